What follows belongs to an exercise in optimizing a design on an open flow for small area, a short achievable clock period and few clock cycles; a production flow would make more cautious choices. Function was checked by simulation only, so behaviour that the tests miss may differ from the original. Order is by start time. A run may have started before the one above it ended, and the first run may already hold edits. Some runs may be left out. An edit can pass the tests and still lose a function that they never use.

==> design/flow/design.v <==
  localparam R_TYPE = 7'b0110011;
  localparam I_TYPE = 7'b0010011;
  localparam LOAD   = 7'b0000011;
  localparam STORE  = 7'b0100011;
module instruction_memory #(parameter NumEntries = 64) (
  input  logic                               clk_100MHz,
  input  logic                               writeEn   ,
  input  logic                               readEn    ,
  input  logic                               reset     ,
  input  logic [($clog2(NumEntries<<2))-1:0] writeAddr ,
  input  logic [                     32-1:0] writeData ,
  input  logic [($clog2(NumEntries<<2))-1:0] readAddr  ,
  output logic [                     32-1:0] readData  ,
  input  logic                               readEn_2  ,
  input  logic [($clog2(NumEntries<<2))-1:0] readAddr_2,
  output logic [                     32-1:0] readData_2
);
  logic [NumEntries-1:0][32-1:0] mem;
  always_ff @(posedge clk_100MHz) begin
    if (writeEn) begin
      mem[writeAddr>>2] <= writeData;
    end
  end
  assign readData   = readEn   ? mem[readAddr>>2]   : 32'd0;
  assign readData_2 = readEn_2 ? mem[readAddr_2>>2] : 32'd0;
endmodule
module system_memory #(parameter NumEntries = 32) (
  input  logic                               clk_100MHz,
  input  logic                               reset     ,
  input  logic [($clog2(NumEntries<<2))-1:0] writeAddr ,
  input  logic [                     32-1:0] writeData ,
  input  logic                               writeEn   ,
  input  logic [($clog2(NumEntries<<2))-1:0] readAddr  ,
  output logic [                     32-1:0] readData  ,
  input  logic                               readEn    ,
  output logic [NumEntries-1:0][32-1:0]      mem
);
  always_ff @(posedge clk_100MHz) begin
    if (reset) begin
      mem <= '0;
    end
    else if (writeEn) begin
      mem[writeAddr>>2] <= writeData;
    end
  end
  assign readData = readEn ? mem[readAddr>>2] : 32'd0;
endmodule
module r_file_memory #(parameter  NumEntries = 32) (
  input  logic                                       clk_100MHz,
  input  logic                                       writeEn   ,
  input  logic                                       readEn    ,
  input  logic                                       reset     ,
  input  logic [($clog2(NumEntries<<2))-1:0]         writeAddr ,
  input  logic [                     32-1:0]         writeData ,
  input  logic [($clog2(NumEntries<<2))-1:0]         readAddr  ,
  input  logic                                       readEn_2  ,
  input  logic [($clog2(NumEntries<<2))-1:0]         readAddr_2,
  output logic [                     32-1:0]         readData_2,
  output logic [                     32-1:0]         readData  
);
  logic [NumEntries-1:0][32-1:0] mem;
  always_ff @(posedge clk_100MHz) begin
    if (reset) begin
      mem <= '0;  
    end
    else begin
      if (writeAddr==0) begin
        mem[0] <= 0;  
      end
      else if(writeEn) begin
        mem[writeAddr>>2] <= writeData;  
      end
    end
  end
  assign readData   = readEn ? mem[readAddr] : 0; 
  assign readData_2 = readEn_2 ? mem[readAddr_2] : 0; 
endmodule
module fetch #(parameter IM_DEPTH = 64) (
  input  logic                             clk_100MHz           ,
  input  logic                             reset                ,
  input  logic [($clog2(IM_DEPTH<<2))-1:0] writeAddr_IM         ,
  input  logic [                     31:0] writeData_IM         ,
  input  logic                             writeEn_IM           ,
  input                                    Memory_Initialization,
  input  logic                             stall                ,
  output logic [                     31:0] instruction_fetched
);
  localparam R_TYPE = 7'b0110011;
  localparam I_TYPE = 7'b0010011;
  localparam LOAD   = 7'b0000011;
  localparam STORE  = 7'b0100011;
  logic [($clog2(IM_DEPTH<<2))-1:0] Program_Counter,Program_Counter_Next;
  logic [                     31:0] readData_IM;
  logic                             PC_en          ;
  always_ff @(posedge clk_100MHz) begin
    if (reset | Memory_Initialization) begin
      instruction_fetched <= 0;
      Program_Counter     <= 0;
    end
    else if (PC_en) begin
      instruction_fetched <= readData_IM;
      if (Program_Counter_Next == (IM_DEPTH<<2)) begin  
        Program_Counter <= 0;
      end
      else begin
        Program_Counter <= Program_Counter_Next;
      end
    end
  end
  always_comb begin
    if (reset| Memory_Initialization) begin
      Program_Counter_Next = 0;
    end
    else if(PC_en) begin
      Program_Counter_Next = Program_Counter + 4;
    end
    else begin
      Program_Counter_Next = Program_Counter;
    end
  end
  assign PC_en = ~stall;
  instruction_memory #(.NumEntries(IM_DEPTH)) Instruction_Memory (
    .clk_100MHz(clk_100MHz     ),
    .writeEn   (writeEn_IM     ),
    .readEn    (1'b1           ),
    .reset     (reset          ),
    .writeAddr (writeAddr_IM   ),
    .writeData (writeData_IM   ),
    .readAddr  (Program_Counter),
    .readData  (readData_IM    ),
    .readEn_2  (1'b0           ),
    .readAddr_2('0             ),
    .readData_2(               )
  );
endmodule
module decode #(parameter RF_DEPTH = 32) (
  input  logic                             clk_100MHz            ,
  input  logic                             reset                 ,
  input  logic [                     31:0] instruction_fetched   ,
  input  logic [                     31:0] readData_RF           ,
  input  logic [                     31:0] readData_RF_2         ,
  output logic [($clog2(RF_DEPTH<<2))-1:0] readAddr_RF           ,
  output logic [($clog2(RF_DEPTH<<2))-1:0] readAddr_RF_2         ,
  output logic [                     31:0] data_rs1              ,
  output logic [                     31:0] data_rs2              ,
  output logic [                      4:0] rd_0                  ,
  output logic [                     11:0] I_imm                 ,
  output logic [                     31:0] instruction_fetched_R0,
  output       [                      2:0] funct3                ,
  output       [                      6:0] funct7                ,
  output       [                      4:0] shamt                 ,
  input  logic                             stall
);
  localparam R_TYPE = 7'b0110011;
  localparam I_TYPE = 7'b0010011;
  localparam LOAD   = 7'b0000011;
  localparam STORE  = 7'b0100011;
  logic [6:0] OPCODE;
  logic [4:0] rd,rs1,rs2;
  assign OPCODE = instruction_fetched[06:00];
  assign rs1    = instruction_fetched[19:15];  
  assign rs2    = instruction_fetched[24:20];  
  assign rd     = instruction_fetched[11:07];  
  assign funct3        = instruction_fetched_R0[14:12];
  assign funct7        = instruction_fetched_R0[31:25];
  assign shamt         = instruction_fetched_R0[24:20];
  assign readAddr_RF   = rs1;
  assign readAddr_RF_2 = rs2;
  always_ff @(posedge clk_100MHz) begin
    if (reset | stall) begin  
      data_rs1               <= 0;
      data_rs2               <= 0;
      rd_0                   <= 0;
      instruction_fetched_R0 <= 0;
      I_imm                  <= 0;
    end
    else begin
      data_rs1               <= readData_RF;
      data_rs2               <= readData_RF_2;
      rd_0                   <= rd;
      instruction_fetched_R0 <= instruction_fetched;
      if (OPCODE == STORE) begin
        I_imm <= {instruction_fetched[31:25],instruction_fetched[11:7]};  
      end
      else begin
        I_imm <= instruction_fetched[31:20];  
      end
    end
  end
endmodule
module execute (
  input  logic        clk_100MHz            ,
  input  logic        reset                 ,
  input  logic [31:0] instruction_fetched   ,
  input  logic [31:0] data_rs1              ,
  input  logic [31:0] data_rs2              ,
  input  logic [ 4:0] rd_0                  ,
  input  logic [11:0] I_imm                 ,
  input        [ 2:0] funct3                ,
  input        [ 6:0] funct7                ,
  input        [ 4:0] shamt                 ,
  output logic [31:0] data_out_exe          ,
  output logic [31:0] instruction_fetched_R1,
  output logic [ 4:0] rd_1                  ,
  output logic [31:0] data_rs2_R1
);
  localparam R_TYPE = 7'b0110011;
  localparam I_TYPE = 7'b0010011;
  localparam LOAD   = 7'b0000011;
  localparam STORE  = 7'b0100011;
  parameter OutputWidth = 32;  
  parameter InputWidth  = 12;  
  logic [31:0] SLTU,SLT,ADD,XOR,OR,AND,SRL,SLL,SUB,SRA;
  logic [31:0] I_imm_Sign_extended;
  logic [31:0] Second_Operand;
  logic [ 3:0] MUX_SELECT         ;
  logic [ 4:0] Second_Operand_2;
  logic [ 6:0] OPCODE             ;
  assign OPCODE = instruction_fetched[6:0];
  always_comb begin
    if (OPCODE == R_TYPE) begin
      MUX_SELECT = {funct7[5],funct3};
    end
    else if (OPCODE == I_TYPE) begin
      if (funct3 == 3'b001 || funct3 == 3'b101) begin
        MUX_SELECT = {funct7[5],funct3};
      end
      else begin
        MUX_SELECT = {1'b0,funct3};
      end
    end
    else if ( (OPCODE == LOAD) || (OPCODE == STORE)) begin
      MUX_SELECT = 0;
    end
    else begin
      MUX_SELECT = 15;
    end
  end
  always_ff @(posedge clk_100MHz) begin
    if (reset) begin
      instruction_fetched_R1 <= 0;
      rd_1                   <= 0;
      data_rs2_R1            <= 0;
      data_out_exe           <= 0;
    end
    else
      begin
        instruction_fetched_R1 <= instruction_fetched;
        rd_1                   <= rd_0;
        data_rs2_R1            <= data_rs2;
        case (MUX_SELECT)  
          4'd0 : begin   
            data_out_exe <= ADD;
          end
          4'd1 : begin   
            data_out_exe <= SLL;
          end
          4'd2 : begin    
            data_out_exe <= SLT;
          end
          4'd3 : begin    
            data_out_exe <= SLTU;
          end
          4'd4 : begin    
            data_out_exe <= XOR;
          end
          4'd5 : begin    
            data_out_exe <= SRL;
          end
          4'd6 : begin    
            data_out_exe <= OR;
          end
          4'd7 : begin    
            data_out_exe <= AND;
          end
          4'd8 : begin    
            data_out_exe <= SUB;
          end
          4'd13 : begin    
            data_out_exe <= SRA;
          end
          4'd15 : begin    
            data_out_exe <= 0;
          end
          default : begin
            data_out_exe <= 32'd0;
          end
        endcase
      end
  end
  assign I_imm_Sign_extended = { {OutputWidth-InputWidth{I_imm[InputWidth-1]}}, I_imm };  
  assign Second_Operand      = (OPCODE == R_TYPE) ? data_rs2 : I_imm_Sign_extended;
  assign Second_Operand_2    = (OPCODE == R_TYPE) ? data_rs2[4:0] : shamt;
  assign ADD                 = data_rs1 + Second_Operand ;  
  assign SLL                 = (data_rs1 << Second_Operand_2)  ;  
  assign SLT                 = {31'd0 , ($signed(data_rs1) < $signed(Second_Operand))} ;  
  assign SLTU                = {31'd0 , (data_rs1 < Second_Operand )};  
  assign XOR                 = data_rs1 ^ Second_Operand ;  
  assign SRL                 = (data_rs1 >> Second_Operand_2) ;  
  assign OR                  = data_rs1 | Second_Operand ;  
  assign AND                 = data_rs1 & Second_Operand ;  
  assign SUB                 = data_rs1 - data_rs2 ;  
  assign SRA                 = ($signed(data_rs1) >>> Second_Operand_2)  ;  
endmodule
module memory #(parameter SM_DEPTH = 32) (
  input  logic                             clk_100MHz            ,
  input  logic                             reset                 ,
  input  logic [                     31:0] data_out_exe          ,
  input  logic [                      4:0] rd_1                  ,
  input  logic [                     31:0] data_rs2_R1           ,
  input  logic [                     31:0] instruction_fetched_R1,
  input  logic                             Memory_Initialization ,
  input  logic [($clog2(SM_DEPTH<<2))-1:0] writeAddr_SM_TB       ,
  input  logic [                     31:0] writeData_SM_TB       ,
  input  logic                             writeEn_SM_TB         ,
  output logic [                     31:0] instruction_fetched_R2,
  output logic [                      4:0] rd_2                  ,
  output logic [                     31:0] data_out_exe_R2       ,
  output logic                             writeEn_SM_pipe       ,
  output logic [($clog2(SM_DEPTH<<2))-1:0] writeAddr_SM_pipe     
);
  localparam R_TYPE = 7'b0110011;
  localparam I_TYPE = 7'b0010011;
  localparam LOAD   = 7'b0000011;
  localparam STORE  = 7'b0100011;
  logic [             SM_DEPTH-1:0][32-1:0] system_mem  ;
  logic [($clog2(SM_DEPTH<<2))-1:0]         writeAddr_SM;
  logic[31:0] writeData_SM ;
  logic       writeEn_SM;
  logic [6:0] OPCODE    ;
  assign OPCODE = instruction_fetched_R1 [ 6:0];
  always_ff @(posedge clk_100MHz ) begin
    if(reset) begin
      instruction_fetched_R2 <= 0;
      rd_2                   <= 0;
    end else begin
      instruction_fetched_R2 <= instruction_fetched_R1;
      rd_2                   <= rd_1;
      case (OPCODE)
        R_TYPE : begin
          data_out_exe_R2 <= data_out_exe;
        end
        I_TYPE : begin
          data_out_exe_R2 <= data_out_exe;
        end
        LOAD : begin
          data_out_exe_R2 <= system_mem[data_out_exe[($clog2(SM_DEPTH<<2))-1:2]];  
        end
        STORE : begin
        end
        default : begin
          data_out_exe_R2 <= 0;
        end
      endcase
    end
  end
  assign writeEn_SM_pipe   = (OPCODE==STORE) ? 1 : 0;
  assign writeAddr_SM_pipe = data_out_exe[($clog2(SM_DEPTH<<2))-1:0];
  assign writeAddr_SM = writeEn_SM_TB ? writeAddr_SM_TB : writeAddr_SM_pipe;
  assign writeData_SM = writeEn_SM_TB ? writeData_SM_TB : data_rs2_R1;
  assign writeEn_SM   = writeEn_SM_TB | writeEn_SM_pipe;
  system_memory #(.NumEntries(SM_DEPTH)) System_memory (
    .clk_100MHz(clk_100MHz  ),
    .reset     (reset       ),
    .writeAddr (writeAddr_SM),
    .writeData (writeData_SM),
    .writeEn   (writeEn_SM  ),
    .readAddr  (7'd0        ),
    .readData  (            ),
    .readEn    (1'b0        ),
    .mem       (system_mem  )
  );
endmodule
module write_back #(parameter RF_DEPTH = 32) (
  input  logic                                   clk_100MHz            ,
  input  logic                                   reset                 ,
  input  logic [                     31:0]       data_out_exe_R2       ,
  input  logic [                     31:0]       instruction_fetched_R2,
  input  logic [                      4:0]       rd_2                  ,
  output logic [($clog2(RF_DEPTH<<2))-1:0]       writeAddr_RF_WB       ,
  output logic [                     31:0]       writeData_RF_WB       ,
  output logic                                   writeEn_RF_WB
);
  localparam R_TYPE = 7'b0110011;
  localparam I_TYPE = 7'b0010011;
  localparam LOAD   = 7'b0000011;
  localparam STORE  = 7'b0100011;
  logic [6:0] OPCODE;
  assign OPCODE = instruction_fetched_R2[6:0];
  always_ff @(posedge clk_100MHz) begin
    writeAddr_RF_WB <= 0;
    writeData_RF_WB <= 0;
    writeEn_RF_WB   <= 0;
    if ((OPCODE == R_TYPE) || (OPCODE == I_TYPE) || (OPCODE == LOAD)) begin
      writeAddr_RF_WB <= (rd_2<<2) ;
      writeData_RF_WB <= data_out_exe_R2;
      writeEn_RF_WB   <= 1;
    end
    else begin
      writeAddr_RF_WB <= 0;
      writeData_RF_WB <= 0;
      writeEn_RF_WB   <= 0;
    end
  end
endmodule : write_back
module riscv_top #(
    parameter IM_DEPTH = 64,
    parameter RF_DEPTH = 32,
    parameter SM_DEPTH = 32
) (
    input  logic clk_100MHz,
    input  logic reset,
    input  logic Memory_Initialization,
    input  logic [($clog2(IM_DEPTH<<2))-1:0] writeAddr_IM,
    input  logic [31:0] writeData_IM,
    input  logic writeEn_IM,
    input  logic [($clog2(SM_DEPTH<<2))-1:0] writeAddr_SM_TB,
    input  logic [31:0] writeData_SM_TB,
    input  logic writeEn_SM_TB,
    output logic        rf_we,
    output logic [4:0]  rf_waddr,
    output logic [31:0] rf_wdata,
    output logic        sm_we,
    output logic [4:0]  sm_waddr,
    output logic [31:0] sm_wdata
);
  localparam R_TYPE = 7'b0110011;
  localparam I_TYPE = 7'b0010011;
  localparam LOAD   = 7'b0000011;
  localparam STORE  = 7'b0100011;
    logic [31:0] instruction_fetched;
    logic [31:0] readData_RF, readData_RF_2;
    logic [($clog2(RF_DEPTH<<2))-1:0] readAddr_RF, readAddr_RF_2;
    logic [31:0] data_rs1, data_rs2;
    logic [4:0] rd_0, rd_1, rd_2;
    logic [11:0] I_imm;
    logic [4:0] shamt;
    logic [2:0] funct3;
    logic [6:0] funct7;
    logic [31:0] instruction_fetched_R0, instruction_fetched_R1, instruction_fetched_R2;
    logic [31:0] data_out_exe, data_out_exe_R2, data_rs2_R1;
    logic [$clog2(RF_DEPTH<<2)-1:0] writeAddr_RF_WB;
    logic [31:0] writeData_RF_WB;
    logic writeEn_RF_WB;
    logic stall;
    logic writeEn_SM_pipe;
    logic [($clog2(SM_DEPTH<<2))-1:0] writeAddr_SM_pipe;
    logic [6:0] op_D, op_E, op_M, op_W;
    logic [4:0] rs1_D, rs2_D;
    logic       use_rs1, use_rs2;
    logic       wr_E, wr_M, wr_W, wr_WB;
    logic       hit_rs1, hit_rs2;
    assign op_D    = instruction_fetched[6:0];
    assign rs1_D   = instruction_fetched[19:15];
    assign rs2_D   = instruction_fetched[24:20];
    assign use_rs1 = (op_D == R_TYPE) || (op_D == I_TYPE) || (op_D == LOAD) || (op_D == STORE);
    assign use_rs2 = (op_D == R_TYPE) || (op_D == STORE);
    assign op_E    = instruction_fetched_R0[6:0];
    assign op_M    = instruction_fetched_R1[6:0];
    assign op_W    = instruction_fetched_R2[6:0];
    assign wr_E    = ((op_E == R_TYPE) || (op_E == I_TYPE) || (op_E == LOAD)) && (rd_0 != 0);
    assign wr_M    = ((op_M == R_TYPE) || (op_M == I_TYPE) || (op_M == LOAD)) && (rd_1 != 0);
    assign wr_W    = ((op_W == R_TYPE) || (op_W == I_TYPE) || (op_W == LOAD)) && (rd_2 != 0);
    assign wr_WB   = writeEn_RF_WB && (writeAddr_RF_WB[6:2] != 0);
    assign hit_rs1 = (wr_E && (rd_0 == rs1_D)) || (wr_M && (rd_1 == rs1_D)) ||
                     (wr_W && (rd_2 == rs1_D)) || (wr_WB && (writeAddr_RF_WB[6:2] == rs1_D));
    assign hit_rs2 = (wr_E && (rd_0 == rs2_D)) || (wr_M && (rd_1 == rs2_D)) ||
                     (wr_W && (rd_2 == rs2_D)) || (wr_WB && (writeAddr_RF_WB[6:2] == rs2_D));
    assign stall   = (use_rs1 && hit_rs1) || (use_rs2 && hit_rs2);
    assign rf_we    = writeEn_RF_WB;
    assign rf_waddr = writeAddr_RF_WB[6:2];
    assign rf_wdata = writeData_RF_WB;
    assign sm_we    = writeEn_SM_pipe;
    assign sm_waddr = writeAddr_SM_pipe[6:2];
    assign sm_wdata = data_rs2_R1;
    fetch #(.IM_DEPTH(IM_DEPTH)) u_fetch (
        .clk_100MHz(clk_100MHz),
        .reset(reset),
        .writeAddr_IM(writeAddr_IM),
        .writeData_IM(writeData_IM),
        .writeEn_IM(writeEn_IM),
        .Memory_Initialization(Memory_Initialization),
        .stall(stall),
        .instruction_fetched(instruction_fetched)
    );
    decode #(.RF_DEPTH(RF_DEPTH)) u_decode (
        .clk_100MHz(clk_100MHz),
        .reset(reset),
        .instruction_fetched(instruction_fetched),
        .readData_RF(readData_RF),
        .readData_RF_2(readData_RF_2),
        .readAddr_RF(readAddr_RF),
        .readAddr_RF_2(readAddr_RF_2),
        .data_rs1(data_rs1),
        .data_rs2(data_rs2),
        .rd_0(rd_0),
        .I_imm(I_imm),
        .instruction_fetched_R0(instruction_fetched_R0),
        .funct3(funct3),
        .funct7(funct7),
        .shamt(shamt),
        .stall(stall)
    );
    execute u_execute (
        .clk_100MHz(clk_100MHz),
        .reset(reset),
        .instruction_fetched(instruction_fetched_R0),
        .data_rs1(data_rs1),
        .data_rs2(data_rs2),
        .rd_0(rd_0),
        .I_imm(I_imm),
        .funct3(funct3),
        .funct7(funct7),
        .shamt(shamt),
        .data_out_exe(data_out_exe),
        .instruction_fetched_R1(instruction_fetched_R1),
        .rd_1(rd_1),
        .data_rs2_R1(data_rs2_R1)
    );
    memory #(.SM_DEPTH(SM_DEPTH)) u_memory (
        .clk_100MHz(clk_100MHz),
        .reset(reset),
        .data_out_exe(data_out_exe),
        .rd_1(rd_1),
        .data_rs2_R1(data_rs2_R1),
        .instruction_fetched_R1(instruction_fetched_R1),
        .Memory_Initialization(Memory_Initialization),
        .writeAddr_SM_TB(writeAddr_SM_TB),
        .writeData_SM_TB(writeData_SM_TB),
        .writeEn_SM_TB(writeEn_SM_TB),
        .instruction_fetched_R2(instruction_fetched_R2),
        .rd_2(rd_2),
        .data_out_exe_R2(data_out_exe_R2),
        .writeEn_SM_pipe(writeEn_SM_pipe),
        .writeAddr_SM_pipe(writeAddr_SM_pipe)
    );
    write_back #(.RF_DEPTH(RF_DEPTH)) u_write_back (
        .clk_100MHz(clk_100MHz),
        .reset(reset),
        .data_out_exe_R2(data_out_exe_R2),
        .instruction_fetched_R2(instruction_fetched_R2),
        .rd_2(rd_2),
        .writeAddr_RF_WB(writeAddr_RF_WB),
        .writeData_RF_WB(writeData_RF_WB),
        .writeEn_RF_WB(writeEn_RF_WB)
    );
    r_file_memory #(.NumEntries(RF_DEPTH)) u_r_file_memory (
        .clk_100MHz(clk_100MHz),
        .writeEn(writeEn_RF_WB),
        .readEn(1'b1),
        .reset(reset),
        .writeAddr(writeAddr_RF_WB),
        .writeData(writeData_RF_WB),
        .readAddr(readAddr_RF),
        .readEn_2(1'b1),
        .readAddr_2(readAddr_RF_2),
        .readData_2(readData_RF_2),
        .readData(readData_RF)
    );
endmodule
==> design/flow/run.sh <==
#!/bin/bash
# synth_recipe.tcl (not shown) runs the flow's synth.tcl, then flattens the netlist and writes it again
# the make line also repeats each setting of config.mk as NAME=value (left out here)
make -C /OpenROAD-flow-scripts/flow DESIGN_CONFIG=/design/flow/config.mk WORK_HOME=/design/flow/orfs CLKGATE_MAP_FILE= SYNTH_SCRIPT=/design/flow/synth_recipe.tcl finish
==> design/flow/config.mk <==
export PLATFORM = sky130hd
export DESIGN_NAME = riscv_top
export DESIGN_NICKNAME = riscv_top
export VERILOG_FILES = /design/flow/design.v
export SDC_FILE = /design/flow/constraint.sdc
export NUM_CORES = 4
export LEC_CHECK = 0
export CAP_MARGIN = 20
export CORE_MARGIN = 2
export CORE_UTILIZATION = 45
export SLEW_MARGIN = 20
==> design/flow/constraint.sdc <==
create_clock -name core_clock -period 10.0 [get_ports {clk_100MHz}]
set_input_delay 2.0000 -clock core_clock [delete_from_list [all_inputs] [get_ports {clk_100MHz}]]
set_output_delay 2.0000 -clock core_clock [all_outputs]
set_load 0.01 [all_outputs]
==> results of run 1 <==
cell usage after synthesis (164+ instances only):
cell      count  area [µm²]
clkbuf_1   1441        5410
dfxtp_1    2308       46200
nand2_1     739        2770
a32oi_1     267        2340
o21ai_0     164         821
nor2_1     2083        7820
buf_1       334        1250
a22oi_1     530        3980
a21oi_1     376        1880
mux4_2     1657       37300
a211oi_1   1069        8030
mux2i_1     234        2340
mux2_2     2062       23200
edfxtp_1   2080       62500
kinds of logic after synthesis:
kind of cell | synth area share
multiplexers | 0.293
XOR/XNOR | 0.00367
flip-flops | 0.506
AND/OR/NAND/NOR | 0.0629
buffers and inverters | 0.0341
adder cells (fa/ha/maj) | 0.00902
AO/OA/AOI/OAI | 0.0907
registers in the layout (all words and copies together), names as in the netlist, 25 cells and up:
signal / count
u_fetch.Instruction_Memory.mem: 2048
u_memory.System_memory.mem: 1024
u_r_file_memory.mem: 1024
u_decode.data_rs1: 32
u_decode.data_rs2: 32
u_execute.data_out_exe: 32
u_execute.data_rs2_R1: 32
u_fetch.instruction_fetched: 32
u_memory.data_out_exe_R2: 32
u_write_back.writeData_RF_WB: 32
u_decode.instruction_fetched_R0: 25
area by class of cell:
type	instances	area share
inverter	103	0.00163
tap	6247	0.0330
clock inverter	218	0.00887
timing repair buffer	573	0.0218
antenna	13	0.000137
multi-input combinational	10189	0.421
clock buffer	632	0.0551
sequential	4388	0.459
metal layers:
layer | track usage | up-vias | wire length, µm
li1 | - | 62022 | -
met1 | 0.369 | 74276 | 277000
met5 | 0 | - | 219
met3 | 0.0485 | 1388 | 55100
met2 | 0.431 | 6132 | 312000
met4 | 0.115 | 32 | 32000
per-stage QoR:
step | worst slack, ns | utilization | instance area (µm²) | cells
finish | 2.60 | 0.499 | 237000 | 22363
global route | 2.36 | 0.499 | 237000 | 22352
CTS | 3.04 | 0.499 | 237000 | 22341
detailed placement | 3.06 | 0.467 | 222000 | 21491
global placement | 3.10 | 0.467 | 222000 | 21488
floorplan | 4.56 | - | 215000 | 16501
path summary, 6_finish.rpt:
check | start | to | cells after the start
worst max-delay path | u_decode.instruction_fetched_R0[4] | u_execute.data_out_exe[25] | 22
worst min-delay path | u_fetch.instruction_fetched[26] | u_decode.instruction_fetched_R0[26] | 1
worst max register to register | u_decode.instruction_fetched_R0[4] | u_execute.data_out_exe[25] | 22
worst min register to register | u_fetch.instruction_fetched[26] | u_decode.instruction_fetched_R0[26] | 1
worst max-delay path, stage by stage, from the launching register on:
cell      delay, ns
dfxtp_1        0.62
and4bb_1       0.41
nand2_1        0.30
buf_4          0.36
a21oi_1        0.40
ha_1           0.34
nand2_1        0.31
nor3_1         0.48
o21ai_0        0.19
buf_4          0.23
o21ai_0        0.08
nand2_1        0.06
o21ai_0        0.11
ha_1           0.35
a211oi_1       0.26
nor2_1         0.09
o311ai_0       0.49
nand4_1        0.43
o22ai_1        0.87
o21bai_1       0.16
xor2_1         0.18
a211oi_1       0.24
o21ai_0        0.14
==> key figures, run 1 <==
Routing
  – Routed Antenna Nets: 0
  – Drt drc: 0
  – Via density per instance: 6.43
  – WL final: 676000 µm
  – Vias: 143850
  – Average wire per standard cell: 30.2 µm
  – Violation count after the first detailed-routing iteration: 16732
  – Pre-antenna DRT Iters: 7

Yosys
  – Primary FF master, synth: dfxtp_1
  – Yosys reg bits: 4388
  – Yosys cell types: 85
  – Synthesized Nets: 16739
  – Post-synthesis instance total: 16501
  – Post-Syn Area: 0.215 mm²
  – Synthesized area per cell: 13.0 µm²
  – Sequential element share of the synthesized area: 0.506
  – YS warnings: 8
  – Synth async-reset ratio: 0
  – Post-synth EDFFs: 2080

Clock tree
  – H-tree depth: 5
  – Post-cts sizing count: 0
  – Hold-fix buffers at CTS: 0
  – TritonCTS clock tree: built
  – Clk sinks: 4388
  – Clock slew at reported path FFs: 0.06 ns
  – Num CTS Buffers: 461
  – Skew-Pair Late Insertion Delay: 1.08 ns
  – CTS root buffer: clkbuf_16
  – Max clock buf depth: 4
  – Postcts setup bufs: 0

Die
  – Initial core utilization: 0.452
  – Die Y-Extent: 694 µm
  – Top-Level Pins: 160
  – Placeable Area: 0.475 mm²
  – Die area: 0.482 mm²
  – Num rows: 253
  – Die width: 694 µm

Setup path
  – Crit Path Category: flip-flop to flip-flop
  – Critical path launch point type: flip-flop
  – Worst setup EP type: flip-flop
  – FF-to-FF setup slack: 2.60 ns
  – Worst Path Required: 10.84 ns
  – Crit Path Max Fanout: 30
  – Arrival @ worst endpoint: 8.24 ns

STA
  – Setup Skew: 0.0968 ns
  – RSZ-0062 raised after global routing: false
  – Slew @ Worst Pin: 1.19 ns
  – Rel. slew slack: 0.181
  – Setup_tns: 0 ns
  – Crit share post-route: 0.740
  – Setup violators final: 0
  – FMAX: 0.135 GHz
  – Final worst path period need: 7.40 ns
  – Final slew viol count: 0
  – Final hold violations: 0
  – Worst hold slack: 0.412 ns

Cells and area
  – Area Overhead vs Synth: 10.5%
  – Nets: 15954
  – FILL cells: 40959
  – Most frequent cells in the layout: dfxtp_1, edfxtp_1, mux2_2
  – FF+latch area: 0.109 mm²
  – Most common cell after layout, fill and taps aside: dfxtp_1
  – Layout cells sized above 1: 0.318
  – Multi-input gate area: 0.0998 mm²

GRT
  – Initial antenna violation count: 35
  – Vias in the first global route: 138884
  – Global-route wire length before repair: 978000 µm
  – Total GRT Usage: 0.272
  – GR Overflow Total: 0
  – Largest net degree at the start of global routing: 202

Outcome
  – Status: timing/DRC/antenna clean

Flow run
  – Max-cap viol count: 0

Placed design
  – Post-DP HPWL: 383000 µm
  – I/O Buffers: 155
  – RD Place Congestion: 0.970

Min path
  – Type of the worst min-delay path: flip-flop to flip-flop
Testbench counts, summed over its fixed seeds: cycles 16,397.
Power of run 1 is not shown: the default activity estimate is doubtful for this run.
==> run 2: changes to the inputs <==
==> design/flow/design.v (replaced) <==
  localparam R_TYPE = 7'b0110011;
  localparam I_TYPE = 7'b0010011;
  localparam LOAD   = 7'b0000011;
  localparam STORE  = 7'b0100011;
module riscv_top #(
    parameter IM_DEPTH = 64,
    parameter RF_DEPTH = 32,
    parameter SM_DEPTH = 32
) (
    input  logic clk_100MHz,
    input  logic reset,
    input  logic Memory_Initialization,
    input  logic [($clog2(IM_DEPTH<<2))-1:0] writeAddr_IM,
    input  logic [31:0] writeData_IM,
    input  logic writeEn_IM,
    input  logic [($clog2(SM_DEPTH<<2))-1:0] writeAddr_SM_TB,
    input  logic [31:0] writeData_SM_TB,
    input  logic writeEn_SM_TB,
    output logic        rf_we,
    output logic [4:0]  rf_waddr,
    output logic [31:0] rf_wdata,
    output logic        sm_we,
    output logic [4:0]  sm_waddr,
    output logic [31:0] sm_wdata
);
  localparam R_TYPE = 7'b0110011;
  localparam I_TYPE = 7'b0010011;
  localparam LOAD   = 7'b0000011;
  localparam STORE  = 7'b0100011;
    logic        rst_q, mi_q;
    logic        im_we_q;
    logic [5:0]  im_wa_q;
    logic [26:0] im_wd_q;
    logic        sm_we_q;
    logic [4:0]  sm_wa_q;
    logic [31:0] sm_wd_q;
    logic [6:0]  in_op;
    logic [1:0]  in_cls;
    logic        in_nop;
    assign in_op  = writeData_IM[6:0];
    assign in_nop = (in_op != R_TYPE) && (in_op != I_TYPE) && (in_op != LOAD) && (in_op != STORE);
    assign in_cls = (in_op == I_TYPE) ? 2'd1 :
                    (in_op == LOAD)   ? 2'd2 :
                    (in_op == STORE)  ? 2'd3 : 2'd0;
    always_ff @(posedge clk_100MHz) begin
        rst_q   <= reset;
        mi_q    <= Memory_Initialization;
        im_we_q <= writeEn_IM;
        im_wa_q <= writeAddr_IM[7:2];
        im_wd_q <= {writeData_IM[31:12], in_nop ? 5'd0 : writeData_IM[11:7], in_cls};
        sm_we_q <= writeEn_SM_TB;
        sm_wa_q <= writeAddr_SM_TB[6:2];
        sm_wd_q <= writeData_SM_TB;
    end
    logic run;
    assign run = ~rst_q & ~mi_q;
    logic [26:0] imem [0:63];
    always_ff @(posedge clk_100MHz) begin
        if (im_we_q) imem[im_wa_q] <= im_wd_q;
    end
    logic [5:0]  pc;
    logic [26:0] ir;
    logic        vD;
    logic [31:0] a_x, b_x;
    logic        fwda_x, fwdb_x;
    logic [4:0]  rd_x, addr_x;
    logic        we_x, st_x, ld_x;
    logic        k_add, k_inv, k_sll, k_sr, k_sra, k_slt, k_sltu, k_xor, k_or, k_and;
    logic [31:0] r_w;
    logic [4:0]  rd_w;
    logic        we_w, st_w;
    logic [31:0] rf [1:31];
    logic [31:0] rfr [0:31];        
    logic [31:0] rvalid;
    logic [31:0] dmem [0:31];
    logic [31:0] dvalid;
    always_ff @(posedge clk_100MHz) begin
        if (rst_q)     rvalid <= '0;
        else if (we_w) rvalid[rd_w] <= 1'b1;
    end
    genvar gi;
    generate
        for (gi = 1; gi < 32; gi++) begin : g_rf
            always_ff @(posedge clk_100MHz) begin
                if (we_w && rd_w == gi) rf[gi] <= r_w;
            end
            assign rfr[gi] = rf[gi];
        end
    endgenerate
    assign rfr[0] = '0;
    logic [31:0] b_fx;             
    logic        dm_we;
    logic [4:0]  dm_wa;
    logic [31:0] dm_wd;
    assign dm_we = sm_we_q | st_x;
    assign dm_wa = sm_we_q ? sm_wa_q : addr_x;
    assign dm_wd = sm_we_q ? sm_wd_q : b_fx;
    always_ff @(posedge clk_100MHz) begin
        if (rst_q)      dvalid <= '0;
        else if (dm_we) dvalid[dm_wa] <= 1'b1;
    end
    always_ff @(posedge clk_100MHz) begin
        if (dm_we) dmem[dm_wa] <= dm_wd;
    end
    logic [1:0]  cls;
    logic [4:0]  rd, rs1, rs2;
    logic [2:0]  f3;
    logic        b30;
    logic [11:0] imm_i, imm_s;
    logic        is_r, is_i, is_l, is_s;
    logic        stall;
    assign cls   = ir[1:0];
    assign rd    = ir[6:2];
    assign f3    = ir[9:7];
    assign rs1   = ir[14:10];
    assign rs2   = ir[19:15];
    assign b30   = ir[25];
    assign imm_i = ir[26:15];
    assign imm_s = {ir[26:20], ir[6:2]};
    assign is_r  = (cls == 2'd0);
    assign is_i  = (cls == 2'd1);
    assign is_l  = (cls == 2'd2);
    assign is_s  = (cls == 2'd3);
    assign stall = vD & (is_l | is_s) & we_x & (rd_x == rs1);
    logic [31:0] rf1, rf2, a_d, b_d;
    assign rf1 = rvalid[rs1] ? rfr[rs1] : 32'd0;
    assign rf2 = rvalid[rs2] ? rfr[rs2] : 32'd0;
    assign a_d = (we_w && rd_w == rs1) ? r_w : rf1;
    assign b_d = (we_w && rd_w == rs2) ? r_w : rf2;
    logic [3:0]  sel;
    logic [6:0]  addr_sum;
    logic        go;
    assign sel      = is_r ? {b30, f3} : ((f3 == 3'd1 || f3 == 3'd5) ? {b30, f3} : {1'b0, f3});
    assign addr_sum = a_d[6:0] + (is_s ? imm_s[6:0] : imm_i[6:0]);
    assign go       = vD & ~stall;
    always_ff @(posedge clk_100MHz) begin
        if (!run) begin
            pc <= '0;
            vD <= 1'b0;
        end else if (!stall) begin
            pc <= pc + 6'd1;
            vD <= 1'b1;
        end
        if (!stall) ir <= imem[pc];
    end
    always_ff @(posedge clk_100MHz) begin
        a_x    <= a_d;
        b_x    <= (is_i | is_l) ? {{20{imm_i[11]}}, imm_i} : b_d;
        fwda_x <= we_x && (rd_x == rs1);
        fwdb_x <= we_x && (rd_x == rs2) && (is_r | is_s);
        rd_x   <= rd;
        addr_x <= addr_sum[6:2];
        if (!run || !go) begin
            we_x <= 1'b0; st_x <= 1'b0; ld_x <= 1'b0;
            k_add <= 1'b0; k_inv <= 1'b0; k_sll <= 1'b0; k_sr <= 1'b0; k_sra <= 1'b0;
            k_slt <= 1'b0; k_sltu <= 1'b0; k_xor <= 1'b0; k_or <= 1'b0; k_and <= 1'b0;
        end else begin
            we_x   <= (is_r | is_i | is_l) && (rd != 5'd0);
            st_x   <= is_s;
            ld_x   <= is_l;
            k_add  <= (is_r | is_i) && (sel == 4'd0 || sel == 4'd8);
            k_inv  <= (is_r | is_i) && (sel == 4'd8 || sel == 4'd2 || sel == 4'd3);
            k_sll  <= (is_r | is_i) && (sel == 4'd1);
            k_sr   <= (is_r | is_i) && (sel == 4'd5 || sel == 4'd13);
            k_sra  <= (is_r | is_i) && (sel == 4'd13);
            k_slt  <= (is_r | is_i) && (sel == 4'd2);
            k_sltu <= (is_r | is_i) && (sel == 4'd3);
            k_xor  <= (is_r | is_i) && (sel == 4'd4);
            k_or   <= (is_r | is_i) && (sel == 4'd6);
            k_and  <= (is_r | is_i) && (sel == 4'd7);
        end
    end
    logic [31:0] a_fx, b_inv, sum;
    logic        cout, lt_u, lt_s;
    logic [31:0] sll_r, sr_r, ld_data, res;
    logic [4:0]  sh;
    assign a_fx  = fwda_x ? r_w : a_x;
    assign b_fx  = fwdb_x ? r_w : b_x;
    assign b_inv = b_fx ^ {32{k_inv}};
    assign {cout, sum} = {1'b0, a_fx} + {1'b0, b_inv} + {32'd0, k_inv};
    assign lt_u  = ~cout;
    assign lt_s  = (a_fx[31] ^ b_fx[31]) ? a_fx[31] : sum[31];
    assign sh    = b_fx[4:0];
    assign sll_r = a_fx << sh;
    logic signed [32:0] sr_in, sr_out;
    assign sr_in  = {k_sra & a_fx[31], a_fx};
    assign sr_out = sr_in >>> sh;
    assign sr_r   = sr_out[31:0];
    assign ld_data = dvalid[addr_x] ? dmem[addr_x] : 32'd0;
    assign res = ({32{k_add}}  & sum)
               | ({32{k_sll}}  & sll_r)
               | ({32{k_sr}}   & sr_r)
               | ({32{k_slt}}  & {31'd0, lt_s})
               | ({32{k_sltu}} & {31'd0, lt_u})
               | ({32{k_xor}}  & (a_fx ^ b_fx))
               | ({32{k_or}}   & (a_fx | b_fx))
               | ({32{k_and}}  & (a_fx & b_fx))
               | ({32{ld_x}}   & ld_data)
               | ({32{st_x}}   & b_fx);
    always_ff @(posedge clk_100MHz) begin
        r_w  <= res;
        rd_w <= st_x ? addr_x : rd_x;
        if (!run) begin
            we_w <= 1'b0;
            st_w <= 1'b0;
        end else begin
            we_w <= we_x;
            st_w <= st_x;
        end
    end
    assign rf_we    = we_w;
    assign rf_waddr = rd_w;
    assign rf_wdata = r_w;
    assign sm_we    = st_w;
    assign sm_waddr = rd_w;
    assign sm_wdata = r_w;
endmodule
==> key figures, run 2 <==
Outcome
  – Status: timing/DRC/antenna clean

STA
  – Setup_tns: 0 ns (unchanged)
  – Slew @ Worst Pin: 1.37 ns (+0.173 ns)
  – Crit share post-route: 0.573 (-0.166)
  – Final hold violations: 0 (unchanged)
  – Final slew viol count: 0 (unchanged)
  – Rel. slew slack: 0.0784 (-0.102)
  – Final worst path period need: 5.73 ns (-1.66 ns)
  – FMAX: 0.174 GHz (+29%)
  – Setup violators final: 0 (unchanged)
  – Setup Skew: 0.0924 ns (-0.00431 ns)
  – Worst setup margin: 4.27 ns (+1.66 ns)
  – Worst hold slack: 0.390 ns (-0.0225 ns)
  – RSZ-0062 raised after global routing: false

Routing
  – Average wire per standard cell: 37.8 µm (+25%)
  – WL final: 541000 µm (-20%)
  – Routed Antenna Nets: 0 (unchanged)
  – Pre-antenna DRT Iters: 14 (+7)
  – Drt drc: 0 (unchanged)
  – Via density per instance: 6.76 (+5.2%)
  – Vias: 96715 (-33%)
  – Violation count after the first detailed-routing iteration: 17561 (+5.0%)

Cells and area
  – Most common cell after layout, fill and taps aside: edfxtp_1
  – Biggest regs: imem (1728), dmem (1024), rf (992)
  – Most frequent cells in the layout: edfxtp_1, mux4_2, a22oi_1
  – Multi-input gate area: 0.0440 mm² (-56%)
  – Nets: 9348 (-41%)
  – FILL cells: 28872 (-30%)
  – Layout cells sized above 1: 0.230 (-0.0878)
  – Max reg flops: 1728 (-16%)
  – FF+latch area: 0.119 mm² (+9.3%)
  – Biggest register: imem
  – Post-route insts no fill: 14298 (-36%)
  – Area Overhead vs Synth: 13.6%

Clock tree
  – Num CTS Buffers: 413 (-10%)
  – Post-cts sizing count: 0 (unchanged)
  – Postcts setup bufs: 0 (unchanged)
  – H-tree depth: 5 (unchanged)
  – Clock slew at reported path FFs: 0.06 ns (about the same)
  – Hold-fix buffers at CTS: 0 (unchanged)
  – TritonCTS clock tree: built
  – Max clock buf depth: 4 (unchanged)
  – CTS root buffer: clkbuf_16
  – Skew-Pair Late Insertion Delay: 1.02 ns (-0.06 ns)
  – Clk sinks: 4044 (-7.8%)

Min path
  – Type of the worst min-delay path: flip-flop to flip-flop
  – Min-delay src: ir[2]
  – Hold path cells: 0 (-1)
  – Hold path endpoint: rd_x[0]

Flow run
  – Max-cap viol count: 0 (unchanged)

GRT
  – Initial antenna violation count: 23 (-34%)
  – Vias in the first global route: 94679 (-32%)
  – Total GRT Usage: 0.286 (+0.0143)
  – GR Overflow Total: 0 (unchanged)
  – Global-route wire length before repair: 744000 µm (-24%)
  – Largest net degree at the start of global routing: 129 (-36%)

Yosys
  – Ranking of synthesized cells by area: edfxtp_1, mux4_2, dfxtp_1
  – Primary FF master, synth: edfxtp_1
  – Yosys cell types: 88 (+3.5%)
  – Post-synthesis instance total: 8858 (-46%)
  – Post-synth EDFFs: 3771 (+81%)
  – Most common cell in the synthesized netlist: edfxtp_1
  – Top cell type's share of synthesized area: 0.689 (+0.398)
  – Post-Syn Area: 0.164 mm² (-23%)
  – Sequential element share of the synthesized area: 0.723 (+0.216)
  – Largest area contributor in the netlist: edfxtp_1
  – Synthesized area per cell: 18.5 µm² (+43%)
  – Post-synth top cells: edfxtp_1, mux4_2, a22oi_1
  – YS warnings: 3 (-5)
  – Synth async-reset ratio: 0 (unchanged)
  – Yosys reg bits: 4044 (-7.8%)
  – Synthesized Nets: 9059 (-46%)

Setup path
  – Worst r2r src: ir[12]
  – Worst setup path start: ir[12]
  – Crit Path Max Fanout: 18 (-40%)
  – Arrival @ worst endpoint: 6.55 ns (-1.69 ns)
  – Critical path launch point type: flip-flop
  – Worst setup EP type: flip-flop
  – Worst Path Required: 10.82 ns (-0.02 ns)
  – Reg2reg end: addr_x[4]
  – FF-to-FF setup slack: 4.27 ns (+1.66 ns)
  – Crit Path Category: flip-flop to flip-flop
  – Reg2Reg Depth: 15 (-32%)

Placed design
  – Placed cells: 13526 (-37%)
  – I/O Buffers: 155 (unchanged)
  – RD Place Congestion: 0.951 (-1.9%)
  – Post-Place Setup Slack: 4.55 ns (+1.49 ns)
  – Post-DP HPWL: 290000 µm (-24%)

Die
  – Die width: 608 µm (-12%)
  – Num rows: 221 (-13%)
  – Die area: 0.370 mm² (-23%)
  – Die Y-Extent: 608 µm (-12%)
  – Top-Level Pins: 160 (unchanged)
  – Placeable Area: 0.363 mm² (-24%)
  – Initial core utilization: 0.453 (+0.000973)
-- run 2: changes by cell type after synthesis, sizes merged, moves of 203 or more --
cell    change
a221oi    +203
nor2     -1661
dfxtp    -2035
a211oi   -1054
a22o      +235
edfxtp   +1691
a32oi     -267
mux4      -744
nand2     -361
mux2     -1976
clkbuf   -1091
-- run 2: worst max path at each step --
stage                end  cells past startpoint  slack, ns
3_3_place_gp      r_w[0]                     15       4.59
3_5_place_dp      r_w[0]                     15       4.55
4_1_cts           r_w[0]                     15       4.56
2_1_floorplan     r_w[0]                     16       5.86
6_report       addr_x[4]                     15       4.27
5_1_grt           r_w[0]                     15       4.16
-- run 2: critical path: stages, from the launching register on --
cell and delay [ns]:
edfxtp_1 0.84, nand2_1 0.78, nor2_4 1.14, buf_4 0.58, a22oi_1 0.13, nand4_1 0.14, nor3_1 0.06, nand4_1 0.24
a22o_1 0.33, ha_1 0.22, nand3_1 0.13, o2bb2a_1 0.32, o21ai_2 0.11, o221ai_2 0.16, o21ba_1 0.20, xnor2_1 0.11
-- run 2: final cells by class --
cell class / count / share of cell area
antenna: 13 / 0.000174
clock buffer: 522 / 0.0596
clock inverter: 237 / 0.0113
inverter: 97 / 0.00195
multi-input combinational: 4119 / 0.236
sequential: 4044 / 0.637
tap: 4794 / 0.0321
timing repair buffer: 472 / 0.0218
-- run 2: logic make-up after synthesis --
| kind of cell | count (synthesis) | share of synthesized area |
|---|---|---|
| xor gates and xnor gates | 94 | 0.00501 |
| and+or+nand+nor | 1172 | 0.0321 |
| DFF | 4044 | 0.723 |
| AOI/OAI and AO/OA | 1562 | 0.0712 |
| muxes | 1174 | 0.142 |
| adders and majority gates | 117 | 0.00896 |
| buffers and inverters | 695 | 0.0182 |
-- run 2: stage by stage --
stage / instance area [µm²] / util
5_1_grt: 187000 / 0.514
4_1_cts: 187000 / 0.514
3_3_place_gp: 173000 / 0.477
3_5_place_dp: 173000 / 0.478
6_report: 187000 / 0.514
2_1_floorplan: 164000 / -
-- run 2: metal layers --
layer	track usage	part of all wire	vias to the layer above	wire length [µm]
met5	0	0.000035	-	19
met4	0.134	0.057	2	30800
met3	0.0645	0.11	1718	60100
met2	0.442	0.46	7030	246000
met1	0.389	0.38	50425	204000
li1	-	-	37540	-
Testbench counts for the RTL of run 2, summed over its fixed seeds: cycles 9,444.
Power of run 2 is not shown: the default activity estimate is doubtful for this run.
==> run 3: changes to the inputs <==
==> design/flow/design.v (replaced) <==
  localparam R_TYPE = 7'b0110011;
  localparam I_TYPE = 7'b0010011;
  localparam LOAD   = 7'b0000011;
  localparam STORE  = 7'b0100011;
module riscv_top #(
    parameter IM_DEPTH = 64,
    parameter RF_DEPTH = 32,
    parameter SM_DEPTH = 32
) (
    input  logic clk_100MHz,
    input  logic reset,
    input  logic Memory_Initialization,
    input  logic [($clog2(IM_DEPTH<<2))-1:0] writeAddr_IM,
    input  logic [31:0] writeData_IM,
    input  logic writeEn_IM,
    input  logic [($clog2(SM_DEPTH<<2))-1:0] writeAddr_SM_TB,
    input  logic [31:0] writeData_SM_TB,
    input  logic writeEn_SM_TB,
    output logic        rf_we,
    output logic [4:0]  rf_waddr,
    output logic [31:0] rf_wdata,
    output logic        sm_we,
    output logic [4:0]  sm_waddr,
    output logic [31:0] sm_wdata
);
  localparam R_TYPE = 7'b0110011;
  localparam I_TYPE = 7'b0010011;
  localparam LOAD   = 7'b0000011;
  localparam STORE  = 7'b0100011;
    logic        rst_q, mi_q;
    logic        im_we_q;
    logic [5:0]  im_wa_q;
    logic [25:0] im_wd_q;
    logic        sm_we_q;
    logic [4:0]  sm_wa_q;
    logic [31:0] sm_wd_q;
    logic [6:0]  in_op;
    logic [31:0] in_m;
    assign in_op = writeData_IM[6:0];
    always_comb begin
        in_m = writeData_IM;
        if (in_op == LOAD) begin
            in_m[14:12] = 3'd0;
        end else if (in_op == STORE) begin
            in_m[14:12] = 3'd1;
        end else if (in_op != I_TYPE) begin
            in_m[29:27] = writeData_IM[14:12];
            in_m[14:12] = 3'd2;
            if (in_op != R_TYPE) in_m[11:7] = 5'd0;
        end
    end
    always_ff @(posedge clk_100MHz) begin
        rst_q   <= reset;
        mi_q    <= Memory_Initialization;
        im_we_q <= writeEn_IM;
        im_wa_q <= writeAddr_IM[7:2];
        im_wd_q <= {in_m[31:7], in_op == I_TYPE};
        sm_we_q <= writeEn_SM_TB;
        sm_wa_q <= writeAddr_SM_TB[6:2];
        sm_wd_q <= writeData_SM_TB;
    end
    logic run;
    assign run = ~rst_q & ~mi_q;
    logic [25:0] imem [0:63];
    logic [25:0] im_rd;
    logic [5:0]  pc;
    always_comb begin
        im_rd = '0;
        for (int k = 0; k < 64; k++) im_rd = im_rd | (imem[k] & {26{pc == k}});
    end
    always_ff @(posedge clk_100MHz) begin
        if (im_we_q) imem[im_wa_q] <= im_wd_q;
    end
    logic [25:0] ir;
    logic        vD;
    logic [31:0] a_x, b_x;
    logic [4:0]  rd_x, addr_x;
    logic        we_x, st_x, ld_x;
    logic        k_add, k_inv, k_sll, k_sr, k_sra, k_slt, k_sltu, k_xor, k_or, k_and;
    logic [31:0] r_w;
    logic [4:0]  rd_w;           
    logic        we_w, st_w;
    logic [31:0] res;            
    logic [31:0] rf [1:31];
    logic [31:0] rvalid;
    logic [31:0] dmem [0:31];
    logic [31:0] dvalid;
    always_ff @(posedge clk_100MHz) begin
        if (rst_q)     rvalid <= '0;
        else if (we_w) rvalid[rd_w] <= 1'b1;
    end
    genvar gi;
    generate
        for (gi = 1; gi < 32; gi++) begin : g_rf
            always_ff @(posedge clk_100MHz) begin
                if (we_w && rd_w == gi) rf[gi] <= r_w;
            end
        end
    endgenerate
    logic        dm_we;
    logic [4:0]  dm_wa;
    logic [31:0] dm_wd;
    assign dm_we = sm_we_q | st_w;
    assign dm_wa = sm_we_q ? sm_wa_q : rd_w;
    assign dm_wd = sm_we_q ? sm_wd_q : r_w;
    always_ff @(posedge clk_100MHz) begin
        if (rst_q)      dvalid <= '0;
        else if (dm_we) dvalid[dm_wa] <= 1'b1;
    end
    always_ff @(posedge clk_100MHz) begin
        if (dm_we) dmem[dm_wa] <= dm_wd;
    end
    logic [4:0]  rd, rs1, rs2;
    logic [2:0]  f3;
    logic        b30;
    logic [11:0] imm_i, imm_s;
    logic        is_r, is_i, is_l, is_s, is_alu;
    logic        stall;
    assign is_i   = ir[0];
    assign is_s   = ~ir[0] & ir[6];
    assign is_r   = ~ir[0] & ir[7];
    assign is_l   = ~ir[0] & ~ir[6] & ~ir[7];
    assign rd     = ir[5:1];
    assign f3     = ir[0] ? ir[8:6] : ir[23:21];
    assign rs1    = ir[13:9];
    assign rs2    = ir[18:14];
    assign b30    = ir[24];
    assign imm_i  = ir[25:14];
    assign imm_s  = {ir[25:19], ir[5:1]};
    assign is_alu = is_r | is_i;
    assign stall = vD & (is_l | is_s) & we_x & (rd_x == rs1);
    logic [31:0] rf1, rf2, a_d, b_d;
    always_comb begin
        rf1 = '0;
        rf2 = '0;
        for (int k = 1; k < 32; k++) begin
            rf1 = rf1 | (rf[k] & {32{rs1 == k && rvalid[k]}});
            rf2 = rf2 | (rf[k] & {32{rs2 == k && rvalid[k]}});
        end
    end
    assign a_d = (we_w && rd_w == rs1) ? r_w : rf1;
    assign b_d = (we_w && rd_w == rs2) ? r_w : rf2;
    logic [3:0]  sel;
    logic [6:0]  addr_sum;
    logic        go, inv_d, fwda_d, fwdb_d;
    assign sel      = is_r ? {b30, f3} : ((f3 == 3'd1 || f3 == 3'd5) ? {b30, f3} : {1'b0, f3});
    assign addr_sum = a_d[6:0] + (is_s ? imm_s[6:0] : imm_i[6:0]);
    assign go       = run & vD & ~stall;
    assign inv_d    = is_alu && (sel == 4'd8 || sel == 4'd2 || sel == 4'd3);
    assign fwda_d   = we_x && (rd_x == rs1);
    assign fwdb_d   = we_x && (rd_x == rs2);
    always_ff @(posedge clk_100MHz) begin
        if (!run) begin
            pc <= '0;
            vD <= 1'b0;
        end else if (!stall) begin
            pc <= pc + 6'd1;
            vD <= 1'b1;
        end
        if (!stall) ir <= im_rd;
    end
    always_ff @(posedge clk_100MHz) begin
        a_x    <= fwda_d ? res : a_d;
        if (is_i | is_l)
            b_x <= {{20{imm_i[11]}}, imm_i} ^ {32{inv_d}};
        else
            b_x <= (fwdb_d ? res : b_d) ^ {32{inv_d}};
        rd_x   <= rd;
        addr_x <= addr_sum[6:2];
        if (!go) begin
            we_x <= 1'b0; st_x <= 1'b0; ld_x <= 1'b0;
            k_add <= 1'b0; k_inv <= 1'b0; k_sll <= 1'b0; k_sr <= 1'b0; k_sra <= 1'b0;
            k_slt <= 1'b0; k_sltu <= 1'b0; k_xor <= 1'b0; k_or <= 1'b0; k_and <= 1'b0;
        end else begin
            we_x   <= (is_alu | is_l) && (rd != 5'd0);
            st_x   <= is_s;
            ld_x   <= is_l;
            k_add  <= is_alu && (sel == 4'd0 || sel == 4'd8);
            k_inv  <= inv_d;
            k_sll  <= is_alu && (sel == 4'd1);
            k_sr   <= is_alu && (sel == 4'd5 || sel == 4'd13);
            k_sra  <= is_alu && (sel == 4'd13);
            k_slt  <= is_alu && (sel == 4'd2);
            k_sltu <= is_alu && (sel == 4'd3);
            k_xor  <= is_alu && (sel == 4'd4);
            k_or   <= is_alu && (sel == 4'd6);
            k_and  <= is_alu && (sel == 4'd7);
        end
    end
    logic [31:0] sum, sll_r, sr_r, dm_rd, ld_data;
    logic        cout, lt_u, lt_s;
    logic [4:0]  sh;
    assign {cout, sum} = {1'b0, a_x} + {1'b0, b_x} + {32'd0, k_inv};
    assign lt_u  = ~cout;
    assign lt_s  = (a_x[31] == b_x[31]) ? a_x[31] : sum[31];    
    assign sh    = b_x[4:0];
    assign sll_r = a_x << sh;
    logic signed [32:0] sr_in, sr_out;
    assign sr_in  = {k_sra & a_x[31], a_x};
    assign sr_out = sr_in >>> sh;
    assign sr_r   = sr_out[31:0];
    always_comb begin
        dm_rd = '0;
        for (int k = 0; k < 32; k++) dm_rd = dm_rd | (dmem[k] & {32{addr_x == k && dvalid[k]}});
    end
    assign ld_data = (st_w && rd_w == addr_x) ? r_w : dm_rd;
    assign res = ({32{k_add}}  & sum)
               | ({32{k_sll}}  & sll_r)
               | ({32{k_sr}}   & sr_r)
               | ({32{k_slt}}  & {31'd0, lt_s})
               | ({32{k_sltu}} & {31'd0, lt_u})
               | ({32{k_xor}}  & (a_x ^ b_x))
               | ({32{k_or}}   & (a_x | b_x))
               | ({32{k_and}}  & (a_x & b_x))
               | ({32{ld_x}}   & ld_data)
               | ({32{st_x}}   & b_x);
    always_ff @(posedge clk_100MHz) begin
        r_w  <= res;
        rd_w <= st_x ? addr_x : rd_x;
        if (!run) begin
            we_w <= 1'b0;
            st_w <= 1'b0;
        end else begin
            we_w <= we_x;
            st_w <= st_x;
        end
    end
    assign rf_we    = we_w;
    assign rf_waddr = rd_w;
    assign rf_wdata = r_w;
    assign sm_we    = st_w;
    assign sm_waddr = rd_w;
    assign sm_wdata = r_w;
endmodule
==> key figures, run 3 <==
Outcome
  – Status: timing/DRC/antenna clean

Routing
  – Pre-antenna DRT Iters: 14 (unchanged)
  – Drt drc: 0 (unchanged)
  – Violation count after the first detailed-routing iteration: 25848 (+47%)
  – WL final: 724000 µm (+34%)
  – Via density per instance: 7.58 (+12%)
  – Average wire per standard cell: 46.7 µm (+24%)
  – Vias: 117391 (+21%)
  – Routed Antenna Nets: 0 (unchanged)

STA
  – Final hold violations: 0 (unchanged)
  – Slew @ Worst Pin: 1.41 ns (+0.0441 ns)
  – Rel. slew slack: 0.0487 (-0.0297)
  – FMAX: 0.173 GHz (-0.90%)
  – RSZ-0062 raised after global routing: false
  – Setup_tns: 0 ns (unchanged)
  – Final slew viol count: 0 (unchanged)
  – Crit share post-route: 0.579 (+0.00519)
  – Final worst path period need: 5.79 ns (+0.0519 ns)
  – Setup Skew: 0.116 ns (+0.0235 ns)
  – Setup violators final: 0 (unchanged)

Setup path
  – Reg2Reg Depth: 12 (-3)
  – Crit Path Category: flip-flop to flip-flop
  – Critical path launch point type: flip-flop
  – Worst Path Required: 10.87 ns (+0.05 ns)
  – FF-to-FF setup slack: 4.21 ns (-0.05 ns)
  – Reg2reg end: b_x[30]
  – Worst setup EP type: flip-flop
  – Arrival @ worst endpoint: 6.65 ns (+0.10 ns)
  – Worst r2r src: addr_x[2]
  – Crit Path Max Fanout: 39 (+21)

Die
  – Die width: 597 µm (-1.9%)
  – Die area: 0.356 mm² (-3.8%)
  – Num rows: 217 (-1.8%)
  – Die Y-Extent: 597 µm (-1.9%)
  – Placeable Area: 0.349 mm² (-3.7%)
  – Top-Level Pins: 160 (unchanged)
  – Initial core utilization: 0.452 (-0.000574)

Min path
  – Min-delay src: ir[2]
  – Type of the worst min-delay path: flip-flop to flip-flop
  – Hold path cells: 0 (unchanged)
  – Hold path endpoint: rd_x[1]

Placed design
  – Post-DP HPWL: 400000 µm (+38%)
  – RD Place Congestion: 0.947 (-0.41%)
  – I/O Buffers: 155 (unchanged)

Cells and area
  – Most common cell after layout, fill and taps aside: edfxtp_1
  – Max reg flops: 1664 (-3.7%)
  – Area Overhead vs Synth: 14.1%
  – Most frequent cells in the layout: edfxtp_1, a22oi_1, nand3_1
  – Layout cells sized above 1: 0.139 (-0.0915)
  – Nets: 10682 (+14%)
  – Biggest register: imem
  – Biggest regs: imem (1664), dmem (1024), rf (992)

Yosys
  – Yosys reg bits: 3975 (-1.7%)
  – Sequential element share of the synthesized area: 0.738 (+0.0157)
  – Synth async-reset ratio: 0 (unchanged)
  – Post-synth top cells: edfxtp_1, a22oi_1, nand3_1
  – YS warnings: 2 (-1)
  – Top cell type's share of synthesized area: 0.704 (+0.0149)
  – Post-synth EDFFs: 3706 (-1.7%)
  – Synthesized area per cell: 15.4 µm² (-17%)
  – Primary FF master, synth: edfxtp_1
  – Most common cell in the synthesized netlist: edfxtp_1
  – Yosys cell types: 90 (+2.3%)
  – Synthesized Nets: 10420 (+15%)
  – Largest area contributor in the netlist: edfxtp_1
  – Post-synthesis instance total: 10251 (+16%)
  – Ranking of synthesized cells by area: edfxtp_1, a22oi_1, dfxtp_1
  – Post-Syn Area: 0.158 mm² (-3.8%)

Clock tree
  – Post-cts sizing count: 0 (unchanged)
  – TritonCTS clock tree: built
  – Clock slew at reported path FFs: 0.06 ns (about the same)
  – Max clock buf depth: 4 (unchanged)
  – Postcts setup bufs: 0 (unchanged)
  – CTS root buffer: clkbuf_16
  – Hold-fix buffers at CTS: 0 (unchanged)
  – H-tree depth: 5 (unchanged)
  – Num CTS Buffers: 395 (-4.4%)
  – Clk sinks: 3975 (-1.7%)
  – Skew-Pair Late Insertion Delay: 1.02 ns (about the same)

GRT
  – Vias in the first global route: 108054 (+14%)
  – Global-route wire length before repair: 953000 µm (+28%)
  – Total GRT Usage: 0.395 (+0.108)
  – Largest net degree at the start of global routing: 70 (-46%)
  – GR Overflow Total: 0 (unchanged)
  – Initial antenna violation count: 56 (+140%)

Flow run
  – Max-cap viol count: 0 (unchanged)
-- run 3: final cells by class --
| type | count | area [µm²] |
|---|---|---|
| flip-flops and latches | 3975 | 117000 |
| well taps | 4599 | 5750 |
| fillers | 28388 | 169000 |
| repair buffers | 599 | 4940 |
| inverters | 103 | 387 |
| clock buffers | 519 | 10700 |
| diodes | 39 | 97.6 |
| multi-input cells | 5439 | 39600 |
| clock inverters | 208 | 2130 |
-- run 3: cell families (layout without fill, tap and decap cells) --
group | after synthesis | count (layout) | synth area share
buf+inv | 837 | 1429 | 0.0220
compound gates | 2654 | 2654 | 0.132
other cells | 0 | 39 | 0
fa+ha+maj | 86 | 86 | 0.00689
mux | 190 | 190 | 0.0170
flops | 3975 | 3975 | 0.738
xor+xnor | 73 | 73 | 0.00405
simple gates | 2436 | 2436 | 0.0800
-- run 3: per-stage QoR --
stage	util	setup WS [ns]	instance area [µm²]	instances	hold WS, ns
after floorplan	-	6.06	158000	10251	0.361
after global placement	0.479	4.53	167000	14710	0.409
after detailed placement	0.479	4.58	167000	14710	0.412
after CTS	0.515	4.55	180000	15437	0.428
after global routing	0.516	4.36	180000	15445	0.442
final	0.516	4.21	180000	15481	0.429
-- run 3: routing by layer --
layer  wire [µm]  global-route usage  part of all wire  vias up
met1      241000               0.506              0.33    58846
li1            -                   -                 -    42889
met2      302000               0.568              0.42    12570
met4       55700               0.235             0.077       32
met5         199                   0           0.00028        -
met3      125000               0.152              0.17     3054
-- run 3: worst max-delay path, cell delays in order, from the launching register on --
cell      delay [ns]
dfxtp_1         0.86
nor3b_2         0.34
buf_4           0.37
buf_4           0.62
and2_1          0.76
buf_4           0.37
a22oi_1         0.12
and3_1          0.17
a31oi_1         0.89
nor3_1          0.37
a41o_1          0.32
a211oi_1        0.26
xnor2_1         0.15
-- run 3: worst max path at each step --
stage,start,endpoint,slack [ns]
after global routing,addr_x[2],b_x[30],4.36
after floorplan,b_x[2],b_x[28],6.06
after detailed placement,ir[9],addr_x[4],4.58
final,addr_x[2],b_x[30],4.21
after global placement,addr_x[3],b_x[20],4.53
after CTS,ir[9],addr_x[4],4.55
Testbench counts for the RTL of run 3, summed over its fixed seeds: cycles 9,444.
Power of run 3 is not shown: the default activity estimate is doubtful for this run.
==> run 4: changes to the inputs <==
==> design/flow/flow/run.sh (new file) <==
#!/bin/bash
set -euo pipefail
MARGIN=6
bash standard.sh synth > synth.log 2>&1
bash standard.sh "BUFFER_PORTS_ARGS=-buffer_cell sky130_fd_sc_hd__buf_4" "SETUP_SLACK_MARGIN=$MARGIN" finish > layout.log 2>&1
==> design/flow/standard.sh (new file) <==
#!/bin/bash
# synth_recipe.tcl (not shown) runs the flow's synth.tcl, then flattens the netlist and writes it again
# the make line also repeats each setting of config.mk as NAME=value (left out here)
make -C /OpenROAD-flow-scripts/flow DESIGN_CONFIG=/design/flow/config.mk WORK_HOME=/design/flow/orfs CLKGATE_MAP_FILE= SYNTH_SCRIPT=/design/flow/synth_recipe.tcl "${@:-finish}"
removed: design/flow/run.sh
==> key figures, run 4 <==
Clock tree
  – Num CTS Buffers: 403 (+2.0%)
  – H-tree depth: 5 (unchanged)
  – Skew-Pair Late Insertion Delay: 1.02 ns (about the same)
  – Clock slew at reported path FFs: 0.06 ns (about the same)
  – TritonCTS clock tree: built
  – Clk sinks: 3975 (unchanged)
  – Max clock buf depth: 4 (unchanged)
  – CTS root buffer: clkbuf_16
  – Hold-fix buffers at CTS: 0 (unchanged)

STA
  – Final slew viol count: 0 (unchanged)
  – Worst hold slack: 0.397 ns (-0.0327 ns)
  – Final worst path period need: 4.26 ns (-1.53 ns)
  – FMAX: 0.235 GHz (+36%)
  – Slew @ Worst Pin: 1.34 ns (-0.0737 ns)
  – RSZ-0062 raised after global routing: true
  – Crit share post-route: 0.426 (-0.153)
  – Final hold violations: 0 (unchanged)
  – Setup violators final: 0 (unchanged)
  – Setup_tns: 0 ns (unchanged)
  – Rel. slew slack: 0.0984 (+0.0497)
  – Setup Skew: 0.0990 ns (-0.0169 ns)

Cells and area
  – Layout cells sized above 1: 0.171 (+0.0323)
  – Area Overhead vs Synth: 15.3%
  – Biggest register: imem
  – Multi-input gate area: 0.0405 mm² (+2.2%)
  – FILL cells: 28219 (-0.60%)
  – Max reg flops: 1664 (unchanged)
  – Most frequent cells in the layout: edfxtp_1, a22oi_1, nand3_1
  – FF+latch area: 0.117 mm² (about the same)
  – Biggest regs: imem (1664), dmem (1024), rf (992)
  – Nets: 10779 (+0.91%)
  – Most common cell after layout, fill and taps aside: edfxtp_1

Yosys
  – Most common cell in the synthesized netlist: edfxtp_1
  – Primary FF master, synth: edfxtp_1
  – Synthesized Nets: 10420 (unchanged)
  – Largest area contributor in the netlist: edfxtp_1
  – Synthesized area per cell: 15.4 µm² (unchanged)
  – Top cell type's share of synthesized area: 0.704 (unchanged)
  – Yosys cell types: 90 (unchanged)
  – Sequential element share of the synthesized area: 0.738 (unchanged)
  – Synth async-reset ratio: 0 (unchanged)
  – YS warnings: 2 (unchanged)
  – Ranking of synthesized cells by area: edfxtp_1, a22oi_1, dfxtp_1
  – Yosys reg bits: 3975 (unchanged)
  – Post-Syn Area: 0.158 mm² (unchanged)
  – Post-synth top cells: edfxtp_1, a22oi_1, nand3_1
  – Post-synthesis instance total: 10251 (unchanged)
  – Post-synth EDFFs: 3706 (unchanged)

GRT
  – GR Overflow Total: 0 (unchanged)
  – Vias in the first global route: 108388 (+0.31%)
  – Largest net degree at the start of global routing: 65 (-7.1%)
  – Initial antenna violation count: 49 (-13%)
  – Global-route wire length before repair: 958000 µm (+0.58%)
  – Total GRT Usage: 0.397 (+0.00260)

Die
  – Die width: 597 µm (unchanged)
  – Top-Level Pins: 160 (unchanged)
  – Die area: 0.356 mm² (unchanged)
  – Placeable Area: 0.349 mm² (unchanged)
  – Initial core utilization: 0.452 (unchanged)
  – Num rows: 217 (unchanged)
  – Die Y-Extent: 597 µm (unchanged)

Outcome
  – Status: timing/DRC/antenna clean

Setup path
  – Critical path launch point type: flip-flop
  – Worst setup EP type: flip-flop
  – Arrival @ worst endpoint: 5.13 ns (-1.52 ns)
  – Worst path slowest cell: and3_2
  – Worst Path Required: 10.87 ns (about the same)
  – Crit-path cells: buf_4, nor2b_1, and3_2, a22oi_1, nand2_1, nor3_1, nand3_1, o211ai_1, a31oi_1, xnor2_1
  – CP peak stage delay: 1.16 ns (+0.27 ns)
  – Crit Path Category: flip-flop to flip-flop
  – Crit Path Max Fanout: 29 (-26%)

Routing
  – WL final: 730000 µm (+0.87%)
  – Violation count after the first detailed-routing iteration: 25301 (-2.1%)
  – Average wire per standard cell: 46.8 µm (+0.13%)
  – Routed Antenna Nets: 0 (unchanged)
  – Vias: 117561 (+0.14%)
  – Pre-antenna DRT Iters: 12 (-2)
  – Via density per instance: 7.54 (-0.59%)
  – Drt drc: 0 (unchanged)

Min path
  – Type of the worst min-delay path: flip-flop to flip-flop

Placed design
  – RD Place Congestion: 0.954 (+0.69%)
  – I/O Buffers: 155 (unchanged)
  – Post-DP HPWL: 398000 µm (-0.51%)

Flow run
  – Max-cap viol count: 0 (unchanged)
## run 4: cells by family (layout without fill, tap and decap cells)
family          count (synthesis)  in the layout  share of synthesized area
other cells                     0             49                          0
xor+xnor                       73             73                    0.00405
fa+ha+maj                      86             86                    0.00689
simple gates                 2436           2441                     0.0800
buf+inv                       837           1528                     0.0220
compound gates               2654           2654                      0.132
flops                        3975           3975                      0.738
mux                           190            190                     0.0170
## run 4: layer usage
layer  GRT usage  share of wire
met1       0.513           0.33
met2       0.569           0.42
met3       0.148           0.17
met4       0.244          0.078
met5     0.00311        0.00072
## run 4: final timing paths
kind,endpoint,depth (start not counted),slack (ns),startpoint
worst max-delay path,b_x[16],10,5.74,ir[14]
worst min register to register,rd_x[2],0,0.40,ir[3]
worst max register to register,b_x[16],10,5.74,ir[14]
worst min-delay path,rd_x[2],0,0.40,ir[3]
## run 4: through the flow
stage | cell area [µm²] | util | setup WS [ns] | cells
6_report | 182000 | 0.521 | 5.74 | 15595
3_3_place_gp | 167000 | 0.477 | 4.52 | 14700
3_5_place_dp | 167000 | 0.477 | 4.55 | 14700
5_1_grt | 182000 | 0.521 | 5.90 | 15552
4_1_cts | 181000 | 0.518 | 5.83 | 15499
2_1_floorplan | 158000 | - | 6.06 | 10251
## run 4: area by class of cell
| cell class | count | share of cell area |
|---|---|---|
| Antenna cell | 49 | 0.000673 |
| Clock buffer | 532 | 0.0603 |
| Clock inverter | 210 | 0.0106 |
| Inverter | 103 | 0.00212 |
| Multi-Input combinational cell | 5444 | 0.222 |
| Sequential cell | 3975 | 0.641 |
| Tap cell | 4599 | 0.0316 |
| Timing Repair Buffer | 683 | 0.0311 |
## run 4: worst max-delay path, delay by kind of cell, from the launching register on
kind | cells | cell delay, ns
compound gates | 3 | 0.78
simple gates | 5 | 2.40
flops | 1 | 0.32
buf+inv | 1 | 0.40
xor+xnor | 1 | 0.15
## run 4: timing repair
action / CTS / global route
setup endpoints to repair: 530 / 167
gates resized for setup: 199 / 112
cloned: 4 / 4
buffers inserted: 53 / 40
pin swaps: 23 / 24
Power of run 4 is not shown: the default activity estimate is doubtful for this run.
==> run 5: changes to the inputs <==
--- a/design/flow/design.v
+++ b/design/flow/design.v
@@ -49,16 +49,14 @@
             if (in_op != R_TYPE) in_m[11:7] = 5'd0;
         end
     end
-    always_ff @(posedge clk_100MHz) begin
-        rst_q   <= reset;
-        mi_q    <= Memory_Initialization;
-        im_we_q <= writeEn_IM;
-        im_wa_q <= writeAddr_IM[7:2];
-        im_wd_q <= {in_m[31:7], in_op == I_TYPE};
-        sm_we_q <= writeEn_SM_TB;
-        sm_wa_q <= writeAddr_SM_TB[6:2];
-        sm_wd_q <= writeData_SM_TB;
-    end
+    assign rst_q   = reset;
+    assign mi_q    = Memory_Initialization;
+    assign im_we_q = writeEn_IM;
+    assign im_wa_q = writeAddr_IM[7:2];
+    assign im_wd_q = {in_m[31:7], in_op == I_TYPE};
+    assign sm_we_q = writeEn_SM_TB;
+    assign sm_wa_q = writeAddr_SM_TB[6:2];
+    assign sm_wd_q = writeData_SM_TB;
     logic run;
     assign run = ~rst_q & ~mi_q;
     logic [25:0] imem [0:63];
@@ -217,18 +215,24 @@
     always_ff @(posedge clk_100MHz) begin
         r_w  <= res;
         rd_w <= st_x ? addr_x : rd_x;
-        if (!run) begin
-            we_w <= 1'b0;
-            st_w <= 1'b0;
-        end else begin
-            we_w <= we_x;
-            st_w <= st_x;
-        end
-    end
-    assign rf_we    = we_w;
-    assign rf_waddr = rd_w;
-    assign rf_wdata = r_w;
-    assign sm_we    = st_w;
-    assign sm_waddr = rd_w;
-    assign sm_wdata = r_w;
+        we_w <= we_x;            
+        st_w <= st_x;
+    end
+    logic        o_rfwe, o_smwe;
+    logic [4:0]  o_addr;
+    logic [31:0] o_data;
+    always_ff @(posedge clk_100MHz) begin
+        o_rfwe <= run & we_x;
+        o_smwe <= run & st_x;
+        if (we_x | st_x) begin
+            o_addr <= st_x ? addr_x : rd_x;
+            o_data <= res;
+        end
+    end
+    assign rf_we    = o_rfwe;
+    assign rf_waddr = o_addr;
+    assign rf_wdata = o_data;
+    assign sm_we    = o_smwe;
+    assign sm_waddr = o_addr;
+    assign sm_wdata = o_data;
 endmodule
==> design/flow/flow/run.sh (replaced) <==
#!/bin/bash
set -euo pipefail
MARGIN=6.5
bash standard.sh synth > synth.log 2>&1
bash standard.sh "BUFFER_PORTS_ARGS=-buffer_cell sky130_fd_sc_hd__buf_4" "SETUP_SLACK_MARGIN=$MARGIN" finish > layout.log 2>&1
--- a/design/flow/config.mk
+++ b/design/flow/config.mk
@@ -8,4 +8,6 @@
 export CAP_MARGIN = 20
 export CORE_MARGIN = 2
 export CORE_UTILIZATION = 45
+export CTS_CLUSTER_DIAMETER = 80
+export CTS_CLUSTER_SIZE = 25
 export SLEW_MARGIN = 20
==> key figures, run 5 <==
Outcome
  – Status: timing/DRC/antenna clean

Yosys
  – Post-synth top cells: edfxtp_1, a22oi_1, nand3_1
  – Post-Syn Area: 0.158 mm² (-0.12%)
  – Synthesized area per cell: 15.4 µm² (+0.11%)
  – Yosys cell types: 84 (-6.7%)
  – YS warnings: 2 (unchanged)
  – Sequential element share of the synthesized area: 0.737 (-0.00111)
  – Primary FF master, synth: edfxtp_1
  – Largest area contributor in the netlist: edfxtp_1
  – Yosys reg bits: 3941 (-0.86%)
  – Post-synth EDFFs: 3743 (+1.0%)
  – Post-synthesis instance total: 10228 (-0.22%)
  – Most common cell in the synthesized netlist: edfxtp_1
  – Ranking of synthesized cells by area: edfxtp_1, a22oi_1, a22o_1
  – Top cell type's share of synthesized area: 0.712 (+0.00786)
  – Synth async-reset ratio: 0 (unchanged)
  – Synthesized Nets: 10397 (-0.22%)

Die
  – Initial core utilization: 0.452 (about the same)
  – Die Y-Extent: 596 µm (about the same)
  – Top-Level Pins: 160 (unchanged)
  – Die width: 596 µm (about the same)
  – Num rows: 217 (unchanged)
  – Die area: 0.356 mm² (-0.12%)
  – Placeable Area: 0.349 mm² (about the same)

STA
  – Final slew viol count: 0 (unchanged)
  – Final hold violations: 0 (unchanged)
  – FMAX: 0.268 GHz (+14%)
  – Slew @ Worst Pin: 1.24 ns (-0.102 ns)
  – Setup_tns: 0 ns (unchanged)
  – Setup Skew: 0.0825 ns (-0.0165 ns)
  – Worst hold slack: 0.407 ns (+0.00995 ns)
  – Crit share post-route: 0.373 (-0.0532)
  – Final worst path period need: 3.73 ns (-0.532 ns)
  – Setup violators final: 0 (unchanged)
  – RSZ-0062 raised after global routing: true
  – Rel. slew slack: 0.167 (+0.0690)

Placed design
  – Post-DP HPWL: 389000 µm (-2.3%)
  – Dpl cell area: 0.167 mm² (+0.18%)
  – RD Place Congestion: 0.963 (+0.94%)
  – I/O Buffers: 155 (unchanged)

Setup path
  – Reg2Reg Depth: 13 (+3)
  – WP buf/inv: 5 (+4)
  – CP peak stage delay: 0.58 ns (-0.58 ns)
  – Crit Path Category: flip-flop to flip-flop
  – End point of the critical path: b_x[31]
  – Worst setup path start: ir[18]
  – FF-to-FF setup slack: 6.27 ns (+0.53 ns)
  – Arrival @ worst endpoint: 4.60 ns (-0.53 ns)
  – Worst path depth: 13 (+3)
  – Crit Path Max Fanout: 24 (-17%)
  – Reg2reg end: b_x[31]
  – Worst setup EP type: flip-flop
  – CP delay by family, top: buffers and inverters
  – Crit-path cells: buf_6, buf_4, nor3b_2, clkbuf_8, and2_4, buf_6, a22oi_1, nand4_1, or4_4, a21oi_4, buf_4, a311o_1, a311oi_2
  – Worst path slowest cell: edfxtp_1
  – Critical path launch point type: flip-flop
  – Worst r2r src: ir[18]
  – Worst Path Required: 10.87 ns (about the same)

GRT
  – Largest net degree at the start of global routing: 65 (unchanged)
  – Global-route wire length before repair: 957000 µm (-0.20%)
  – GR Overflow Total: 0 (unchanged)
  – Vias in the first global route: 107394 (-0.92%)
  – Initial antenna violation count: 48 (-2.0%)
  – Total GRT Usage: 0.398 (+0.000530)

Clock tree
  – Skew-Pair Late Insertion Delay: 0.99 ns (-0.03 ns)
  – Num CTS Buffers: 192 (-52%)
  – Max clock buf depth: 4 (unchanged)
  – Clock slew at reported path FFs: 0.10 ns (+0.04 ns)
  – TritonCTS clock tree: built
  – H-tree depth: 4 (-1)
  – CTS root buffer: clkbuf_16
  – Hold-fix buffers at CTS: 0 (unchanged)
  – Clk sinks: 3941 (-0.86%)

Flow run
  – Max-cap viol count: 0 (unchanged)

Routing
  – Average wire per standard cell: 47.8 µm (+2.2%)
  – WL final: 735000 µm (+0.66%)
  – Drt drc: 0 (unchanged)
  – Via density per instance: 7.69 (+2.0%)
  – Routed Antenna Nets: 0 (unchanged)
  – Violation count after the first detailed-routing iteration: 25869 (+2.2%)
  – Vias: 118070 (+0.43%)
  – Pre-antenna DRT Iters: 13 (+1)

Cells and area
  – Most common cell after layout, fill and taps aside: edfxtp_1
  – Final core occ: 0.517 (-0.00464)
  – Design Area, Final: 0.180 mm² (-0.97%)
  – Nets: 10763 (-0.15%)
  – Area Overhead vs Synth: 14.3%
  – Layout cells sized above 1: 0.185 (+0.0134)
  – Biggest regs: imem (1664), dmem (1024), rf (992)
  – Max reg flops: 1664 (unchanged)
  – FILL cells: 28504 (+1.0%)
  – Biggest register: imem
  – Most frequent cells in the layout: edfxtp_1, a22oi_1, buf_4

Min path
  – Type of the worst min-delay path: flip-flop to flip-flop
run 5: stage by stage:
stage	instances	setup WS, ns
after floorplan	10228	5.93
after global placement	14687	4.84
after detailed placement	14687	4.80
after CTS	15141	6.19
after global routing	15312	6.30
final	15357	6.27
run 5: what timing repair did:
action                                  4_1_cts  5_1_grt
buffers inserted                            128      142
pin swaps                                    72      115
gates cloned                                 20       16
resized for setup                           678      300
endpoints found under the setup margin     1009      563
run 5: how the worst min path moves through the flow:
stage               to  slack, ns  depth (start not counted)  start
2_1_floorplan  rd_x[3]       0.36                          0  ir[4]
3_3_place_gp   rd_x[4]       0.39                          0  ir[5]
3_5_place_dp   rd_x[3]       0.38                          0  ir[4]
4_1_cts        rd_x[3]       0.40                          0  ir[4]
5_1_grt        rd_x[3]       0.43                          0  ir[4]
6_report       rd_x[3]       0.41                          0  ir[4]
run 5: metal layers:
| layer | share of wire | GRT usage | routed length, µm |
|---|---|---|---|
| met4 | 0.085 | 0.252 | 62600 |
| met2 | 0.41 | 0.569 | 303000 |
| met1 | 0.33 | 0.513 | 244000 |
| met3 | 0.17 | 0.144 | 124000 |
| met5 | 0.0014 | 0.00703 | 1060 |
run 5: logic make-up (layout without fill, tap and decap cells):
| group | Yosys count | in the layout | synth area share |
|---|---|---|---|
| flops | 3941 | 3941 | 0.737 |
| compound gates | 2695 | 2695 | 0.134 |
| simple gates | 2419 | 2425 | 0.0800 |
| buf+inv | 850 | 1322 | 0.0227 |
| mux | 167 | 167 | 0.0157 |
| fa+ha+maj | 85 | 85 | 0.00683 |
| xor+xnor | 71 | 71 | 0.00394 |
| other cells | 0 | 52 | 0 |
run 5: layout make-up:
| type | count | area, µm² | area share |
|---|---|---|---|
| clock buffer | 254 | 5200 | 0.0289 |
| inverter | 103 | 419 | 0.00232 |
| sequential | 3941 | 116000 | 0.645 |
| clock inverter | 52 | 554 | 0.00307 |
| tap | 4599 | 5750 | 0.0319 |
| timing repair buffer | 913 | 9710 | 0.0538 |
| multi-input combinational | 5443 | 42200 | 0.234 |
| antenna | 52 | 130 | 0.000721 |
Testbench counts for the RTL of run 5, summed over its fixed seeds: cycles 9,420.
Power of run 5 is not shown: the default activity estimate is doubtful for this run.
==> run 6: changes to the inputs <==
==> design/flow/flow/run.sh (replaced) <==
#!/bin/bash
set -euo pipefail
MARGIN=7
bash standard.sh synth > synth.log 2>&1
bash standard.sh "BUFFER_PORTS_ARGS=-buffer_cell sky130_fd_sc_hd__buf_4" "SETUP_SLACK_MARGIN=$MARGIN" finish > layout.log 2>&1
==> key figures, run 6 <==
Routing
  – WL final: 775000 µm (+5.5%)
  – Met1 Wirelength: 248000 µm (+1.9%)
  – Met2 routed WL: 314000 µm (+3.8%)
  – Pre-antenna DRT Iters: 17 (+4)
  – Routed Antenna Nets: 0 (unchanged)
  – Vias: 123555 (+4.6%)
  – Violation count after the first detailed-routing iteration: 27358 (+5.8%)
  – Top sig layer: met5
  – Via density per instance: 7.72 (+0.44%)
  – Met3 Wirelength: 137000 µm (+10%)
  – Average wire per standard cell: 48.4 µm (+1.3%)
  – Drt drc: 0 (unchanged)

STA
  – Setup violators final: 0 (unchanged)
  – Final slew viol count: 0 (unchanged)
  – Crit share post-route: 0.368 (-0.00495)
  – Setup_tns: 0 ns (unchanged)
  – Rel. slew slack: 0.174 (+0.00683)
  – Final worst path period need: 3.68 ns (-0.0495 ns)
  – Slew @ Worst Pin: 1.24 ns (+0.00281 ns)
  – FMAX: 0.272 GHz (+1.3%)
  – Final hold violations: 0 (unchanged)
  – RSZ-0062 raised after global routing: true
  – Setup Skew: 0.131 ns (+0.0489 ns)

Die
  – Die area: 0.356 mm² (unchanged)
  – Die Y-Extent: 596 µm (unchanged)
  – Placeable Area: 0.349 mm² (unchanged)
  – Die width: 596 µm (unchanged)
  – Top-Level Pins: 160 (unchanged)
  – Num rows: 217 (unchanged)
  – Initial core utilization: 0.452 (unchanged)

GRT
  – Global-route wire length before repair: 997000 µm (+4.2%)
  – Initial antenna violation count: 60 (+25%)
  – Largest net degree at the start of global routing: 65 (unchanged)
  – Vias in the first global route: 111045 (+3.4%)
  – Total GRT Usage: 0.416 (+0.0183)
  – GR Overflow Total: 0 (unchanged)

Yosys
  – Ranking of synthesized cells by area: edfxtp_1, a22oi_1, a22o_1
  – Largest area contributor in the netlist: edfxtp_1
  – Post-Syn Area: 0.158 mm² (unchanged)
  – Post-synthesis mux area share: 0.0157 (unchanged)
  – Most common cell in the synthesized netlist: edfxtp_1
  – Sequential element share of the synthesized area: 0.737 (unchanged)
  – Post-synth EDFFs: 3743 (unchanged)
  – YS warnings: 2 (unchanged)
  – Synth Area in XOR/XNOR: 0.00394 (unchanged)
  – Synthesized Nets: 10397 (unchanged)
  – Synth async-reset ratio: 0 (unchanged)
  – Post-Synth Simple-Gate Area: 0.0800 (unchanged)
  – Post-synth top cells: edfxtp_1, a22oi_1, nand3_1
  – Top cell type's share of synthesized area: 0.712 (unchanged)
  – Yosys cell types: 84 (unchanged)
  – Synth Area in Compound Gates: 0.134 (unchanged)
  – Synthesized area per cell: 15.4 µm² (unchanged)
  – Largest family of logic cells by synthesized area: compound AO/OA/AOI/OAI gates
  – Yosys reg bits: 3941 (unchanged)
  – Primary FF master, synth: edfxtp_1
  – Post-synthesis instance total: 10228 (unchanged)
  – Synth Area in Adders: 0.00683 (unchanged)

Cells and area
  – Most common cell after layout, fill and taps aside: edfxtp_1
  – Most frequent cells in the layout: edfxtp_1, a22oi_1, buf_4
  – Layout cells sized above 1: 0.272 (+0.0872)
  – Biggest register: imem
  – FF+latch area: 0.117 mm² (about the same)
  – Biggest regs: imem (1664), dmem (1024), rf (992)
  – FILL cells: 27119 (-4.9%)
  – Multi-input gate area: 0.0459 mm² (+8.8%)
  – Max reg flops: 1664 (unchanged)
  – Area Overhead vs Synth: 22.5%
  – Nets: 11399 (+5.9%)

Min path
  – Type of the worst min-delay path: flip-flop to flip-flop
  – Hold path cells: 0 (unchanged)

Clock tree
  – Clock slew at reported path FFs: 0.10 ns (about the same)
  – Num CTS Buffers: 196 (+2.1%)
  – CTS root buffer: clkbuf_16
  – H-tree depth: 4 (unchanged)
  – Hold-fix buffers at CTS: 0 (unchanged)
  – TritonCTS clock tree: built
  – Skew-Pair Late Insertion Delay: 1.04 ns (+0.05 ns)
  – Max clock buf depth: 4 (unchanged)
  – Clk sinks: 3941 (unchanged)

Setup path
  – End point of the critical path: sm_wdata[9]
  – Crit Path Category: flip-flop to output pin
  – Worst Path Required: 8.00 ns (-2.87 ns)
  – Reg2reg end: addr_x[4]
  – FF-to-FF setup slack: 6.41 ns (+0.14 ns)
  – Crit Path Max Fanout: 2 (-92%)
  – Arrival @ worst endpoint: 1.68 ns (-2.92 ns)
  – Critical path launch point type: flip-flop
  – Worst setup path start: o_data[9]
  – Worst setup EP type: output pin
  – Reg2Reg Depth: 14 (+1)
  – Worst r2r src: ir[9]

Outcome
  – Status: timing/DRC/antenna clean

Placed design
  – Post-DP HPWL: 383000 µm (-1.6%)
  – I/O Buffers: 155 (unchanged)
  – RD Place Congestion: 0.988 (+2.6%)

Flow run
  – Max-cap viol count: 0 (unchanged)
==> run 6: cell types whose count changed in the layout (fill, tap and decap cells not counted), moves of 42 or more <==
cell	previous run	this run
buf_12	70	264
a22oi_2	15	91
buf_8	31	73
buf_4	594	816
buf_6	160	273
a221oi_1	482	435
a22oi_1	924	848
a221oi_2	6	52
==> run 6: stage by stage <==
stage | setup slack [ns] | hold slack, ns | util | instance area, µm² | cells
global route | 6.32 | 0.418 | 0.553 | 193000 | 15953
CTS | 6.31 | 0.399 | 0.538 | 188000 | 15679
global placement | 4.92 | 0.380 | 0.479 | 167000 | 14679
detailed placement | 4.93 | 0.376 | 0.479 | 167000 | 14680
finish | 6.32 | 0.396 | 0.554 | 193000 | 16000
floorplan | 5.93 | 0.358 | - | 160000 | 10228
==> run 6: cell families after synthesis <==
| family | after synthesis |
|---|---|
| xor gates and xnor gates | 71 |
| buffers and inverters | 850 |
| muxes | 167 |
| adders and majority gates | 85 |
| and+or+nand+nor | 2419 |
| AOI/OAI and AO/OA | 2695 |
| DFF | 3941 |
==> run 6: worst min-delay path by stage <==
stage,startpoint,end
detailed placement,ir[1],rd_x[0]
global placement,ir[2],rd_x[1]
floorplan,ir[4],rd_x[3]
CTS,ir[1],rd_x[0]
finish,ir[1],rd_x[0]
global route,ir[2],rd_x[1]
==> run 6: repair_timing <==
action / in CTS / in global routing
gates resized for setup: 1687 / 543
setup buffers: 625 / 234
cloned: 60 / 32
setup endpoints to repair: 3259 / 1729
pin swaps: 344 / 322
==> run 6: area by class of cell <==
type / count / share of cell area
flip-flops and latches: 3941 / 0.603
diodes: 55 / 0.000712
clock buffers: 260 / 0.0276
clock inverters: 54 / 0.00336
repair buffers: 1540 / 0.0964
inverters: 103 / 0.00223
well taps: 4599 / 0.0298
multi-input cells: 5448 / 0.237
==> run 6: metal layers <==
metal | global-route usage | up-vias
li1 | - | 44197
met2 | 0.587 | 13921
met3 | 0.161 | 3935
met1 | 0.527 | 61452
met5 | 0.00297 | -
met4 | 0.288 | 50
==> run 6: worst max-delay path, stage by stage, from the launching register on <==
cell and delay [ns]:
edfxtp_1 0.41, buf_6 0.17, buf_6 0.12
Power of run 6 is not shown: the default activity estimate is doubtful for this run.
==> run 7: changes to the inputs <==
--- a/design/flow/design.v
+++ b/design/flow/design.v
@@ -61,18 +61,28 @@
     assign run = ~rst_q & ~mi_q;
     logic [25:0] imem [0:63];
     logic [25:0] im_rd;
-    logic [5:0]  pc;
+    logic [7:0]  pc_lo, pc_hi;
     always_comb begin
         im_rd = '0;
-        for (int k = 0; k < 64; k++) im_rd = im_rd | (imem[k] & {26{pc == k}});
-    end
+        for (int k = 0; k < 64; k++) im_rd = im_rd | (imem[k] & {26{pc_hi[k/8] & pc_lo[k%8]}});
+    end
+    function automatic logic [3:0] dec2(input logic [1:0] v);
+        dec2 = 4'd1 << v;
+    endfunction
+    function automatic logic [7:0] dec3(input logic [2:0] v);
+        dec3 = 8'd1 << v;
+    endfunction
     always_ff @(posedge clk_100MHz) begin
         if (im_we_q) imem[im_wa_q] <= im_wd_q;
     end
     logic [25:0] ir;
+    logic [3:0]  rs1_lo, rs2_lo;    
+    logic [7:0]  rs1_hi, rs2_hi;
     logic        vD;
     logic [31:0] a_x, b_x;
     logic [4:0]  rd_x, addr_x;
+    logic [3:0]  ad_lo;             
+    logic [7:0]  ad_hi;
     logic        we_x, st_x, ld_x;
     logic        k_add, k_inv, k_sll, k_sr, k_sra, k_slt, k_sltu, k_xor, k_or, k_and;
     logic [31:0] r_w;
@@ -132,12 +142,12 @@
         rf1 = '0;
         rf2 = '0;
         for (int k = 1; k < 32; k++) begin
-            rf1 = rf1 | (rf[k] & {32{rs1 == k && rvalid[k]}});
-            rf2 = rf2 | (rf[k] & {32{rs2 == k && rvalid[k]}});
-        end
-    end
-    assign a_d = (we_w && rd_w == rs1) ? r_w : rf1;
-    assign b_d = (we_w && rd_w == rs2) ? r_w : rf2;
+            rf1 = rf1 | (rf[k] & {32{rs1_hi[k/4] & rs1_lo[k%4]}});
+            rf2 = rf2 | (rf[k] & {32{rs2_hi[k/4] & rs2_lo[k%4]}});
+        end
+    end
+    assign a_d = (we_w && rd_w == rs1) ? r_w : (rvalid[rs1] ? rf1 : 32'd0);
+    assign b_d = (we_w && rd_w == rs2) ? r_w : (rvalid[rs2] ? rf2 : 32'd0);
     logic [3:0]  sel;
     logic [6:0]  addr_sum;
     logic        go, inv_d, fwda_d, fwdb_d;
@@ -149,13 +159,21 @@
     assign fwdb_d   = we_x && (rd_x == rs2);
     always_ff @(posedge clk_100MHz) begin
         if (!run) begin
-            pc <= '0;
-            vD <= 1'b0;
+            pc_lo <= 8'd1;
+            pc_hi <= 8'd1;
+            vD    <= 1'b0;
         end else if (!stall) begin
-            pc <= pc + 6'd1;
-            vD <= 1'b1;
-        end
-        if (!stall) ir <= im_rd;
+            pc_lo <= {pc_lo[6:0], pc_lo[7]};
+            if (pc_lo[7]) pc_hi <= {pc_hi[6:0], pc_hi[7]};
+            vD    <= 1'b1;
+        end
+        if (!stall) begin
+            ir     <= im_rd;
+            rs1_lo <= dec2(im_rd[10:9]);
+            rs1_hi <= dec3(im_rd[13:11]);
+            rs2_lo <= dec2(im_rd[15:14]);
+            rs2_hi <= dec3(im_rd[18:16]);
+        end
     end
     always_ff @(posedge clk_100MHz) begin
         a_x    <= fwda_d ? res : a_d;
@@ -165,6 +183,8 @@
             b_x <= (fwdb_d ? res : b_d) ^ {32{inv_d}};
         rd_x   <= rd;
         addr_x <= addr_sum[6:2];
+        ad_lo  <= dec2(addr_sum[3:2]);
+        ad_hi  <= dec3(addr_sum[6:4]);
         if (!go) begin
             we_x <= 1'b0; st_x <= 1'b0; ld_x <= 1'b0;
             k_add <= 1'b0; k_inv <= 1'b0; k_sll <= 1'b0; k_sr <= 1'b0; k_sra <= 1'b0;
@@ -199,9 +219,9 @@
     assign sr_r   = sr_out[31:0];
     always_comb begin
         dm_rd = '0;
-        for (int k = 0; k < 32; k++) dm_rd = dm_rd | (dmem[k] & {32{addr_x == k && dvalid[k]}});
-    end
-    assign ld_data = (st_w && rd_w == addr_x) ? r_w : dm_rd;
+        for (int k = 0; k < 32; k++) dm_rd = dm_rd | (dmem[k] & {32{ad_hi[k/4] & ad_lo[k%4]}});
+    end
+    assign ld_data = (st_w && rd_w == addr_x) ? r_w : (dvalid[addr_x] ? dm_rd : 32'd0);
     assign res = ({32{k_add}}  & sum)
                | ({32{k_sll}}  & sll_r)
                | ({32{k_sr}}   & sr_r)
@@ -213,8 +233,10 @@
                | ({32{ld_x}}   & ld_data)
                | ({32{st_x}}   & b_x);
     always_ff @(posedge clk_100MHz) begin
-        r_w  <= res;
-        rd_w <= st_x ? addr_x : rd_x;
+        if (we_x | st_x) begin
+            r_w  <= res;
+            rd_w <= st_x ? addr_x : rd_x;
+        end
         we_w <= we_x;            
         st_w <= st_x;
     end
@@ -224,10 +246,8 @@
     always_ff @(posedge clk_100MHz) begin
         o_rfwe <= run & we_x;
         o_smwe <= run & st_x;
-        if (we_x | st_x) begin
-            o_addr <= st_x ? addr_x : rd_x;
-            o_data <= res;
-        end
+        o_addr <= st_x ? addr_x : rd_x;
+        o_data <= res;
     end
     assign rf_we    = o_rfwe;
     assign rf_waddr = o_addr;
==> design/flow/flow/run.sh (replaced) <==
#!/bin/bash
set -euo pipefail
MARGIN=6.5
bash standard.sh synth > synth.log 2>&1
bash standard.sh "BUFFER_PORTS_ARGS=-buffer_cell sky130_fd_sc_hd__buf_4" "SETUP_SLACK_MARGIN=$MARGIN" finish > layout.log 2>&1
==> key figures, run 7 <==
Placed design
  – Post-Place Setup Slack: 5.00 ns (+0.0716 ns)
  – I/O Buffers: 155 (unchanged)
  – RD Place Congestion: 0.921 (-6.8%)
  – Post-DP HPWL: 363000 µm (-5.2%)
  – Dpl cell area: 0.167 mm² (-0.45%)

Yosys
  – Yosys reg bits: 3988 (+1.2%)
  – Largest area contributor in the netlist: edfxtp_1
  – Post-synth EDFFs: 3767 (+0.64%)
  – Yosys cell types: 88 (+4.8%)
  – Primary FF master, synth: edfxtp_1
  – Post-synth top cells: edfxtp_1, a22o_1, a221oi_1
  – Most common cell in the synthesized netlist: edfxtp_1
  – Ranking of synthesized cells by area: edfxtp_1, a22o_1, a221oi_1
  – Post-Syn Area: 0.158 mm² (+0.25%)
  – Top cell type's share of synthesized area: 0.715 (+0.00275)
  – Synthesized area per cell: 16.1 µm² (+4.6%)
  – Post-synthesis instance total: 9804 (-4.1%)
  – Synthesized Nets: 9970 (-4.1%)
  – Synth async-reset ratio: 0 (unchanged)
  – Sequential element share of the synthesized area: 0.743 (+0.00559)
  – YS warnings: 2 (unchanged)

GRT
  – GR Overflow Total: 0 (unchanged)
  – Initial antenna violation count: 36 (-40%)
  – Vias in the first global route: 104370 (-6.0%)
  – Total GRT Usage: 0.378 (-0.0384)
  – Largest net degree at the start of global routing: 66 (+1.5%)
  – Global-route wire length before repair: 914000 µm (-8.3%)

Cells and area
  – FF+latch area: 0.118 mm² (+1.0%)
  – Area Overhead vs Synth: 11.5%
  – FILL cells: 28718 (+5.9%)
  – Nets: 10129 (-11%)
  – Most common cell after layout, fill and taps aside: edfxtp_1
  – Layout cells sized above 1: 0.174 (-0.0977)
  – Biggest regs: imem (1664), dmem (1024), rf (992)
  – Biggest register: imem
  – Multi-input gate area: 0.0400 mm² (-13%)
  – Design Area, Final: 0.176 mm² (-8.8%)
  – Most frequent cells in the layout: edfxtp_1, a22o_1, a221oi_1
  – Max reg flops: 1664 (unchanged)

Routing
  – Via density per instance: 7.65 (-0.98%)
  – Routed Antenna Nets: 1 (+1)
  – Drt drc: 0 (unchanged)
  – Average wire per standard cell: 47.1 µm (-2.8%)
  – Vias: 112307 (-9.1%)
  – Violation count after the first detailed-routing iteration: 23278 (-15%)
  – Pre-antenna DRT Iters: 14 (-3)
  – WL final: 692000 µm (-11%)

Clock tree
  – TritonCTS clock tree: built
  – CTS root buffer: clkbuf_16
  – Clk sinks: 3988 (+1.2%)
  – Num CTS Buffers: 196 (unchanged)
  – Clock slew at reported path FFs: 0.10 ns (about the same)
  – H-tree depth: 4 (unchanged)
  – Max clock buf depth: 4 (unchanged)
  – Skew-Pair Late Insertion Delay: 1.03 ns (about the same)
  – Hold-fix buffers at CTS: 0 (unchanged)

Setup path
  – CP delay by family, top: simple AND/OR/NAND/NOR gates
  – Most frequent CP cell: nand4_1
  – Worst setup EP type: flip-flop
  – Crit Path Max Fanout: 26 (+24)
  – CP peak stage delay: 0.54 ns (+0.13 ns)
  – Crit Path Category: flip-flop to flip-flop
  – Critical path launch point type: flip-flop
  – Arrival @ worst endpoint: 4.78 ns (+3.10 ns)
  – WP buf/inv: 2 (unchanged)
  – Worst Path Required: 10.89 ns (+2.89 ns)
  – Crit-path cells: buf_6, and2_2, buf_8, a22o_1, a221oi_1, nand4_1, nor2_4, o31ai_2, ha_1, a21o_4, or4b_1, nand4_1
  – Worst path slowest cell: edfxtp_1

STA
  – Setup Skew: 0.0980 ns (-0.0333 ns)
  – FMAX: 0.257 GHz (-5.5%)
  – Slew @ Worst Pin: 1.16 ns (-0.0769 ns)
  – Final worst path period need: 3.89 ns (+0.214 ns)
  – Worst setup margin: 6.11 ns (-0.214 ns)
  – Rel. slew slack: 0.225 (+0.0504)
  – Setup violators final: 0 (unchanged)
  – Setup_tns: 0 ns (unchanged)
  – Final slew viol count: 0 (unchanged)
  – Crit share post-route: 0.389 (+0.0214)
  – Final hold violations: 0 (unchanged)
  – RSZ-0062 raised after global routing: true

Die
  – Die Y-Extent: 597 µm (+0.13%)
  – Num rows: 217 (unchanged)
  – Top-Level Pins: 160 (unchanged)
  – Placeable Area: 0.350 mm² (+0.16%)
  – Die area: 0.356 mm² (+0.25%)
  – Initial core utilization: 0.452 (about the same)
  – Die width: 597 µm (+0.13%)

Flow run
  – Max-cap viol count: 0 (unchanged)

Outcome
  – Status: failed layout checks
  – Layout check faults: antenna violations

Min path
  – Type of the worst min-delay path: flip-flop to flip-flop
## run 7: changes by cell type after synthesis, sizes merged, moves of 53 or more
cell     change
a22o       +244
a221oi     +256
and2       +102
nand2      -105
nor2        -76
and3       -212
nand3      -462
a222oi      +80
clkbuf      +79
a22oi      -267
a2111oi     -53
nor4        -73
buf         -55
## run 7: final cells by class
type	instances	area share
diodes	23	0.000326
flip-flops and latches	3988	0.667
inverters	129	0.00289
repair buffers	728	0.0366
clock buffers	253	0.0298
well taps	4599	0.0326
clock inverters	47	0.00360
multi-input cells	4920	0.227
## run 7: routing by layer
| metal | vias to the layer above | track usage | share of wire |
|---|---|---|---|
| li1 | 41208 | - | - |
| met1 | 57112 | 0.487 | 0.33 |
| met2 | 11286 | 0.555 | 0.43 |
| met3 | 2667 | 0.119 | 0.16 |
| met4 | 34 | 0.237 | 0.081 |
| met5 | - | 0.00325 | 0.00049 |
## run 7: what timing repair did
| item | 4_1_cts | 5_1_grt |
|---|---|---|
| pin swaps | 73 | 47 |
| setup buffers | 136 | 37 |
| setup endpoints to repair | 833 | 395 |
| gates cloned | 8 | 2 |
| resized for setup | 410 | 140 |
| hold endpoints to repair | 0 | 0 |
## run 7: worst reg2reg max path, delay by kind of cell, from the launching register on
kind	cells	cell delay (ns)
AOI/OAI and AO/OA	4	1.06
buffers and inverters	2	0.47
and+or+nand+nor	5	1.32
adders and majority gates	1	0.41
DFF	1	0.54
## run 7: worst paths after layout
check	start	endpoint	slack, ns	cells after the start
worst max-delay path	rs1_lo[1]	addr_x[4]	6.11	12
worst min-delay path	ir[3]	rd_x[2]	0.43	0
worst max register to register	rs1_lo[1]	addr_x[4]	6.11	12
worst min register to register	ir[3]	rd_x[2]	0.43	0
## run 7: kinds of logic (layout without fill, tap and decap cells)
kind of cell / after synthesis / after routing / share of synthesized area
multiplexers: 231 / 231 / 0.0220
buffers and inverters: 900 / 1157 / 0.0227
flip-flops: 3988 / 3988 / 0.743
AND/OR/NAND/NOR: 1529 / 1533 / 0.0494
other: 0 / 23 / 0
adder cells (fa/ha/maj): 82 / 82 / 0.00658
XOR/XNOR: 81 / 81 / 0.00453
AO/OA/AOI/OAI: 2993 / 2993 / 0.152
## run 7: metrics by stage
step,instances,hold WS (ns),utilization
after global placement,14173,0.420,0.476
after detailed placement,14178,0.408,0.476
after CTS,14622,0.429,0.502
final,14687,0.432,0.504
after global routing,14666,0.428,0.504
after floorplan,9804,0.362,-
Testbench counts for the RTL of run 7, summed over its fixed seeds: cycles 9,420.
Power of run 7 is not shown: the default activity estimate is doubtful for this run.
==> run 8: changes to the inputs <==
==> design/flow/flow/run.sh (replaced) <==
#!/bin/bash
set -euo pipefail
MARGIN=6.3
bash standard.sh synth > synth.log 2>&1
bash standard.sh "BUFFER_PORTS_ARGS=-buffer_cell sky130_fd_sc_hd__buf_4" "SETUP_SLACK_MARGIN=$MARGIN" finish > layout.log 2>&1
--- a/design/flow/config.mk
+++ b/design/flow/config.mk
@@ -9,5 +9,5 @@
 export CORE_MARGIN = 2
 export CORE_UTILIZATION = 45
 export CTS_CLUSTER_DIAMETER = 80
-export CTS_CLUSTER_SIZE = 25
+export CTS_CLUSTER_SIZE = 20
 export SLEW_MARGIN = 20
==> key figures, run 8 <==
Outcome
  – Status: timing/DRC/antenna clean

Yosys
  – Post-synthesis instance total: 9804 (unchanged)
  – Synth async-reset ratio: 0 (unchanged)
  – Post-Syn Area: 0.158 mm² (unchanged)
  – Post-synth top cells: edfxtp_1, a22o_1, a221oi_1
  – Top cell type's share of synthesized area: 0.715 (unchanged)
  – Primary FF master, synth: edfxtp_1
  – Sequential element share of the synthesized area: 0.743 (unchanged)
  – Yosys cell types: 88 (unchanged)
  – YS warnings: 2 (unchanged)
  – Synthesized Nets: 9970 (unchanged)
  – Post-synth EDFFs: 3767 (unchanged)
  – Yosys reg bits: 3988 (unchanged)
  – Largest area contributor in the netlist: edfxtp_1
  – Most common cell in the synthesized netlist: edfxtp_1
  – Synthesized area per cell: 16.1 µm² (unchanged)
  – Ranking of synthesized cells by area: edfxtp_1, a22o_1, a221oi_1

Clock tree
  – TritonCTS clock tree: built
  – Clock slew at reported path FFs: 0.09 ns (about the same)
  – Clk sinks: 3988 (unchanged)
  – Hold-fix buffers at CTS: 0 (unchanged)
  – Skew-Pair Late Insertion Delay: 1.04 ns (about the same)
  – Max clock buf depth: 4 (unchanged)
  – CTS root buffer: clkbuf_16
  – H-tree depth: 4 (unchanged)
  – Num CTS Buffers: 230 (+17%)

Setup path
  – Reg2Reg Depth: 9 (-3)
  – FF-to-FF setup slack: 6.10 ns (about the same)
  – Critical path launch point type: flip-flop
  – End point of the critical path: b_x[14]
  – Worst path slowest cell: o31ai_1
  – Worst Path Required: 10.97 ns (+0.08 ns)
  – Crit-path cells: and2_2, buf_4, a22o_1, a221oi_1, nand4_1, o31ai_1, a21oi_1, o21ai_1, xor2_1
  – Crit Path Max Fanout: 22 (-15%)
  – Arrival @ worst endpoint: 4.87 ns (+0.09 ns)
  – Worst setup EP type: flip-flop
  – Crit Path Category: flip-flop to flip-flop
  – Worst r2r src: rs2_lo[2]
  – Worst setup path start: rs2_lo[2]
  – CP peak stage delay: 1.03 ns (+0.49 ns)
  – Reg2reg end: b_x[14]

Die
  – Die Y-Extent: 597 µm (unchanged)
  – Num rows: 217 (unchanged)
  – Die area: 0.356 mm² (unchanged)
  – Placeable Area: 0.350 mm² (unchanged)
  – Die width: 597 µm (unchanged)
  – Initial core utilization: 0.452 (unchanged)
  – Top-Level Pins: 160 (unchanged)

GRT
  – Vias in the first global route: 103969 (-0.38%)
  – Largest net degree at the start of global routing: 66 (unchanged)
  – Total GRT Usage: 0.376 (-0.00144)
  – GR Overflow Total: 0 (unchanged)
  – Initial antenna violation count: 36 (unchanged)
  – Global-route wire length before repair: 911000 µm (-0.36%)

STA
  – Final worst path period need: 3.90 ns (+0.00689 ns)
  – Final slew viol count: 0 (unchanged)
  – Setup_tns: 0 ns (unchanged)
  – Worst setup margin: 6.10 ns (-0.00689 ns)
  – Crit share post-route: 0.390 (+0.000689)
  – Slew @ Worst Pin: 1.27 ns (+0.106 ns)
  – Final hold violations: 0 (unchanged)
  – Setup violators final: 0 (unchanged)
  – RSZ-0062 raised after global routing: true
  – Rel. slew slack: 0.148 (-0.0770)
  – Setup Skew: 0.0945 ns (-0.00349 ns)
  – FMAX: 0.257 GHz (-0.18%)

Cells and area
  – Layout cells sized above 1: 0.164 (-0.0101)
  – Area Overhead vs Synth: 11.3%
  – Final core occ: 0.504 (-0.000823)
  – Biggest register: imem
  – Biggest regs: imem (1664), dmem (1024), rf (992)
  – FILL cells: 28674 (-0.15%)
  – Most common cell after layout, fill and taps aside: edfxtp_1
  – Multi-input gate area: 0.0395 mm² (-1.2%)
  – Max reg flops: 1664 (unchanged)
  – Most frequent cells in the layout: edfxtp_1, a22o_1, a221oi_1
  – Nets: 10127 (-0.020%)
  – FF+latch area: 0.118 mm² (about the same)

Flow run
  – Max-cap viol count: 0 (unchanged)

Routing
  – Vias: 113167 (+0.77%)
  – Violation count after the first detailed-routing iteration: 24835 (+6.7%)
  – WL final: 692000 µm (about the same)
  – Pre-antenna DRT Iters: 15 (+1)
  – Routed Antenna Nets: 0 (-1)
  – Via density per instance: 7.70 (+0.67%)
  – Average wire per standard cell: 47.0 µm (-0.12%)
  – Drt drc: 0 (unchanged)

Placed design
  – Post-Place Setup Slack: 4.85 ns (-0.144 ns)
  – Post-DP HPWL: 354000 µm (-2.5%)
  – RD Place Congestion: 0.931 (+1.1%)
  – I/O Buffers: 155 (unchanged)

Min path
  – Type of the worst min-delay path: flip-flop to flip-flop
## run 8: worst min path at each step
| stage | startpoint | end | slack, ns | cells past startpoint |
|---|---|---|---|---|
| floorplan | st_x | st_w | 0.36 | 0 |
| global placement | ir[2] | rd_x[1] | 0.40 | 0 |
| global route | ir[4] | rd_x[3] | 0.43 | 0 |
| CTS | ir[4] | rd_x[3] | 0.42 | 0 |
| detailed placement | ir[4] | rd_x[3] | 0.39 | 0 |
| finish | ir[2] | rd_x[1] | 0.41 | 0 |
## run 8: cell families after synthesis
group	Yosys count	synth area share
simple gates	1529	0.0494
fa+ha+maj	82	0.00658
flops	3988	0.743
xor+xnor	81	0.00453
buf+inv	900	0.0227
mux	231	0.0220
compound gates	2993	0.152
## run 8: metal layers
layer / vias up / global-route usage / share of wire
met2: 11944 / 0.545 / 0.42
met1: 57077 / 0.481 / 0.33
met4: 40 / 0.237 / 0.080
met3: 2852 / 0.134 / 0.17
li1: 41254 / - / -
met5: - / 0.00257 / 0.00067
## run 8: layout make-up
cell class / count / share of cell area
Timing Repair Buffer: 689 / 0.0342
Clock buffer: 309 / 0.0350
Inverter: 129 / 0.00293
Multi-Input combinational cell: 4923 / 0.224
Clock inverter: 27 / 0.00222
Tap cell: 4599 / 0.0327
Sequential cell: 3988 / 0.668
Antenna cell: 37 / 0.000526
## run 8: critical path, delay by kind of cell (launching register included)
family,cells,cell delay [ns]
flip-flops,1,0.61
AO/OA/AOI/OAI,5,1.95
AND/OR/NAND/NOR,2,0.67
XOR/XNOR,1,0.16
buffers and inverters,1,0.44
## run 8: repair_timing
action                     in CTS  in global routing
pin swaps                      43                 39
buffers inserted               93                 40
gates resized for setup       231                121
setup endpoints to repair     305                146
gates cloned                   16                  5
## run 8: stage by stage
step | hold WS, ns | instance area [µm²] | cells
after floorplan | 0.362 | 159000 | 9804
after global placement | 0.398 | 166000 | 14172
after detailed placement | 0.392 | 166000 | 14172
after CTS | 0.416 | 175000 | 14617
after global routing | 0.428 | 176000 | 14665
final | 0.412 | 176000 | 14701
Power of run 8 is not shown: the default activity estimate is doubtful for this run.
==> run 9: changes to the inputs <==
--- a/design/flow/design.v
+++ b/design/flow/design.v
@@ -152,7 +152,14 @@
     logic [6:0]  addr_sum;
     logic        go, inv_d, fwda_d, fwdb_d;
     assign sel      = is_r ? {b30, f3} : ((f3 == 3'd1 || f3 == 3'd5) ? {b30, f3} : {1'b0, f3});
-    assign addr_sum = a_d[6:0] + (is_s ? imm_s[6:0] : imm_i[6:0]);
+    logic [6:0]  imm7, sum_rf, sum_bp;
+    logic        byp1, val1;
+    assign imm7     = is_s ? imm_s[6:0] : imm_i[6:0];
+    assign sum_rf   = rf1[6:0] + imm7;
+    assign sum_bp   = r_w[6:0] + imm7;
+    assign byp1     = we_w && rd_w == rs1;
+    assign val1     = rvalid[rs1];
+    assign addr_sum = byp1 ? sum_bp : (val1 ? sum_rf : imm7);
     assign go       = run & vD & ~stall;
     assign inv_d    = is_alu && (sel == 4'd8 || sel == 4'd2 || sel == 4'd3);
     assign fwda_d   = we_x && (rd_x == rs1);
@@ -183,8 +190,8 @@
             b_x <= (fwdb_d ? res : b_d) ^ {32{inv_d}};
         rd_x   <= rd;
         addr_x <= addr_sum[6:2];
-        ad_lo  <= dec2(addr_sum[3:2]);
-        ad_hi  <= dec3(addr_sum[6:4]);
+        ad_lo  <= byp1 ? dec2(sum_bp[3:2]) : (val1 ? dec2(sum_rf[3:2]) : dec2(imm7[3:2]));
+        ad_hi  <= byp1 ? dec3(sum_bp[6:4]) : (val1 ? dec3(sum_rf[6:4]) : dec3(imm7[6:4]));
         if (!go) begin
             we_x <= 1'b0; st_x <= 1'b0; ld_x <= 1'b0;
             k_add <= 1'b0; k_inv <= 1'b0; k_sll <= 1'b0; k_sr <= 1'b0; k_sra <= 1'b0;
==> design/flow/flow/run.sh (replaced) <==
#!/bin/bash
set -euo pipefail
MARGIN=6.5
bash standard.sh synth > synth.log 2>&1
bash standard.sh "BUFFER_PORTS_ARGS=-buffer_cell sky130_fd_sc_hd__buf_4" "SETUP_SLACK_MARGIN=$MARGIN" finish > layout.log 2>&1
--- a/design/flow/config.mk
+++ b/design/flow/config.mk
@@ -9,5 +9,5 @@
 export CORE_MARGIN = 2
 export CORE_UTILIZATION = 45
 export CTS_CLUSTER_DIAMETER = 80
-export CTS_CLUSTER_SIZE = 20
+export CTS_CLUSTER_SIZE = 25
 export SLEW_MARGIN = 20
==> key figures, run 9 <==
Yosys
  – Post-synth EDFFs: 3767 (unchanged)
  – Primary FF master, synth: edfxtp_1
  – Synth Area in Compound Gates: 0.150 (-0.00184)
  – Post-Synth Simple-Gate Area: 0.0513 (+0.00199)
  – Post-synthesis instance total: 9768 (-0.37%)
  – Most common cell in the synthesized netlist: edfxtp_1
  – Largest family of logic cells by synthesized area: compound AO/OA/AOI/OAI gates
  – Yosys cell types: 85 (-3.4%)
  – Synth Area in Adders: 0.00689 (+0.000314)
  – Ranking of synthesized cells by area: edfxtp_1, a22o_1, a221oi_1
  – Synthesized Nets: 9938 (-0.32%)
  – Synth Area in XOR/XNOR: 0.00470 (+0.000173)
  – Post-Syn Area: 0.158 mm² (about the same)
  – YS warnings: 2 (unchanged)
  – Synthesized area per cell: 16.2 µm² (+0.40%)
  – Synth async-reset ratio: 0 (unchanged)
  – Yosys reg bits: 3988 (unchanged)
  – Sequential element share of the synthesized area: 0.743 (about the same)
  – Top cell type's share of synthesized area: 0.715 (about the same)
  – Post-synth top cells: edfxtp_1, a22o_1, a221oi_1
  – Post-synthesis mux area share: 0.0222 (+0.000191)
  – Largest area contributor in the netlist: edfxtp_1

STA
  – Slew @ Worst Pin: 1.18 ns (-0.0897 ns)
  – Rel. slew slack: 0.215 (+0.0670)
  – Final worst path period need: 4.00 ns (+0.106 ns)
  – Setup_tns: 0 ns (unchanged)
  – Final slew viol count: 0 (unchanged)
  – Crit share post-route: 0.400 (+0.0106)
  – Setup violators final: 0 (unchanged)
  – Worst hold slack: 0.417 ns (+0.00442 ns)
  – Final hold violations: 0 (unchanged)
  – FMAX: 0.250 GHz (-2.6%)
  – RSZ-0062 raised after global routing: true
  – Setup Skew: 0.0927 ns (-0.00179 ns)

Setup path
  – Worst path depth: 12 (+3)
  – Crit Path Max Fanout: 10 (-55%)
  – WP buf/inv: 1 (unchanged)
  – Crit Path Category: flip-flop to flip-flop
  – Worst path slowest cell: or4_4
  – Crit-path cells: buf_6, and2_2, a22oi_1, nand3_1, or4_4, ha_4, a21oi_4, a21oi_2, o41a_1, or4b_4, o2111ai_4, and3_4
  – Worst setup path start: rs1_lo[0]
  – Arrival @ worst endpoint: 4.90 ns (+0.03 ns)
  – Critical path launch point type: flip-flop
  – Worst setup EP type: flip-flop
  – Worst Path Required: 10.90 ns (-0.07 ns)
  – CP peak stage delay: 0.59 ns (-0.44 ns)
  – Reg2Reg Depth: 12 (+3)
  – CP delay by family, top: simple AND/OR/NAND/NOR gates
  – Worst r2r src: rs1_lo[0]

Cells and area
  – Most common cell after layout, fill and taps aside: edfxtp_1
  – Area Overhead vs Synth: 11.6%
  – Max reg flops: 1664 (unchanged)
  – Layout cells sized above 1: 0.172 (+0.00828)
  – FILL cells: 28593 (-0.28%)
  – Final core occ: 0.505 (+0.00166)
  – Multi-input gate area: 0.0400 mm² (+1.4%)
  – Nets: 10120 (-0.069%)
  – Biggest regs: imem (1664), dmem (1024), rf (992)
  – Most frequent cells in the layout: edfxtp_1, a22o_1, a221oi_1
  – Biggest register: imem
  – FF+latch area: 0.118 mm² (about the same)
  – Post-route insts no fill: 14661 (-0.27%)

Clock tree
  – Hold-fix buffers at CTS: 0 (unchanged)
  – H-tree depth: 4 (unchanged)
  – Clock slew at reported path FFs: 0.10 ns (about the same)
  – TritonCTS clock tree: built
  – CTS root buffer: clkbuf_16
  – Max clock buf depth: 4 (unchanged)
  – Num CTS Buffers: 193 (-16%)
  – Skew-Pair Late Insertion Delay: 1.02 ns (-0.02 ns)
  – Clk sinks: 3988 (unchanged)

Die
  – Die width: 597 µm (about the same)
  – Die area: 0.357 mm² (about the same)
  – Num rows: 217 (unchanged)
  – Top-Level Pins: 160 (unchanged)
  – Initial core utilization: 0.453 (about the same)
  – Die Y-Extent: 597 µm (about the same)
  – Placeable Area: 0.350 mm² (unchanged)

Routing
  – Vias: 112762 (-0.36%)
  – Pre-antenna DRT Iters: 8 (-7)
  – Average wire per standard cell: 47.0 µm (about the same)
  – Routed Antenna Nets: 0 (unchanged)
  – Drt drc: 0 (unchanged)
  – WL final: 689000 µm (-0.32%)
  – Via density per instance: 7.69 (about the same)
  – Violation count after the first detailed-routing iteration: 23594 (-5.0%)

Placed design
  – I/O Buffers: 155 (unchanged)
  – Post-DP HPWL: 357000 µm (+0.91%)
  – RD Place Congestion: 0.935 (+0.38%)
  – Placed cells: 14148 (-0.17%)

Min path
  – Min-delay src: ir[3]
  – Hold path cells: 0 (unchanged)
  – Type of the worst min-delay path: flip-flop to flip-flop

GRT
  – GR Overflow Total: 0 (unchanged)
  – Total GRT Usage: 0.376 (about the same)
  – Largest net degree at the start of global routing: 66 (unchanged)
  – Vias in the first global route: 103686 (-0.27%)
  – Initial antenna violation count: 45 (+25%)
  – Global-route wire length before repair: 910000 µm (about the same)

Flow run
  – Max-cap viol count: 0 (unchanged)

Outcome
  – Status: timing/DRC/antenna clean
## run 9: cell types whose count changed after synthesis, moves of 24 or more
cell	delta
a21oi_1	+24
clkbuf_1	-35
a22o_1	+127
a222oi_1	-43
a22oi_1	-253
a221oi_1	+128
nand3_1	+58
## run 9: per-stage QoR
| step | setup slack, ns | instance area (µm²) |
|---|---|---|
| 2_1_floorplan | 6.15 | 159000 |
| 3_3_place_gp | 4.99 | 167000 |
| 3_5_place_dp | 4.96 | 167000 |
| 4_1_cts | 6.15 | 175000 |
| 5_1_grt | 5.98 | 177000 |
| 6_report | 6.00 | 177000 |
## run 9: final timing paths
| check | to | slack, ns |
|---|---|---|
| worst max register to register | ad_hi[7] | 6.00 |
| worst min register to register | rd_x[2] | 0.42 |
| worst min-delay path | rd_x[2] | 0.42 |
| worst max-delay path | ad_hi[7] | 6.00 |
## run 9: logic make-up (layout without fill, tap and decap cells)
group,Yosys count,count (layout)
xor+xnor,85,85
buf+inv,873,1142
fa+ha+maj,86,86
simple gates,1573,1575
compound gates,2942,2943
flops,3988,3988
other cells,0,22
mux,221,221
## run 9: area by class of cell
cell class | count | area share
Antenna cell | 22 | 0.000312
Tap cell | 4599 | 0.0326
Multi-Input combinational cell | 4910 | 0.227
Clock inverter | 50 | 0.00292
Inverter | 121 | 0.00285
Timing Repair inverter | 1 | 0.0000283
Timing Repair Buffer | 735 | 0.0395
Sequential cell | 3988 | 0.666
Clock buffer | 235 | 0.0290
## run 9: timing repair
item                                    in CTS  in global routing
endpoints found under the hold margin        0                  0
gates cloned                                15                  3
buffers inserted                           134                 49
pin swaps                                   50                 42
endpoints found under the setup margin     534                483
resized for setup                          427                167
## run 9: metal layers
layer | track usage | share of wire
met2 | 0.549 | 0.42
met3 | 0.116 | 0.16
met5 | 0 | 0.00028
met1 | 0.495 | 0.34
met4 | 0.224 | 0.077
Testbench counts for the RTL of run 9, summed over its fixed seeds: cycles 9,420.
Power of run 9 is not shown: the default activity estimate is doubtful for this run.
==> run 10: changes to the inputs <==
==> design/flow/flow/run.sh (replaced) <==
#!/bin/bash
set -euo pipefail
MARGIN=6.7
bash standard.sh synth > synth.log 2>&1
bash standard.sh "BUFFER_PORTS_ARGS=-buffer_cell sky130_fd_sc_hd__buf_4" "SETUP_SLACK_MARGIN=$MARGIN" finish > layout.log 2>&1
==> key figures, run 10 <==
Outcome
  – Status: timing/DRC/antenna clean

Clock tree
  – Num CTS Buffers: 194 (+0.52%)
  – Clock slew at reported path FFs: 0.11 ns (about the same)
  – Max clock buf depth: 4 (unchanged)
  – Clk sinks: 3988 (unchanged)
  – H-tree depth: 4 (unchanged)
  – Skew-Pair Late Insertion Delay: 1.02 ns (about the same)
  – CTS root buffer: clkbuf_16
  – TritonCTS clock tree: built

Yosys
  – Synthesized area per cell: 16.2 µm² (unchanged)
  – Primary FF master, synth: edfxtp_1
  – Synthesized Nets: 9938 (unchanged)
  – Post-synth EDFFs: 3767 (unchanged)
  – Post-Syn Area: 0.158 mm² (unchanged)
  – Ranking of synthesized cells by area: edfxtp_1, a22o_1, a221oi_1
  – Yosys reg bits: 3988 (unchanged)
  – Sequential element share of the synthesized area: 0.743 (unchanged)
  – Largest area contributor in the netlist: edfxtp_1
  – YS warnings: 2 (unchanged)
  – Post-synth top cells: edfxtp_1, a22o_1, a221oi_1
  – Synth async-reset ratio: 0 (unchanged)
  – Top cell type's share of synthesized area: 0.715 (unchanged)
  – Most common cell in the synthesized netlist: edfxtp_1
  – Yosys cell types: 85 (unchanged)
  – Post-synthesis instance total: 9768 (unchanged)

Setup path
  – Worst Path Required: 10.85 ns (-0.05 ns)
  – Crit-path cells: and2_4, buf_4, a22oi_1, nand4_1, or4_4, ha_4, a21oi_4, a21oi_2, o41a_1, or4b_4, buf_4, o2111ai_4, nor3_1
  – Worst setup EP type: flip-flop
  – Arrival @ worst endpoint: 4.94 ns (+0.04 ns)
  – Crit Path Max Fanout: 6 (-4)
  – CP delay by family, top: simple AND/OR/NAND/NOR gates
  – Reg2Reg Depth: 13 (+1)
  – Critical path launch point type: flip-flop
  – Reg2reg end: ad_hi[3]
  – Crit Path Category: flip-flop to flip-flop
  – CP peak stage delay: 0.67 ns (+0.08 ns)
  – Most frequent CP cell: buf_4
  – WP buf/inv: 2 (+1)
  – Worst r2r src: rs1_hi[0]
  – FF-to-FF setup slack: 5.91 ns (-0.09 ns)
  – Worst path slowest cell: or4_4

Die
  – Die Y-Extent: 597 µm (unchanged)
  – Placeable Area: 0.350 mm² (unchanged)
  – Die width: 597 µm (unchanged)
  – Num rows: 217 (unchanged)
  – Initial core utilization: 0.453 (unchanged)
  – Top-Level Pins: 160 (unchanged)
  – Die area: 0.357 mm² (unchanged)

Routing
  – Violation count after the first detailed-routing iteration: 24046 (+1.9%)
  – WL final: 693000 µm (+0.56%)
  – Routed Antenna Nets: 0 (unchanged)
  – Via density per instance: 7.65 (-0.48%)
  – Vias: 112765 (+0.0027%)
  – Pre-antenna DRT Iters: 13 (+5)
  – Average wire per standard cell: 47.1 µm (about the same)
  – Drt drc: 0 (unchanged)

Cells and area
  – Post-route insts no fill: 14732 (+0.48%)
  – Max reg flops: 1664 (unchanged)
  – Most common cell after layout, fill and taps aside: edfxtp_1
  – Area Overhead vs Synth: 12.6%
  – Biggest register: imem
  – Nets: 10179 (+0.58%)
  – Layout cells sized above 1: 0.185 (+0.0123)
  – Most frequent cells in the layout: edfxtp_1, a22o_1, a221oi_1
  – Biggest regs: imem (1664), dmem (1024), rf (992)

Placed design
  – I/O Buffers: 155 (unchanged)
  – Placed cells: 14141 (-0.049%)
  – RD Place Congestion: 0.944 (+1.0%)
  – Post-DP HPWL: 353000 µm (-1.0%)

GRT
  – Global-route wire length before repair: 911000 µm (about the same)
  – Largest net degree at the start of global routing: 66 (unchanged)
  – Total GRT Usage: 0.377 (+0.000711)
  – Initial antenna violation count: 39 (-13%)
  – Vias in the first global route: 103753 (+0.065%)
  – GR Overflow Total: 0 (unchanged)

STA
  – Setup_tns: 0 ns (unchanged)
  – Rel. slew slack: 0.209 (-0.00553)
  – RSZ-0062 raised after global routing: true
  – Final slew viol count: 0 (unchanged)
  – Crit share post-route: 0.409 (+0.00851)
  – Setup violators final: 0 (unchanged)
  – FMAX: 0.245 GHz (-2.1%)
  – Final hold violations: 0 (unchanged)
  – Setup Skew: 0.0894 ns (-0.00335 ns)
  – Slew @ Worst Pin: 1.19 ns (+0.00830 ns)
  – Final worst path period need: 4.09 ns (+0.0851 ns)

Min path
  – Type of the worst min-delay path: flip-flop to flip-flop
  – Hold path endpoint: we_w
  – Hold path cells: 0 (unchanged)
  – Min-delay src: we_x

Flow run
  – Max-cap viol count: 0 (unchanged)
==> run 10: metal layers <==
metal / track usage / share of wire
met1: 0.494 / 0.34
met2: 0.546 / 0.42
met3: 0.123 / 0.16
met4: 0.229 / 0.080
met5: 0 / 0.00040
==> run 10: worst max-delay path by stage <==
stage                       start      endpoint  slack (ns)  cells after the start
floorplan           writeEn_SM_TB   dmem[10][0]        6.15                      5
global placement    writeEn_SM_TB  dmem[18][12]        4.45                      7
detailed placement  writeEn_SM_TB  dmem[18][12]        4.39                      7
CTS                     rs1_hi[1]      ad_hi[7]        6.08                     13
global route            rs1_hi[3]      ad_hi[7]        5.92                     13
finish                  rs1_hi[0]      ad_hi[3]        5.91                     13
==> run 10: per-stage QoR <==
stage               hold slack [ns]  utilization  area, µm²  setup WS, ns
floorplan                     0.359            -     160000          6.15
global placement              0.404        0.477     167000          4.45
detailed placement            0.406        0.477     167000          4.39
CTS                           0.422        0.506     177000          6.08
global route                  0.438        0.509     178000          5.92
finish                        0.423        0.510     178000          5.91
==> run 10: cell type report <==
| class | instances | area [µm²] |
|---|---|---|
| Fill cell | 28371 | 172000 |
| Tap cell | 4599 | 5750 |
| Timing Repair inverter | 1 | 8.76 |
| Antenna cell | 27 | 67.6 |
| Clock buffer | 249 | 5190 |
| Timing Repair Buffer | 791 | 7870 |
| Clock inverter | 44 | 577 |
| Sequential cell | 3988 | 118000 |
| Inverter | 121 | 494 |
| Multi-Input combinational cell | 4912 | 40500 |
==> run 10: cells by family (layout without fill, tap and decap cells) <==
family | count (synthesis) | count (layout) | synth area share
multiplexers | 221 | 221 | 0.0222
AO/OA/AOI/OAI | 2942 | 2943 | 0.150
adder cells (fa/ha/maj) | 86 | 86 | 0.00689
flip-flops | 3988 | 3988 | 0.743
XOR/XNOR | 85 | 85 | 0.00470
other | 0 | 27 | 0
buffers and inverters | 873 | 1206 | 0.0221
AND/OR/NAND/NOR | 1573 | 1577 | 0.0513
==> run 10: timing repair <==
item / CTS / global route
gates resized for setup: 617 / 187
setup buffers: 197 / 52
pin swaps: 85 / 58
setup endpoints to repair: 1731 / 378
gates cloned: 13 / 4
hold buffers: 0 / 0
Power of run 10 is not shown: the default activity estimate is doubtful for this run.

[afterwards: timing with drivers on the ports]
How much do the figures lean on ideal ports? The routed layouts below were timed once more, with nothing changed but the port constraints. Step 1: set_driving_cell puts a clkbuf_16 on clk_100MHz and a buf_2 on each other input, an assumption about the parent block. Step 2 adds t to the input delays and takes it off the output delays; t is the mean of the earliest and latest rising clock arrival at the registers after step 1. Input paths then give back, and output paths get back, about the clock's delay inside the block. Slacks: ideal ports / drivers / drivers and shift; pairs: ideal ports / drivers.
run	t (ns)	slack for setup (ns)	hold WS [ns]	worst register clock-pin slew, ns	worst data-port slew with drivers (ns)
run 1	1.159	2.603 / 2.603 / 2.603	0.412 / 0.412 / 0.412	0.08 / 0.08	0.26
run 2	1.081	4.266 / 4.266 / 4.266	0.390 / 0.390 / 0.390	0.07 / 0.07	0.09
run 3	1.083	4.214 / 4.214 / 4.214	0.429 / 0.429 / 0.429	0.07 / 0.07	0.09
run 4	1.107	5.741 / 5.741 / 5.741	0.397 / 0.397 / 0.397	0.07 / 0.07	0.15
run 5	1.058	6.273 / 6.229 / 5.476	0.407 / 0.407 / 0.407	0.11 / 0.11	0.21
run 6	1.091	6.323 / 6.208 / 5.888	0.396 / 0.396 / 0.396	0.11 / 0.11	0.17
run 7	1.085	6.109 / 6.109 / 5.510	0.432 / 0.432 / 0.432	0.11 / 0.11	0.21
run 8	1.109	6.102 / 6.102 / 5.269	0.412 / 0.412 / 0.412	0.10 / 0.10	0.18
run 9	1.080	5.996 / 5.996 / 5.495	0.417 / 0.417 / 0.417	0.11 / 0.11	0.25
run 10	1.099	5.911 / 5.911 / 5.677	0.423 / 0.423 / 0.423	0.11 / 0.11	0.22
For run 8, which loses most, drivers alone change the setup slack by 0.000 ns; drivers and shift together by -0.833 ns.
